What follows belongs to an exercise in optimizing a design on an open flow for small area; a production flow would make more cautious choices.
In this exercise RTL edits were held to simulation tests only and were not proved equivalent to the original.
Order is by start time. A run may have started before the one above it ended, and the first run may already hold edits.
Some runs may be left out. An edit can pass the tests and still lose a function that they never use.
Power figures rest on the tool's default switching activity, not on a simulated workload.

--- flow/config.mk ---
export PLATFORM = sky130hd
export DESIGN_NAME = GameUI
export DESIGN_NICKNAME = GameUI
export VERILOG_FILES = /design/flow/design.v
export SDC_FILE = /design/flow/constraint.sdc
export NUM_CORES = 4
export LEC_CHECK = 0
export CAP_MARGIN = 20
export CORE_MARGIN = 2
export CORE_UTILIZATION = 40
export PLACE_DENSITY = 0.6
export SLEW_MARGIN = 20
--- flow/constraint.sdc ---
create_clock -name core_clock -period 12.0 [get_ports {myClock}]
set_input_delay 2.4000 -clock core_clock [delete_from_list [all_inputs] [get_ports {myClock}]]
set_output_delay 2.4000 -clock core_clock [all_outputs]
set_load 0.01 [all_outputs]
--- flow/design.v ---
`timescale 1ns / 1ps
module GameUI(input myClock, input rst, input left_button_result, input right_button_result, input center_button_result, input [12:0]pixel_index, output reg [15:0]oled_data, output reg [3:0]anode_seg_output, output reg [6:0]led_seg_output);
reg [7:0]x_coordinate;
reg [6:0]y_coordinate;
reg [3:0]points_counter;
reg [7:0] var1;  
reg [7:0] var2;  
reg [6:0] var3;  
reg [13:0] counter;
reg [15:0] counter2;
reg [13:0] counter3;
reg [14:0] counter4;
reg flag;
reg release_flag;
always @(posedge myClock)
if (rst)
begin
    points_counter = 0;
    var1 = 0;
    var2 = 0;
    var3 = 0;
    counter = 0;
    counter2 = 0;
    counter3 = 0;
    counter4 = 0;
    flag = 0;
    release_flag = 0;
end
else
begin
    y_coordinate = pixel_index/96;
    x_coordinate = pixel_index%96;
    if( y_coordinate >=0 && y_coordinate < 41) 
        oled_data = 16'h5FFD;  
    else
        oled_data = 16'h1620;     
    if(y_coordinate == 1)
    begin
        if(x_coordinate == 3 || x_coordinate == 6 )
            oled_data = 16'hFE81;  
    end 
    if(y_coordinate == 2)
    begin
        if(x_coordinate == 8)
            oled_data =  16'hFE81;
        if(x_coordinate >= 22 && x_coordinate <= 24)
            oled_data = 16'hFFFF;
    end 
    if(y_coordinate == 3)
    begin 
        if(x_coordinate == 1)
            oled_data = 16'hFE81;  
        if(x_coordinate >=4 && x_coordinate <=6)
            oled_data = 16'hFE81;  
        if(x_coordinate >= 21 && x_coordinate <= 27) 
            oled_data = 16'hFFFF;  
    end
    if(y_coordinate == 4)
    begin 
        if(x_coordinate >= 3 && x_coordinate <= 7)
            oled_data = 16'hFE81;  
        if(x_coordinate == 10)
            oled_data = 16'hFE81;  
        if(x_coordinate >= 18 && x_coordinate <= 30)
            oled_data = 16'hFFFF;  
        if(x_coordinate >= 75 && x_coordinate <= 77)
            oled_data = 16'hFFFF;  
    end 
    if(y_coordinate == 5)
    begin
        if(x_coordinate >=2 && x_coordinate <= 8)
            oled_data = 16'hFE81;  
        if(x_coordinate >= 17 && x_coordinate <= 31)
            oled_data = 16'hFFFF;  
        if(x_coordinate >= 45 && x_coordinate <= 49)
                oled_data = 16'hFFFF;  
        if(x_coordinate >= 73 && x_coordinate <= 81)
                    oled_data = 16'hFFFF;  
    end 
    if(y_coordinate == 6)
    begin
        if(x_coordinate == 0)
            oled_data = 16'hFE81;  
        if(x_coordinate >=2 && x_coordinate <= 8)
            oled_data = 16'hFE81;  
        if(x_coordinate == 10)
            oled_data = 16'hFE81;  
        if(x_coordinate >=14 && x_coordinate <= 32)
            oled_data = 16'hFFFF;   
        if(x_coordinate >= 44 && x_coordinate <= 52)
            oled_data = 16'hFFFF;  
        if(x_coordinate >= 72 && x_coordinate <= 82)
                oled_data = 16'hFFFF;  
    end
    if(y_coordinate == 7)
    begin
        if(x_coordinate >=2 && x_coordinate <= 8)
            oled_data = 16'hFE81;  
        if(x_coordinate >= 14 && x_coordinate <= 33)
                oled_data = 16'hFFFF;  
        if(x_coordinate >= 42 && x_coordinate <= 53)
            oled_data = 16'hFFFF;  
        if(x_coordinate >= 69 && x_coordinate <= 83)
            oled_data = 16'hFFFF;  
    end
    if(y_coordinate == 8)
    begin
        if(x_coordinate >= 3 && x_coordinate <= 7)
            oled_data = 16'hFE81;  
        if(x_coordinate == 10)
            oled_data = 16'hFE81;  
        if(x_coordinate >= 14 && x_coordinate <= 33)
            oled_data = 16'hFFFF;  
        if(x_coordinate >= 39 && x_coordinate <= 56)
                oled_data = 16'hFFFF;  
        if(x_coordinate >= 68 && x_coordinate <= 84)
                oled_data = 16'hFFFF;  
    end 
    if(y_coordinate == 9)
    begin
        if(x_coordinate == 1)
            oled_data = 16'hFE81;  
        if(x_coordinate >=4 && x_coordinate <= 6)
            oled_data = 16'hFE81;  
        if(x_coordinate >= 16 && x_coordinate <= 31)
                oled_data = 16'hFFFF;  
        if(x_coordinate >= 37 && x_coordinate <= 57)
                    oled_data = 16'hFFFF;  
        if(x_coordinate >= 70 && x_coordinate <= 86)
            oled_data = 16'hFFFF;  
    end
    if(y_coordinate == 10)
    begin
        if(x_coordinate == 9)
            oled_data = 16'hFE81;  
        if(x_coordinate >= 18 && x_coordinate <= 30)
                oled_data = 16'hFFFF;  
        if(x_coordinate >= 37 && x_coordinate <= 58)
                    oled_data = 16'hFFFF;  
        if(x_coordinate >= 70 && x_coordinate <= 86)
                        oled_data = 16'hFFFF;  
    end
    if(y_coordinate == 11)
    begin
        if(x_coordinate == 3 || x_coordinate == 7)
            oled_data = 16'hFE81;
        if(x_coordinate >= 18 && x_coordinate <= 28)
                oled_data = 16'hFFFF;  
        if(x_coordinate >= 39 && x_coordinate <= 59)
            oled_data = 16'hFFFF;  
        if(x_coordinate >= 71 && x_coordinate <= 85)
                oled_data = 16'hFFFF;  
    end
    if(y_coordinate == 12)
    begin
        if(x_coordinate == 5)
            oled_data = 16'hFE81;
        if(x_coordinate >= 21 && x_coordinate <= 27)
                oled_data = 16'hFFFF;  
        if(x_coordinate >= 40 && x_coordinate <= 55)
                    oled_data = 16'hFFFF;  
        if(x_coordinate >= 74 && x_coordinate <= 84)
                        oled_data = 16'hFFFF;  
    end 
    if(y_coordinate == 13)
    begin 
        if(x_coordinate >= 23  && x_coordinate <= 26)
        oled_data = 16'hFFFF;  
        if(x_coordinate >= 43 && x_coordinate <= 52)
            oled_data = 16'hFFFF;  
        if(x_coordinate >= 74 && x_coordinate <= 79)
            oled_data = 16'hFFFF;  
    end
    if(y_coordinate == 14)
    begin
        if(x_coordinate >= 44 && x_coordinate <= 45)
            oled_data = 16'hFFFF;  
        if(x_coordinate >= 48 && x_coordinate <= 50)
            oled_data = 16'hFFFF;  
        if(x_coordinate>= 56 && x_coordinate <= 60)
            oled_data = 16'd0;  
    end 
    if(y_coordinate == 15)
    begin
        if(x_coordinate >= 55 && x_coordinate <= 56)
            oled_data = 16'd0;  
        if(x_coordinate >= 57 && x_coordinate <= 60)
            oled_data = 16'hFFFF;  
        if(x_coordinate >= 61 && x_coordinate <= 62)
            oled_data = 16'd0;  
        if(x_coordinate >= 70 && x_coordinate <= 71)
                oled_data = 16'd0;  
    end
    if(y_coordinate == 16)
    begin
        if(x_coordinate >= 54 && x_coordinate <= 55)
            oled_data = 16'd0;  
        if(x_coordinate >=56 && x_coordinate <= 61)
            oled_data = 16'hFFFF;  
        if(x_coordinate == 62)
            oled_data = 16'd0;  
        if(x_coordinate >= 69 && x_coordinate <= 70)
            oled_data = 16'd0;          
        if(x_coordinate == 72)
            oled_data = 16'd0;  
    end
    if(y_coordinate == 17)
    begin
        if((x_coordinate >= 39 && x_coordinate <= 42) || x_coordinate == 53 || x_coordinate == 54 || x_coordinate == 63 || x_coordinate == 64 || (x_coordinate >= 68 && x_coordinate <= 69) || (x_coordinate>=72 && x_coordinate <= 73)) 
            oled_data = 16'd0;  
         if((x_coordinate >= 55 && x_coordinate <= 62) || x_coordinate == 70 || x_coordinate === 71)
            oled_data = 16'hFFFF;    
    end
    if(y_coordinate == 18)
    begin
        if((x_coordinate >= 37 && x_coordinate <= 39) || (x_coordinate >= 42 && x_coordinate <= 43) || (x_coordinate >= 51 && x_coordinate <= 53) || x_coordinate == 65 || x_coordinate == 67 || x_coordinate == 68 || x_coordinate == 73 || x_coordinate == 74)
            oled_data = 16'd0;  
        if(x_coordinate == 40 || x_coordinate == 41 || (x_coordinate >= 54 && x_coordinate <= 64) || (x_coordinate >= 69 && x_coordinate <= 72))     
            oled_data = 16'hFFFF;  
    end
    if(y_coordinate == 19)
    begin
        if(x_coordinate == 36 || x_coordinate == 37 || x_coordinate == 43 || x_coordinate == 44 || x_coordinate == 50 || x_coordinate == 51 || (x_coordinate >= 65 && x_coordinate <= 67) || x_coordinate == 74 || x_coordinate == 75 ||(x_coordinate >= 88 && x_coordinate <= 90))
            oled_data = 16'd0;  
        if((x_coordinate >= 38 && x_coordinate <= 42) || (x_coordinate >= 52 && x_coordinate <= 64) || (x_coordinate >= 68 && x_coordinate <= 73))
            oled_data = 16'hFFFF;  
    end
    if(y_coordinate == 20)
    begin
        if((x_coordinate >= 15 && x_coordinate <= 18) || x_coordinate == 35 || x_coordinate == 36 || x_coordinate == 44 || x_coordinate == 49 || x_coordinate == 50 || x_coordinate == 66 || x_coordinate == 67 || x_coordinate == 75 || x_coordinate == 76 || x_coordinate == 87 || x_coordinate == 88 || x_coordinate == 91 || x_coordinate == 92)
            oled_data = 16'd0;  
        if((x_coordinate >= 37 && x_coordinate <= 43) || (x_coordinate >= 51 && x_coordinate <= 65) || (x_coordinate >= 68 && x_coordinate <= 74) || x_coordinate == 89 || x_coordinate == 90)     
            oled_data = 16'hFFFF; 
    end
    if(y_coordinate == 21)
    begin
        if((x_coordinate >= 13 && x_coordinate <= 15) || x_coordinate == 19 || (x_coordinate >= 29 && x_coordinate <= 32) || x_coordinate == 35 || x_coordinate == 45 || x_coordinate == 48 || x_coordinate == 49 || x_coordinate == 66 || x_coordinate == 76 ||(x_coordinate >= 85 && x_coordinate <= 87 ) || x_coordinate == 93)
            oled_data = 16'd0;  
        if((x_coordinate >= 16 && x_coordinate <= 18) || (x_coordinate >= 36 && x_coordinate <= 44) || (x_coordinate >= 50 && x_coordinate <= 65) || (x_coordinate >= 67 && x_coordinate <= 75) || (x_coordinate >= 88 && x_coordinate <= 92))
            oled_data = 16'hFFFF;  
    end
    if(y_coordinate == 22)
    begin 
        if(x_coordinate == 12 || x_coordinate == 13 || x_coordinate == 20 || x_coordinate == 28 || x_coordinate == 32 || x_coordinate == 33 || x_coordinate == 34 || x_coordinate == 45 || x_coordinate == 46 || x_coordinate == 47 || x_coordinate == 66 || x_coordinate == 77 || x_coordinate == 78 || x_coordinate == 83 || x_coordinate == 84 || x_coordinate == 94)
            oled_data =  16'd0;  
        if((x_coordinate >= 14 && x_coordinate <= 19)|| (x_coordinate>= 29 && x_coordinate <= 31)||(x_coordinate >= 35 && x_coordinate <= 44) || (x_coordinate >= 48 && x_coordinate <= 65) || (x_coordinate >= 67 && x_coordinate <= 76) || (x_coordinate >= 85 && x_coordinate <=93))
            oled_data = 16'hFFFF;  
    end
   if(y_coordinate == 23)
   begin 
       if(x_coordinate == 11 || x_coordinate == 12 || x_coordinate == 21 || (x_coordinate >= 26 && x_coordinate <= 28) || x_coordinate == 33 || x_coordinate == 34 || x_coordinate == 46 || x_coordinate == 47 || x_coordinate == 65 || x_coordinate == 78 || x_coordinate == 83 || x_coordinate == 94)
        oled_data = 16'd0;  
       if((x_coordinate >= 13 && x_coordinate <= 20) || (x_coordinate >= 29 && x_coordinate <= 32) || (x_coordinate >= 35 && x_coordinate <= 45)||(x_coordinate >= 48 && x_coordinate <=64) || (x_coordinate >= 66 && x_coordinate <= 77) || (x_coordinate>= 84 && x_coordinate <= 93))
         oled_data = 16'hFFFF;  
   end 
   if(y_coordinate == 24)
   begin
        if(x_coordinate == 10 || x_coordinate == 11 || x_coordinate == 22 || x_coordinate == 26 || x_coordinate == 33 || x_coordinate == 47 || x_coordinate == 64 || x_coordinate == 65 || x_coordinate == 78 || x_coordinate == 79 || x_coordinate == 82 || x_coordinate == 95)
            oled_data = 16'd0;  
        if((x_coordinate >= 12 && x_coordinate <= 21) || (x_coordinate >= 27 && x_coordinate <= 32) || (x_coordinate >= 34 && x_coordinate <= 46) || (x_coordinate >= 52 && x_coordinate <= 62) || x_coordinate == 66 || x_coordinate == 67 || (x_coordinate >=69 && x_coordinate <= 77) || (x_coordinate >= 83 && x_coordinate <=94))
            oled_data = 16'hFFFF;  
        if((x_coordinate >=48 && x_coordinate <= 51) || x_coordinate == 63)
            oled_data = 16'h0B9D;  
        if(x_coordinate == 68)
            oled_data = 16'hCE79;  
   end  
   if(y_coordinate == 25)
   begin 
        if(x_coordinate == 10 || x_coordinate == 22 || x_coordinate == 25 || x_coordinate == 32 || x_coordinate == 48 || x_coordinate == 64 || x_coordinate == 79 || x_coordinate == 81 || x_coordinate == 95)
            oled_data = 16'd0;  
        if((x_coordinate >= 11 && x_coordinate <= 21) || (x_coordinate >= 26 && x_coordinate <= 31) || (x_coordinate >= 33 && x_coordinate <= 47 ) || (x_coordinate >= 58 && x_coordinate <= 60) || (x_coordinate >= 70 && x_coordinate <= 75) || (x_coordinate >= 84 && x_coordinate <= 95))
            oled_data = 16'hFFFF;  
        if((x_coordinate >= 49 && x_coordinate <= 57) || (x_coordinate >= 61 && x_coordinate <= 63) || (x_coordinate >= 76 && x_coordinate <= 78) || x_coordinate == 82 || x_coordinate == 83) 
            oled_data = 16'h0B9D;  
        if(x_coordinate >= 65 && x_coordinate <= 69)
            oled_data = 16'hCE79;            
   end  
   if(y_coordinate == 26)
   begin
        if(x_coordinate == 9 || x_coordinate == 10 || x_coordinate == 22 || x_coordinate == 23 || x_coordinate == 25 || x_coordinate == 31 || x_coordinate == 32 || (x_coordinate >= 49 && x_coordinate <= 52) || x_coordinate == 63 || x_coordinate == 80)
            oled_data = 16'd0;  
        if((x_coordinate >= 11 && x_coordinate <= 21) || (x_coordinate >= 26 && x_coordinate <= 30 ) || (x_coordinate >= 34 && x_coordinate <= 45 ) || (x_coordinate >= 71 && x_coordinate <= 73) || (x_coordinate >= 84 && x_coordinate <=92))
            oled_data = 16'hFFFF;  
        if(x_coordinate == 33 || (x_coordinate >= 46 && x_coordinate <= 48)|| (x_coordinate >= 53 && x_coordinate <= 62) || (x_coordinate >= 74 && x_coordinate <= 79) || (x_coordinate >= 81 && x_coordinate <= 83) || (x_coordinate >= 93 && x_coordinate <= 95))
           oled_data = 16'h0B9D;  
       if(x_coordinate >= 64 && x_coordinate <= 70)
            oled_data = 16'hCE79;  
   end
   if(y_coordinate == 27)
   begin 
    if(x_coordinate == 9  || x_coordinate == 23 || x_coordinate == 24 || x_coordinate == 31 || x_coordinate == 52 || x_coordinate == 63 || x_coordinate == 81 )
        oled_data = 16'd0;  
    if((x_coordinate >= 12 && x_coordinate <= 22) || (x_coordinate >= 35 && x_coordinate <= 43) || (x_coordinate >= 85 && x_coordinate <= 89))
        oled_data = 16'hFFFF;
    if(x_coordinate == 10 || x_coordinate == 11 || (x_coordinate >= 32 && x_coordinate <= 34) || (x_coordinate >= 44 && x_coordinate <= 51) || (x_coordinate >= 53 && x_coordinate <= 62) || (x_coordinate >= 72 && x_coordinate <= 80 ) || (x_coordinate >= 82 && x_coordinate <= 84) || (x_coordinate >= 90 && x_coordinate <= 95))    
        oled_data = 16'h0B9D;  
       if(x_coordinate >= 64 && x_coordinate <= 71)
             oled_data = 16'hCE79;  
   end
   if(y_coordinate == 28)
   begin
    if(x_coordinate == 8 || x_coordinate == 9 || x_coordinate == 23 || x_coordinate == 24 || x_coordinate == 31 || x_coordinate == 53 || x_coordinate == 62 || x_coordinate == 81)
        oled_data = 16'd0;  
    if((x_coordinate >= 12 && x_coordinate <= 22) || (x_coordinate >= 36 && x_coordinate <= 41))
        oled_data = 16'hFFFF;  
    if(x_coordinate == 10 || x_coordinate == 11 || (x_coordinate >=25 && x_coordinate <= 28) || (x_coordinate >= 32 && x_coordinate <= 35) ||(x_coordinate >= 42 && x_coordinate <= 52) || (x_coordinate >=54 && x_coordinate <= 61) || x_coordinate == 63 || (x_coordinate >= 73 && x_coordinate <= 80) || (x_coordinate >= 82 && x_coordinate <= 95))    
        oled_data = 16'h0B9D;  
       if(x_coordinate >= 64 && x_coordinate <= 72)
              oled_data = 16'hCE79;  
   end 
   if(y_coordinate == 29)
   begin
    if(x_coordinate >= 3 && x_coordinate <= 7 || x_coordinate == 24 || x_coordinate == 30 || x_coordinate == 53 || x_coordinate == 61 || x_coordinate == 62 || x_coordinate == 81)
        oled_data = 16'd0;   
    if((x_coordinate >= 17 && x_coordinate <= 19) || (x_coordinate >= 37 && x_coordinate <= 41))
        oled_data = 16'hFFFF;  
    if((x_coordinate >= 11 && x_coordinate <= 16 ) || (x_coordinate >= 20 && x_coordinate <= 23) || (x_coordinate  >= 31 && x_coordinate <= 36) || (x_coordinate >= 42 && x_coordinate <=52) || (x_coordinate >= 54 && x_coordinate <= 60) || x_coordinate == 63 || x_coordinate ==  64 || (x_coordinate >= 73 && x_coordinate <= 80) || (x_coordinate >= 82 && x_coordinate <= 95))
        oled_data = 16'h0B9D;   
    if(x_coordinate >= 8 && x_coordinate <= 10)
        oled_data = 16'h0401; 
    if(x_coordinate >= 65 && x_coordinate <= 72)
        oled_data = 16'hCE79;   
   end 
   if(y_coordinate == 30)
   begin 
        if(x_coordinate == 2 || x_coordinate == 24 || x_coordinate == 29 || x_coordinate == 30 || x_coordinate == 54 || x_coordinate == 60 || x_coordinate == 61 || (x_coordinate >= 81 && x_coordinate <= 83))
            oled_data = 16'd0;  
        if((x_coordinate >=3 && x_coordinate <=5) || x_coordinate == 38 || x_coordinate == 39)
            oled_data = 16'hFFFF;  
        if((x_coordinate >= 13 && x_coordinate <= 23) || (x_coordinate >= 31 && x_coordinate <= 37) || (x_coordinate >= 40 && x_coordinate <= 53) || (x_coordinate >= 55 && x_coordinate <= 59) || (x_coordinate >= 62 && x_coordinate <= 66) || (x_coordinate >= 73 && x_coordinate <= 80) || (x_coordinate >= 84 && x_coordinate <= 95))
            oled_data = 16'h0B9D;  
        if(x_coordinate >= 6 && x_coordinate <= 12)
            oled_data = 16'h0401;  
        if(x_coordinate >= 67 && x_coordinate <= 72)
            oled_data = 16'hCE79;  
   end
   if(y_coordinate == 31)
   begin
        if(x_coordinate == 1 || x_coordinate == 25 || x_coordinate == 29 || x_coordinate == 54 || x_coordinate == 59 || x_coordinate == 60 || x_coordinate == 83 || x_coordinate == 84 || x_coordinate == 75)
            oled_data = 16'd0;  
        if(x_coordinate >= 2 && x_coordinate <= 4)
            oled_data = 16'hFFFF;  
        if((x_coordinate >= 14 && x_coordinate <= 24 ) || (x_coordinate >= 26 && x_coordinate <=28) || (x_coordinate >= 30 && x_coordinate <= 53 ) || (x_coordinate >= 55 && x_coordinate <= 58 ) || (x_coordinate >= 61 && x_coordinate <= 67) || x_coordinate == 73 || x_coordinate == 74 || (x_coordinate >= 76 && x_coordinate <= 82) || (x_coordinate >= 85 && x_coordinate <= 95))
            oled_data = 16'h0B9D;  
        if(x_coordinate == 5 || x_coordinate == 6 || (x_coordinate >= 8 && x_coordinate <= 13))
            oled_data = 16'h0401;  
        if(x_coordinate >= 68 && x_coordinate <= 72)
            oled_data = 16'hCE79;  
        if(x_coordinate == 7)    
            oled_data = 16'hF8C0;  
   end
   if(y_coordinate == 32)
   begin 
        if(x_coordinate == 0 || x_coordinate == 25 || x_coordinate == 28 || x_coordinate == 29 || x_coordinate == 54 || x_coordinate == 59 || (x_coordinate >= 69 && x_coordinate  <= 72) || x_coordinate == 74 || x_coordinate == 76 || x_coordinate == 85)
            oled_data = 16'd0; 
        if(x_coordinate == 1 || x_coordinate == 2 ||(x_coordinate >= 15 && x_coordinate <= 24) || x_coordinate == 26 || x_coordinate == 27 || (x_coordinate >= 30 && x_coordinate <= 53) || (x_coordinate >= 55 && x_coordinate <= 58 ) || (x_coordinate >= 60 && x_coordinate <= 68) || x_coordinate == 73 || (x_coordinate >= 77 && x_coordinate <= 84) || (x_coordinate >= 86 && x_coordinate <= 95))
            oled_data = 16'h0B9D; 
        if((x_coordinate >= 3 && x_coordinate <= 9) || (x_coordinate >= 11 && x_coordinate <= 14))
            oled_data = 16'h0401;  
        if(x_coordinate == 10 || x_coordinate == 75)
            oled_data = 16'hF8C0;  
   end
   if(y_coordinate == 33)
   begin
        if(x_coordinate == 25 || x_coordinate == 27 || x_coordinate == 55 || x_coordinate == 58 || x_coordinate == 59 || x_coordinate == 69 || x_coordinate == 72 || x_coordinate == 73 || x_coordinate == 77 || x_coordinate == 85)
            oled_data = 16'd0;
        if(x_coordinate == 0 || x_coordinate == 1 || (x_coordinate >= 16 && x_coordinate <= 24 ) || x_coordinate == 26 || (x_coordinate >= 28 && x_coordinate <= 54) || x_coordinate == 56 || x_coordinate == 57 || (x_coordinate >= 60 && x_coordinate <= 68) || (x_coordinate >= 78 && x_coordinate <= 84 ) || (x_coordinate >= 86 && x_coordinate <=95))
            oled_data = 16'h0B9D;  
        if(x_coordinate >= 2 && x_coordinate <= 15)
            oled_data = 16'h0401;  
        if(x_coordinate == 70 || x_coordinate == 71)
            oled_data = 16'h8C71;  
        if(x_coordinate >= 74 && x_coordinate <= 76)
                oled_data = 16'hF8C0;  
   end
   if(y_coordinate == 34)
   begin 
        if(x_coordinate == 26 || x_coordinate == 55 || x_coordinate == 58 || x_coordinate == 69 || x_coordinate == 72 || x_coordinate == 78 || x_coordinate == 86)
            oled_data = 16'd0;  
        if(x_coordinate == 0 || x_coordinate == 1 || (x_coordinate >= 17 && x_coordinate <= 25) || (x_coordinate >= 27 && x_coordinate <= 54) || x_coordinate == 56 || x_coordinate == 57 || (x_coordinate >= 59 && x_coordinate <= 68) || (x_coordinate >= 79 && x_coordinate <= 85) || (x_coordinate >= 87 && x_coordinate <= 95))
            oled_data = 16'h0B9D;  
        if(x_coordinate == 2 || x_coordinate == 3 || (x_coordinate >= 5 && x_coordinate <= 16))
            oled_data = 16'h0401;  
        if(x_coordinate == 4 || (x_coordinate >= 73 && x_coordinate <= 77))
            oled_data = 16'hF8C0;  
        if(x_coordinate == 70 || x_coordinate == 71)
            oled_data = 16'h8C71;  
   end
   if(y_coordinate == 35)
   begin
        if(x_coordinate == 26 || x_coordinate == 56 || x_coordinate == 57 || x_coordinate == 69 || x_coordinate == 71 || x_coordinate == 79 || x_coordinate == 87) 
            oled_data = 16'd0;  
        if(x_coordinate == 0 || (x_coordinate >= 18 && x_coordinate <= 25) || (x_coordinate >= 27 && x_coordinate <= 55) || (x_coordinate >= 58 && x_coordinate <= 68) || (x_coordinate >= 80 && x_coordinate <= 86) || (x_coordinate >= 88 && x_coordinate <= 95))
            oled_data = 16'h0B9D;  
        if((x_coordinate >= 1 && x_coordinate <= 6) || (x_coordinate >= 8 && x_coordinate <= 12 ) || (x_coordinate >= 14 && x_coordinate <= 17 ))
            oled_data = 16'h0401;  
        if(x_coordinate == 7 || x_coordinate == 13 || (x_coordinate >= 72 && x_coordinate <= 78))
            oled_data = 16'hF8C0;  
        if(x_coordinate == 70)
                oled_data = 16'h8C71;  
   end
   if(y_coordinate == 36)
   begin 
        if(x_coordinate == 25 || x_coordinate == 56 || x_coordinate == 69 || x_coordinate == 70 || x_coordinate == 80 || x_coordinate == 88)
            oled_data = 16'd0;  
        if(x_coordinate == 0 || (x_coordinate >= 18 && x_coordinate <= 24) || (x_coordinate >= 26 && x_coordinate <= 55) || (x_coordinate >= 57 && x_coordinate <= 68) || (x_coordinate >= 81 && x_coordinate <= 87) || (x_coordinate >= 89 && x_coordinate <= 95))
            oled_data  = 16'h0B9D;  
        if((x_coordinate >= 1 && x_coordinate <= 9) || (x_coordinate >= 11 && x_coordinate <= 15) || x_coordinate == 17)    
            oled_data = 16'h0401;  
        if(x_coordinate == 10 || x_coordinate == 16 || (x_coordinate >= 71 && x_coordinate <= 79))
            oled_data = 16'hF8C0;  
   end
   if(y_coordinate == 37)
   begin
        if(x_coordinate == 24 || x_coordinate == 57 || x_coordinate == 69 || x_coordinate == 81 || x_coordinate == 89 || x_coordinate == 90) 
            oled_data = 16'd0;  
        if(x_coordinate == 0 || (x_coordinate >= 18 && x_coordinate <= 23) || (x_coordinate >= 25 && x_coordinate <= 56) || (x_coordinate >= 58 && x_coordinate <= 68) || (x_coordinate >= 82 && x_coordinate <= 88) || (x_coordinate >= 91 && x_coordinate <= 95))
            oled_data = 16'h0B9D;  
        if(x_coordinate >= 1 && x_coordinate <= 17)
            oled_data = 16'h0401;  
        if(x_coordinate >= 70 && x_coordinate <= 80)
            oled_data = 16'hF8C0;    
   end
   if(y_coordinate == 38)
   begin
        if(x_coordinate == 24 || x_coordinate == 57 || (x_coordinate >= 68 && x_coordinate <= 82) || (x_coordinate >= 91 && x_coordinate <= 92))
            oled_data = 16'd0;  
        if(x_coordinate == 0 || (x_coordinate >= 18 && x_coordinate <= 23) || (x_coordinate >= 25 && x_coordinate <= 56) || (x_coordinate >= 58 && x_coordinate <= 67) || (x_coordinate >= 83 && x_coordinate <= 90)|| (x_coordinate >= 93 && x_coordinate <= 95))
            oled_data = 16'h0B9D;  
        if(x_coordinate == 1 || (x_coordinate >= 3 && x_coordinate <= 13) || (x_coordinate >= 15 && x_coordinate <= 17))
            oled_data = 16'h0401;  
        if(x_coordinate == 2 || x_coordinate == 14)
            oled_data = 16'hF8C0;  
   end 
   if(y_coordinate == 39)  
   begin
        if(x_coordinate == 23 || x_coordinate == 24 || x_coordinate == 58 || x_coordinate == 68 || x_coordinate == 82 || x_coordinate == 93)
            oled_data = 16'd0;  
        if(x_coordinate == 0 || (x_coordinate >= 18 && x_coordinate <= 22) || (x_coordinate >= 25 && x_coordinate <= 57 ) || (x_coordinate >= 58 && x_coordinate <= 67) || (x_coordinate >= 83 && x_coordinate <= 92) || x_coordinate == 94 || x_coordinate == 95)
            oled_data = 16'h0B9D;  
        if((x_coordinate >= 1 && x_coordinate <= 6) || (x_coordinate >= 8 && x_coordinate <= 17))
            oled_data = 16'h0401;  
        if(x_coordinate == 7)
            oled_data = 16'hF8C0;  
        if(x_coordinate >= 69 && x_coordinate <= 81)
            oled_data = 16'hFF80;  
   end
   if(y_coordinate == 40)
   begin
        if(x_coordinate == 68 || x_coordinate == 82)
            oled_data = 16'd0;  
        if(x_coordinate >= 1 && x_coordinate <= 17)
            oled_data = 16'h0401;  
        if(x_coordinate >= 69 && x_coordinate <= 81)
            oled_data = 16'hFF80;  
   end
   if(y_coordinate == 41)
   begin
        if(x_coordinate == 68 || x_coordinate == 82)
            oled_data = 16'd0;  
        if((x_coordinate >= 1 && x_coordinate <= 3) || (x_coordinate>=5 && x_coordinate <= 10) || (x_coordinate >= 12 && x_coordinate <= 15))
            oled_data = 16'h0401;  
        if(x_coordinate >= 69 && x_coordinate <= 81)
            oled_data = 16'hFF80;  
        if(x_coordinate == 4 || x_coordinate == 11)
            oled_data = 16'hF8C0;  
   end 
   if(y_coordinate == 42)
   begin
        if(x_coordinate == 68 || x_coordinate == 82)
            oled_data = 16'd0;  
        if(x_coordinate >= 2 && x_coordinate <= 15)
            oled_data = 16'h0401;  
        if(x_coordinate >= 69 && x_coordinate <= 81)
                oled_data = 16'hFF80;  
        if(x_coordinate >= 27 && x_coordinate <= 58)
                oled_data = 16'h4DDD;  
   end
   if(y_coordinate == 43)
   begin
         if(x_coordinate == 68 || x_coordinate == 82)
             oled_data = 16'd0;  
         if(x_coordinate >= 5 && x_coordinate <= 12)
             oled_data = 16'h0401;  
        if(x_coordinate >= 69 && x_coordinate <= 81)
            oled_data = 16'hFF80;  
        if(x_coordinate >= 25 && x_coordinate <= 60)
            oled_data = 16'h4DDD;  
   end
   if(y_coordinate == 44)
   begin
        if(x_coordinate == 68 || x_coordinate == 82)
            oled_data = 16'd0;  
        if(x_coordinate >= 8 && x_coordinate <= 10)
            oled_data = 16'hB4E0;  
        if(x_coordinate >= 13 && x_coordinate <= 15)
            oled_data = 16'h0401;  
        if(x_coordinate >= 69 && x_coordinate <= 81)
            oled_data = 16'hFF80;  
        if(x_coordinate >= 24 && x_coordinate <= 61)
            oled_data = 16'h4DDD;  
   end
   if(y_coordinate == 45)
   begin
        if(x_coordinate == 68 || x_coordinate == 82)
            oled_data = 16'd0;  
        if((x_coordinate >= 8 && x_coordinate <= 10) || x_coordinate == 12)
            oled_data = 16'hB4E0;  
        if((x_coordinate >= 3 && x_coordinate <= 5)||(x_coordinate >= 13 && x_coordinate <= 15))
            oled_data = 16'h0401;  
        if(x_coordinate >= 69 && x_coordinate <= 81)
            oled_data = 16'hFF80;  
        if(x_coordinate >= 73 && x_coordinate <= 77)
            oled_data = 16'hF8C0;
        if(x_coordinate >= 23 && x_coordinate <= 63)
            oled_data = 16'h4DDD;  
   end
   if(y_coordinate == 46)
   begin
        if(x_coordinate == 68 || x_coordinate == 82)
            oled_data = 16'd0;  
        if((x_coordinate >= 8 && x_coordinate <= 10) || x_coordinate == 12)
            oled_data = 16'hB4E0;  
        if(x_coordinate >= 2 && x_coordinate <= 5)
            oled_data = 16'h0401;  
        if(x_coordinate >= 69 && x_coordinate <= 81)
            oled_data = 16'hFF80;  
        if(x_coordinate >= 73 && x_coordinate <= 77)
            oled_data = 16'hF8C0;  
        if(x_coordinate >= 22 && x_coordinate <= 63)
            oled_data = 16'h4DDD;  
   end
   if(y_coordinate == 47)
   begin
        if(x_coordinate == 68 || x_coordinate == 82)
            oled_data = 16'd0;  
        if((x_coordinate == 5)||(x_coordinate >= 8 && x_coordinate <= 12))
            oled_data = 16'hB4E0;  
        if(x_coordinate >= 3 && x_coordinate <= 5)
            oled_data = 16'h0401;  
        if(x_coordinate >= 69 && x_coordinate <= 81)
            oled_data = 16'hFF80;  
        if(x_coordinate == 73 || x_coordinate == 77)
            oled_data = 16'hF8C0;  
        if(x_coordinate >= 20 && x_coordinate <= 62)
            oled_data = 16'h4DDD;  
   end   
   if(y_coordinate == 48)
   begin
        if(x_coordinate == 68 || x_coordinate == 82)
            oled_data = 16'd0;  
        if(x_coordinate >= 5 && x_coordinate <= 10)
            oled_data = 16'hB4E0;  
        if(x_coordinate >= 69 && x_coordinate <= 81)
            oled_data = 16'hFF80;  
        if(x_coordinate == 73 || x_coordinate == 74 || x_coordinate == 77)
            oled_data = 16'hF8C0;  
        if(x_coordinate >= 19 && x_coordinate <= 61)
            oled_data = 16'h4DDD;  
   end 
   if(y_coordinate == 49)
   begin
        if(x_coordinate == 68 || x_coordinate == 82)
            oled_data = 16'd0;  
        if((x_coordinate >= 8 && x_coordinate <= 10))
            oled_data = 16'hB4E0;  
        if(x_coordinate >= 69 && x_coordinate <= 81)
            oled_data = 16'hFF80;  
        if(x_coordinate == 73 || x_coordinate == 77)
            oled_data = 16'hF8C0;  
        if(x_coordinate >= 19 && x_coordinate <= 59)
            oled_data = 16'h4DDD;  
   end
   if(y_coordinate == 50)
   begin
        if(x_coordinate >= 68 && x_coordinate <= 82)
            oled_data = 16'd0;  
        if((x_coordinate >= 8 && x_coordinate <= 10))
            oled_data = 16'hB4E0;  
        if(x_coordinate >= 18 && x_coordinate <= 56)
            oled_data = 16'h4DDD;  
   end   
   if(y_coordinate == 51)
   begin
        if((x_coordinate >= 8 && x_coordinate <= 10))
            oled_data = 16'hB4E0;  
        if(x_coordinate >= 19 && x_coordinate <= 54)
            oled_data = 16'h4DDD;  
   end 
   if(y_coordinate == 52)
   begin
        if((x_coordinate >= 8 && x_coordinate <= 10))
            oled_data = 16'hB4E0;  
        if(x_coordinate >= 19 && x_coordinate <= 51)
            oled_data = 16'h4DDD;  
   end 
   if(y_coordinate == 53)
   begin    
        if(x_coordinate >= 20 && x_coordinate <= 46)
            oled_data = 16'h4DDD;  
   end 
   if(y_coordinate == 54)
   begin    
        if(x_coordinate >= 27 && x_coordinate <= 43)
            oled_data = 16'h4DDD;  
   end   
     if(center_button_result == 1)
     begin 
        release_flag = 1;
     end 
     if(right_button_result == 1 && release_flag == 0)
     begin
        if(var2 + 6 != 95)
        begin
        var2 = (counter2 == 16'b1111_1111_1111_1111)? var2 + 1 : var2;
        counter2 = (counter2 == 16'b1111_1111_1111_1111)?0:counter2 +1;
        end     
     end
     if(left_button_result == 1 && release_flag == 0)
     begin
        if(var2 != 0)
        var2 = (counter2 == 16'b1111_1111_1111_1111)? var2 - 1 : var2;
        counter2 = (counter2 == 16'b1111_1111_1111_1111)?0:counter2 +1;
     end 
 if(release_flag == 0)begin    
     if(y_coordinate == 0)
     begin
        if(x_coordinate >= 1 + var2 && x_coordinate <=5 + var2)
        begin
            oled_data = 16'd0; 
        end 
     end   
     if(y_coordinate == 1)
     begin 
        if(x_coordinate >= 0 + var2 && x_coordinate <= 6 + var2)
        begin 
            oled_data = 16'd0;
        end
     end 
     if(y_coordinate == 2)
     begin
        if(x_coordinate >= 0 + var2 && x_coordinate <= 6 + var2)
        begin
            oled_data = 16'd0; 
        end
     end
     if(y_coordinate == 3)
     begin 
        if(x_coordinate >= 0 + var2 && x_coordinate <= 6 + var2)
        begin 
            oled_data = 16'd0;
        end 
     end
     if(y_coordinate == 4)
     begin
        if(x_coordinate >= 0 + var2 && x_coordinate <= 6 + var2)
        begin 
            oled_data = 16'd0;
        end  
     end
     if(y_coordinate == 5)
     begin
        if(x_coordinate >= 1 + var2 && x_coordinate <= 5 + var2)
        begin
            oled_data = 16'd0;
        end 
     end
 end    
     if(release_flag == 1)
     begin
        if(y_coordinate == var3)
        begin
            if(x_coordinate >= 1 + var2 && x_coordinate <=5 + var2)
            begin
                oled_data = 16'd0; 
            end 
        end   
        if(y_coordinate == 1 + var3)
        begin 
            if(x_coordinate >= 0 + var2 && x_coordinate <= 6 + var2)
            begin 
                oled_data = 16'd0;
            end
        end 
        if(y_coordinate == 2 + var3)
        begin
            if(x_coordinate >= 0 + var2 && x_coordinate <= 6 + var2)
            begin
                oled_data = 16'd0; 
            end
        end
        if(y_coordinate == 3 + var3)
        begin 
            if(x_coordinate >= 0 + var2 && x_coordinate <= 6 + var2)
            begin 
                oled_data = 16'd0;
            end 
        end
        if(y_coordinate == 4 + var3)
        begin
            if(x_coordinate >= 0 + var2 && x_coordinate <= 6 + var2)
            begin 
                oled_data = 16'd0;
            end  
        end
        if(y_coordinate == 5 + var3)
        begin
            if(x_coordinate >= 1 + var2 && x_coordinate <= 5 + var2)
            begin
                oled_data = 16'd0;
            end 
        end 
        if(var3 != 58)
        begin 
        var3 = (counter3 == 14'b11_1111_1111_1111)? var3 + 1 : var3;
        counter3 = (counter3 == 14'b11_1111_1111_1111)?0:counter3 +1;
        end 
        else 
        begin
            var3 = 0;
            release_flag =0;
        end 
     end
     if (flag == 0)
     begin
         if(y_coordinate == 56)
         begin
             if(x_coordinate >= var1 + 2 && x_coordinate <= var1 + 20)
                 oled_data = 16'h9491;
         end 
         if(y_coordinate == 57)
         begin
             if(x_coordinate >= var1  && x_coordinate <= var1 + 1) 
                 oled_data = 16'h9491;
             if(x_coordinate >= var1 + 3 && x_coordinate <= var1 + 19 )
                 oled_data = 16'd0;
             if(x_coordinate >= var1 + 20 && x_coordinate <= var1 + 21)
                 oled_data = 16'h9491;    
         end
         if(y_coordinate == 58)
         begin
             if(x_coordinate >= var1 && x_coordinate <= var1 + 1) 
                 oled_data = 16'h9491;
             if(x_coordinate >= var1 + 3 && x_coordinate <= var1 + 19)
                 oled_data = 16'd0;
             if(x_coordinate >= var1 + 20  && x_coordinate <= var1 + 21 )
                 oled_data = 16'h9491;    
         end
         if(y_coordinate >= 59 && y_coordinate <64)
         begin
             if(x_coordinate >= var1  && x_coordinate <= var1 + 22) 
                 oled_data = 16'h9491;
         end
         var1 = (counter == 14'b11_1111_1111_1111)? var1 + 1 : var1;
         counter = (counter == 14'b11_1111_1111_1111)?0:counter +1;
         if(var1 + 22 == 95)
         begin   
             flag = 1;
         end     
      end 
 if (flag == 1)
     begin
         if(y_coordinate == 56)
         begin
             if(x_coordinate >= var1 + 2 && x_coordinate <= var1 + 20)
                 oled_data = 16'h9491;
         end 
         if(y_coordinate == 57)
         begin
             if(x_coordinate >= var1  && x_coordinate <= var1 + 1) 
                 oled_data = 16'h9491;
             if(x_coordinate >= var1 + 3 && x_coordinate <= var1 + 19 )
                 oled_data = 16'd0;
             if(x_coordinate >= var1 + 21 && x_coordinate <= var1 + 21)
                 oled_data = 16'h9491;    
         end
         if(y_coordinate == 58)
         begin
             if(x_coordinate >= var1 && x_coordinate <= var1 + 1) 
                 oled_data = 16'h9491;
             if(x_coordinate >= var1 + 3 && x_coordinate <= var1 + 20)
                 oled_data = 16'd0;
             if(x_coordinate >= var1 + 21  && x_coordinate <= var1 + 22)
                 oled_data = 16'h9491;    
         end
         if(y_coordinate >= 59 && y_coordinate <64)
         begin
             if(x_coordinate >= var1  && x_coordinate <= var1 + 22) 
                 oled_data = 16'h9491;
         end
         var1 = (counter == 14'b11_1111_1111_1111)? var1 - 1 : var1;
         counter = (counter == 14'b11_1111_1111_1111)?0:counter +1;
         if(var1 == 0)
         begin   
             flag = 0;
         end     
      end        
      if(var3 == 57)
      begin
        if(points_counter != 4'd10)
        begin
         if(var2 > var1 && var2+6 < var1 + 21 )
         begin     
               points_counter = (counter4 == 14'b11_1111_1111_1111)? points_counter + 1 : points_counter;
               counter4 = (counter4 == 14'b11_1111_1111_1111)?0:counter4 +1;            
         end
        end    
        else 
            points_counter = 4'd0;
      end 
      case(points_counter)
        4'd0: begin anode_seg_output = 4'b1100; led_seg_output = 7'b1000000; end
        4'd1: begin anode_seg_output = 4'b1100; led_seg_output = 7'b1111001; end
        4'd2: begin anode_seg_output = 4'b1100; led_seg_output = 7'b0100100; end
        4'd3: begin anode_seg_output = 4'b1100; led_seg_output = 7'b0110000; end
        4'd4: begin anode_seg_output = 4'b1100; led_seg_output = 7'b0011001; end
        4'd5: begin anode_seg_output = 4'b1100; led_seg_output = 7'b0010010; end
        4'd6: begin anode_seg_output = 4'b1100; led_seg_output = 7'b0000010; end
        4'd7: begin anode_seg_output = 4'b1100; led_seg_output = 7'b1111000; end 
        4'd8: begin anode_seg_output = 4'b1100; led_seg_output = 7'b0000000; end 
        4'd9: begin anode_seg_output = 4'b1100; led_seg_output = 7'b0010000; end
      endcase
end 
endmodule
--- flow/run.sh ---
#!/bin/bash
# synth_recipe.tcl (not shown) runs the flow's synth.tcl, then flattens the netlist and writes it again
# the make line also repeats each setting of config.mk as NAME=value (left out here)
make -C /OpenROAD-flow-scripts/flow DESIGN_CONFIG=/design/flow/config.mk WORK_HOME=/design/flow/orfs CLKGATE_MAP_FILE= SYNTH_SCRIPT=/design/flow/synth_recipe.tcl finish
==> metrics.log, run 1 <==
[metrics] run status: complete, no violations
[metrics] half-perimeter wire length of the detailed placement result: a little over 100000 um
[metrics] number of clock sinks: approximately 110
[metrics] post-route clock skew: approximately 0.021 ns
[metrics] GRT Util Overall: 0.445
[metrics] weighted congestion reported at the end of routability-driven placement: ~1.1
[metrics] CTS tree: yes
[metrics] worst endpoint required time: roughly 12 ns
[metrics] # setup viols final: 0
[metrics] number of setup buffers added after CTS: 0
[metrics] total wirelength of the detailed-routed design: about 130000 um
[metrics] Final Net Count: about 3400
[metrics] synthesized area per cell: between 6 and 7 um^2
[metrics] unrepaired setup endpoints after global routing: false
[metrics] fraction of post-synthesis cell area in the top cell type by area: 0.112
[metrics] cts hold-fix bufs: 0
[metrics] Bufs on Longest Clock Path: 2
[metrics] number of remaining DRC errors: 0
[metrics] number of synthesis warnings: 1
[metrics] maximum fanout along the worst path: 24
[metrics] vias after detailed routing: approximately 28000
[metrics] post-placement setup slack: 1.46 ns
[metrics] dominant delay contributor by cell family on the critical path: simple AND/OR/NAND/NOR gates
[metrics] slew at the pin closest to its max-slew limit: around 1.2 ns
[metrics] minimum clock period after layout: about 10 ns
[metrics] DRT met1 WL: around 51000 um
[metrics] max-capacitance violation count: 0
[metrics] initial core utilization: 0.407
[metrics] routed via count divided by cell count: just over 7
[metrics] wire length of the first global-routing pass: 186000 um
[metrics] commonest cells in the synthesized netlist: sky130_fd_sc_hd__nor2_1, sky130_fd_sc_hd__nand2_1, sky130_fd_sc_hd__a21oi_1, sky130_fd_sc_hd__ha_1, sky130_fd_sc_hd__o21ai_0
[metrics] Max stage delay cell, worst path: sky130_fd_sc_hd__nor4b_1
[metrics] period utilization: 0.853
[metrics] met3 WL: 17200 um
[metrics] Post-Synthesis Cells: 3170
[metrics] # IOs: 45
[metrics] antenna-violating nets left: 0
[metrics] met2 WL: 53000 um
[metrics] post-synth cell types: ~130
[metrics] Peak Freq: 97.7 MHz
[metrics] Seq/Total Area, Yosys: 0.112
[metrics] max-slew headroom at the worst pin: 0.164
[metrics] Register-to-Register Setup Slack: 3.25 ns
[metrics] CTS-repair resized insts: 0
[metrics] WL/cell: around 34 um
[metrics] Die Outline Area: roughly 57000 um^2
[metrics] top cells by area in the synthesized netlist: sky130_fd_sc_hd__ha_1, sky130_fd_sc_hd__dfxtp_1, sky130_fd_sc_hd__nor2_1, sky130_fd_sc_hd__xnor2_1, sky130_fd_sc_hd__nand2_1
[metrics] Final Worst Setup Slack: about 1.8 ns
[metrics] most frequent cell after synthesis: sky130_fd_sc_hd__nor2_1
[metrics] worst vdd ir: ~0.00006 V
[metrics] Post-Syn Area: approximately 22000 um^2
[metrics] Lkg Pwr: between 0.008 and 0.009 uW
[metrics] Async SR Flop Fraction: 0
[metrics] maximum number of pins on one net before global-route repair: just over 50
[metrics] most common flop cell mapped by yosys: sky130_fd_sc_hd__dfxtp_1
[metrics] worst path arrival time: between 10 and 15 ns
[metrics] clock network latency to the later pin of the worst-skew pair: ~0.38 ns
[metrics] initial antenna violation count: 4
[metrics] highest metal layer with signal wires: met5
[metrics] initial DRC count: about 4400
[metrics] number of enable-type register cells in the synthesized netlist: 23
[metrics] WP buf/inv: 4
[metrics] layout overhead on the synthesized area: 7.49%
[metrics] number of H-tree levels: 3
[metrics] start-to-end type of the worst setup path: in2reg
[metrics] overflow left after global routing: 0
[metrics] count of cells along the worst register-to-register path: 28
[metrics] final slew viol count: 0
[metrics] startpoint of the most critical setup path: pixel_index[11]
[metrics] Die X-Extent: approximately 240 um
[metrics] Levels on crit path: 25
[metrics] cell at the root of the clock tree: sky130_fd_sc_hd__clkbuf_16
[metrics] startpoint class of the critical path: input port
[metrics] final hold viol count: 0
[metrics] number of port buffers: 40
[metrics] number of standard-cell rows in the floorplan: 85
[metrics] delay of the slowest cell on the worst path: 0.68 ns
[metrics] Crit. End Element: flip-flop
[metrics] core area: about 54000 um^2
[metrics] Critical R2R Launch: flag
[metrics] Die H: 238 um
[metrics] share of cells above drive strength 1: 0.0844
[metrics] TritonCTS Buffers: 9
[metrics] Total Negative Setup Slacks: 0 ns
[metrics] HP Start: counter4[14]
[metrics] most area-hungry cell type in the Yosys netlist: sky130_fd_sc_hd__ha_1
[metrics] P per Cell Area: around 80 nW/um^2
[metrics] Hold Path Class: reg2reg
[metrics] dominant cell type by count on the critical path: sky130_fd_sc_hd__o21a_1
[metrics] vias in the first global route: between 20000 and 30000
[metrics] post-synthesis sequential element count: approximately 110
[metrics] Pre-Repair DR Iteration Count: 7
[metrics] WHS Path Cells: 2
[metrics] clock-pin slew reported for the worst setup and hold paths after clock tree synthesis: about 0.090 ns
area by class of cell:
| class | instances | area (um^2) |
|---|---|---|
| Multi-Input combinational cell | 2786 | 18500 |
| Inverter | 97 | 370 |
| Sequential cell | 111 | 2450 |
| Fill cell | 5582 | 30400 |
| Clock buffer | 9 | 225 |
| Antenna cell | 1 | 2.50 |
| Clock inverter | 7 | 77.6 |
| Timing Repair Buffer | 143 | 1150 |
| Tap cell | 696 | 871 |
kinds of logic after synthesis:
logic type,synth area share
AO/OA/AOI/OAI,0.317
multiplexers,0.0128
AND/OR/NAND/NOR,0.308
adder cells (fa/ha/maj),0.112
other,0.000342
XOR/XNOR,0.0850
buffers and inverters,0.0527
flip-flops,0.112
final timing paths:
| kind | endpoint |
|---|---|
| min reg2reg | counter4[14] |
| max reg2reg | led_seg_output[3] |
| max | oled_data[10] |
| min | counter4[14] |
registers in the layout, summed over array words and instances (netlist names):
name            flops
counter            14
counter2           16
counter3           14
counter4           15
flag                1
led_seg_output      7
oled_data          16
points_counter      4
release_flag        1
var1                8
var2                8
var3                7
stage by stage:
step | util | cell area (um^2) | power [uW] | std cells | hold slack (ns)
floorplan | - | 22000 | 1020 | 3172 | 0.413
global placement | 0.431 | 23300 | 1520 | 3833 | 0.424
detailed placement | 0.431 | 23300 | 1520 | 3833 | 0.445
CTS | 0.437 | 23600 | 1830 | 3849 | 0.457
global route | 0.437 | 23600 | 1930 | 3849 | 0.482
finish | 0.437 | 23600 | 1900 | 3850 | 0.451
tightest hold or removal path, cell delays in order (launching register included):
cell and delay [ns]:
sky130_fd_sc_hd__dfxtp_1 0.32, sky130_fd_sc_hd__nand2_1 0.06, sky130_fd_sc_hd__a31oi_1 0.03
per-layer routing:
metal,up-vias,GRT usage
li1,11800,-
met1,13400,0.571
met2,2278,0.657
met3,568,0.137
met4,4,0.251
met5,-,0
power by group:
part | internal (uW) | switching [uW]
clock network | 148 | 167
registers | 402 | 11.1
logic | 333 | 838
total | 883 | 1020
placed cells by master, fill, tap and decap left out, drive strengths merged, types with 15 or more instances in the layout:
cell type	n
inv	93
a22oi	16
and3	41
o2111ai	15
o22ai	42
nand3	146
a211o	15
a2111oi	15
a21oi	242
ha	197
o21a	62
o31ai	24
xnor2	144
clkdlybuf4s50	35
nand2	324
a221oi	15
nor3b	15
o21ai	206
nor2b	41
nor4	38
mux2i	15
nor2	370
o221ai	17
nand4	62
edfxtp	23
a31oi	46
o211ai	32
xor2	64
buf	108
nand2b	41
or3	32
a21o	53
or2	15
and2	22
a211oi	42
dfxtp	88
nor3	119
==> run 2, diff against run 1 <==
==> flow/design.v (replaced) <==
module GameUI(input myClock, input rst, input left_button_result, input right_button_result, input center_button_result, input [12:0]pixel_index, output [15:0]oled_data, output [3:0]anode_seg_output, output [6:0]led_seg_output);
localparam TW = 14;   
localparam BW = 16;   
reg [6:0]    var1;            
reg          flag;            
reg [TW-1:0] counter;         
reg [6:0]    var2;            
reg [BW-1:0] counter2;        
reg          release_flag;    
reg [5:0]    var3;            
reg [TW-1:0] counter3;        
reg [3:0]    points_counter;  
reg [TW-1:0] counter4;        
reg [3:0]    cidx;            
wire [5:0] y_coordinate;
wire [1:0] xr;
GameUI_div3 u_div(.q(pixel_index[12:5]), .y(y_coordinate), .r(xr));
wire [6:0] x_coordinate = {xr, pixel_index[4:0]};    
wire w1 = &counter;                                   
wire v1_72 = var1[6] & var1[3];                       
wire v1_1 = ~|var1[6:1];                              
wire trans = ~flag & w1 & v1_72;                      
wire flag_n = flag ? ~(w1 & v1_1) : trans;
wire [6:0] var1_n = var1 + {{6{flag & w1}}, w1};
wire [TW-1:0] counter_n = (counter + 1'b1) | trans;
wire rel1 = release_flag | center_button_result;
wire v2_89 = var2[6] & var2[4] & var2[3] & var2[0];   
wire v2_0 = ~|var2;
wire ra = right_button_result & ~rel1 & ~v2_89;
wire la = left_button_result & ~rel1;
wire c2_hi = &counter2[BW-1:1];
wire up = ra & c2_hi & counter2[0];                   
wire down = la & c2_hi & (counter2[0] ^ ra) & ~v2_0;  
wire [BW-1:0] counter2_n = counter2 + {ra & la, ra ^ la};
wire [6:0] var2_n = var2 + {{6{down}}, up | down};
wire v3_58 = var3[5] & var3[4] & var3[3] & var3[1];   
wire rel_n = rel1 & ~v3_58;
wire [TW+5:0] fall_n = ({var3, counter3} + 1'b1) & {(TW+6){rel_n}};
wire w3 = &counter3;
wire at57 = (var3[5:1] == 5'b11100) & (var3[0] ^ w3);    
wire [7:0] dcatch = {1'b0, var2} - {1'b0, var1_n};     
wire caught = ~dcatch[7] & ~|dcatch[6:4] & |dcatch[3:0] & ~&dcatch[3:0];   
wire pc10 = points_counter[3] & points_counter[1];     
wire cnt_en = at57 & ~pc10 & caught;
wire [TW+3:0] pts_inc = {points_counter, counter4} + cnt_en;
wire [3:0] points_n = pts_inc[TW+3:TW] & ~{4{at57 & pc10}};
wire [3:0] bg;
GameUI_bg u_bg(.y(y_coordinate), .x(x_coordinate), .c(bg));
wire [7:0] bdx = {1'b0, x_coordinate} - {1'b0, var2_n};
wire [6:0] bdy = {1'b0, y_coordinate} - {1'b0, var3};
wire bx_wide = ~|bdx[7:3] & ~&bdx[2:0];                  
wire bx_narrow = bx_wide & |bdx[2:0] & (bdx[2:0] != 3'd6);  
wire by_mid = ~|bdy[6:3] & |bdy[2:0] & (bdy[2:0] != 3'd5) & ~&bdy[2:1];  
wire by_end = ~|bdy[6:3] & ((bdy[2:0] == 3'd0) | (bdy[2:0] == 3'd5));    
wire ball = (by_mid & bx_wide) | (by_end & bx_narrow);
wire [7:0] cdx = {1'b0, x_coordinate} - {1'b0, var1};
wire [4:0] d = cdx[4:0];
wire cin = ~|cdx[7:5];
wire rows = &y_coordinate[5:3];                         
wire r56 = rows & (y_coordinate[2:0] == 3'd0);
wire r57 = rows & (y_coordinate[2:0] == 3'd1);
wire r58 = rows & (y_coordinate[2:0] == 3'd2);
wire rlo = rows & (y_coordinate[2:0] >= 3'd3);          
reg cgrey, cblack;
always @* begin
    cgrey = 1'b0; cblack = 1'b0;
    if (r56)
        cgrey = (d >= 5'd2) && (d <= (trans ? 5'd21 : 5'd20));
    if (r57 || r58) begin
        cblack = (d >= 5'd3) && (d <= (trans ? (r58 ? 5'd21 : 5'd20) : (flag && r58) ? 5'd20 : 5'd19));
        if (trans)
            cgrey = (d <= 5'd2) || (r57 ? (d == 5'd21 || d == 5'd22) : (d == 5'd22 || d == 5'd23));
        else if (flag)
            cgrey = (d <= 5'd1) || d == 5'd21 || (r58 && d == 5'd22);
        else
            cgrey = (d <= 5'd1) || d == 5'd20 || d == 5'd21;
    end
    if (rlo)
        cgrey = d <= (trans ? 5'd23 : 5'd22);
    cgrey = cgrey & cin;
    cblack = cblack & cin;
end
localparam [3:0] C_GREY = 4'd4;
localparam [3:0] C_BLACK = 4'd15;
wire [3:0] cidx_n = cgrey ? C_GREY : (cblack | ball) ? C_BLACK : bg;
always @(posedge myClock) begin
    cidx <= cidx_n;
    if (rst) begin
        var1 <= 7'd0; flag <= 1'b0; counter <= 1'b0;
        var2 <= 7'd0; counter2 <= 1'b0;
        release_flag <= 1'b0; var3 <= 6'd0; counter3 <= 1'b0;
        points_counter <= 4'd0; counter4 <= 1'b0;
    end else begin
        var1 <= var1_n; flag <= flag_n; counter <= counter_n;
        var2 <= var2_n; counter2 <= counter2_n;
        release_flag <= rel_n; {var3, counter3} <= fall_n;
        points_counter <= points_n; counter4 <= pts_inc[TW-1:0];
    end
end
assign anode_seg_output = 4'b1100;
assign led_seg_output[0] = (points_counter[2] & ~points_counter[1] & ~points_counter[0]) | (~points_counter[3] & ~points_counter[2] & ~points_counter[1] & points_counter[0]);
assign led_seg_output[1] = (points_counter[2] & ~points_counter[1] & points_counter[0]) | (points_counter[2] & points_counter[1] & ~points_counter[0]);
assign led_seg_output[2] = (~points_counter[3] & ~points_counter[2] & points_counter[1] & ~points_counter[0]);
assign led_seg_output[3] = (points_counter[2] & ~points_counter[1] & ~points_counter[0]) | (points_counter[2] & points_counter[1] & points_counter[0]) | (~points_counter[3] & ~points_counter[2] & ~points_counter[1] & points_counter[0]);
assign led_seg_output[4] = (points_counter[0]) | (points_counter[3] & points_counter[1]) | (points_counter[2] & ~points_counter[1]);
assign led_seg_output[5] = (points_counter[1] & points_counter[0]) | (~points_counter[3] & ~points_counter[2] & points_counter[1]) | (~points_counter[3] & ~points_counter[2] & points_counter[0]);
assign led_seg_output[6] = (~points_counter[3] & ~points_counter[2] & ~points_counter[1]) | (points_counter[2] & points_counter[1] & points_counter[0]);
assign oled_data[0] = (~cidx[3] & cidx[2]) | (~cidx[3] & ~cidx[0]) | (cidx[3] & ~cidx[2] & cidx[1]) | (cidx[3] & ~cidx[1] & cidx[0]);
assign oled_data[1] = (cidx[3] & ~cidx[2] & ~cidx[1] & cidx[0]);
assign oled_data[2] = (cidx[3] & ~cidx[2] & cidx[0]) | (cidx[2] & ~cidx[1] & cidx[0]);
assign oled_data[3] = (~cidx[3] & cidx[2] & cidx[0]) | (cidx[3] & ~cidx[2] & cidx[0]) | (cidx[3] & ~cidx[1] & cidx[0]);
assign oled_data[4] = (~cidx[3] & cidx[2]) | (cidx[3] & ~cidx[2] & cidx[0]) | (cidx[3] & ~cidx[1] & cidx[0]);
assign oled_data[5] = (~cidx[3] & cidx[1]) | (~cidx[2] & cidx[0]);
assign oled_data[6] = (~cidx[3] & cidx[1]) | (~cidx[3] & cidx[2] & cidx[0]) | (cidx[3] & ~cidx[2] & cidx[0]) | (cidx[3] & cidx[2] & ~cidx[0]);
assign oled_data[7] = (cidx[3] & ~cidx[2]) | (~cidx[2] & cidx[1]) | (cidx[2] & ~cidx[1]);
assign oled_data[8] = (cidx[3] & ~cidx[2] & ~cidx[1]) | (cidx[3] & ~cidx[2] & cidx[0]) | (cidx[2] & ~cidx[1] & cidx[0]);
assign oled_data[9] = (cidx[3] & ~cidx[2]) | (cidx[3] & ~cidx[1] & cidx[0]) | (~cidx[2] & ~cidx[1] & cidx[0]) | (~cidx[3] & cidx[2] & cidx[1] & cidx[0]);
assign oled_data[10] = (~cidx[3]) | (~cidx[2]);
assign oled_data[11] = (cidx[3] & ~cidx[2]) | (cidx[3] & ~cidx[1]) | (cidx[1] & ~cidx[0]) | (~cidx[3] & cidx[2] & cidx[0]);
assign oled_data[12] = (cidx[3] & ~cidx[2]) | (~cidx[2] & cidx[0]) | (cidx[2] & ~cidx[1] & ~cidx[0]);
assign oled_data[13] = (cidx[3] & ~cidx[0]) | (~cidx[3] & ~cidx[2] & cidx[1]) | (cidx[3] & ~cidx[2] & ~cidx[1]);
assign oled_data[14] = (cidx[3] & ~cidx[2]) | (cidx[3] & ~cidx[0]) | (~cidx[3] & cidx[2] & cidx[0]);
assign oled_data[15] = (~cidx[3] & cidx[1]) | (cidx[3] & ~cidx[0]) | (cidx[2] & ~cidx[0]) | (cidx[3] & ~cidx[2] & ~cidx[1]);
endmodule
module GameUI_bg(input [5:0] y, input [6:0] x, output [3:0] c);
  wire x00 = y[5];
  wire x01 = y[4];
  wire x02 = y[3];
  wire x03 = y[2];
  wire x04 = y[1];
  wire x05 = y[0];
  wire x06 = x[6];
  wire x07 = x[5];
  wire x08 = x[4];
  wire x09 = x[3];
  wire x10 = x[2];
  wire x11 = x[1];
  wire x12 = x[0];
  wire z0, z1, z2, z3;
wire new_n18, new_n19, new_n20, new_n21, new_n22, new_n23, new_n24,
    new_n25, new_n26, new_n27, new_n28, new_n29, new_n30, new_n31, new_n32,
    new_n33, new_n34, new_n35, new_n36, new_n37, new_n38, new_n39, new_n40,
    new_n41, new_n42, new_n43, new_n44, new_n45, new_n46, new_n47, new_n48,
    new_n49, new_n50, new_n51, new_n52, new_n53, new_n54, new_n55, new_n56,
    new_n57, new_n58, new_n59, new_n60, new_n61, new_n62, new_n63, new_n64,
    new_n65, new_n66, new_n67, new_n68, new_n69, new_n70, new_n71, new_n72,
    new_n73, new_n74, new_n75, new_n76, new_n77, new_n78, new_n79, new_n80,
    new_n81, new_n82, new_n83, new_n84, new_n85, new_n86, new_n87, new_n88,
    new_n89, new_n90, new_n91, new_n92, new_n93, new_n94, new_n95, new_n96,
    new_n97, new_n98, new_n99, new_n100, new_n101, new_n102, new_n103,
    new_n104, new_n105, new_n106, new_n107, new_n108, new_n109, new_n110,
    new_n111, new_n112, new_n113, new_n114, new_n115, new_n116, new_n117,
    new_n118, new_n119, new_n120, new_n121, new_n122, new_n123, new_n124,
    new_n125, new_n126, new_n127, new_n128, new_n129, new_n130, new_n131,
    new_n132, new_n133, new_n134, new_n135, new_n136, new_n137, new_n138,
    new_n139, new_n140, new_n141, new_n142, new_n143, new_n144, new_n145,
    new_n146, new_n147, new_n148, new_n149, new_n150, new_n151, new_n152,
    new_n153, new_n154, new_n155, new_n156, new_n157, new_n158, new_n159,
    new_n160, new_n161, new_n162, new_n163, new_n164, new_n165, new_n166,
    new_n167, new_n168, new_n169, new_n170, new_n171, new_n172, new_n173,
    new_n174, new_n175, new_n176, new_n177, new_n178, new_n179, new_n180,
    new_n181, new_n182, new_n183, new_n184, new_n185, new_n186, new_n187,
    new_n188, new_n189, new_n190, new_n191, new_n192, new_n193, new_n194,
    new_n195, new_n196, new_n197, new_n198, new_n199, new_n200, new_n201,
    new_n202, new_n203, new_n204, new_n205, new_n206, new_n207, new_n208,
    new_n209, new_n210, new_n211, new_n212, new_n213, new_n214, new_n215,
    new_n216, new_n217, new_n218, new_n219, new_n220, new_n221, new_n222,
    new_n223, new_n224, new_n225, new_n226, new_n227, new_n228, new_n229,
    new_n230, new_n231, new_n232, new_n233, new_n234, new_n235, new_n236,
    new_n237, new_n238, new_n240, new_n241, new_n242, new_n243, new_n244,
    new_n245, new_n246, new_n247, new_n248, new_n249, new_n250, new_n251,
    new_n252, new_n253, new_n254, new_n255, new_n256, new_n257, new_n258,
    new_n259, new_n260, new_n261, new_n262, new_n263, new_n264, new_n265,
    new_n266, new_n267, new_n268, new_n269, new_n270, new_n271, new_n272,
    new_n273, new_n274, new_n275, new_n276, new_n277, new_n278, new_n279,
    new_n280, new_n281, new_n282, new_n283, new_n284, new_n285, new_n286,
    new_n287, new_n288, new_n289, new_n290, new_n291, new_n292, new_n293,
    new_n294, new_n295, new_n296, new_n297, new_n298, new_n299, new_n300,
    new_n301, new_n302, new_n303, new_n304, new_n305, new_n306, new_n307,
    new_n308, new_n309, new_n310, new_n311, new_n312, new_n313, new_n314,
    new_n315, new_n316, new_n317, new_n318, new_n319, new_n320, new_n321,
    new_n322, new_n323, new_n324, new_n325, new_n326, new_n327, new_n328,
    new_n329, new_n330, new_n331, new_n332, new_n333, new_n334, new_n335,
    new_n336, new_n337, new_n338, new_n339, new_n340, new_n341, new_n342,
    new_n343, new_n344, new_n345, new_n346, new_n347, new_n348, new_n349,
    new_n350, new_n351, new_n352, new_n353, new_n354, new_n355, new_n356,
    new_n357, new_n358, new_n359, new_n360, new_n361, new_n362, new_n363,
    new_n364, new_n365, new_n366, new_n367, new_n368, new_n369, new_n370,
    new_n371, new_n372, new_n373, new_n374, new_n375, new_n376, new_n377,
    new_n378, new_n379, new_n380, new_n381, new_n382, new_n383, new_n384,
    new_n385, new_n386, new_n387, new_n388, new_n389, new_n390, new_n391,
    new_n392, new_n393, new_n394, new_n395, new_n396, new_n397, new_n398,
    new_n399, new_n400, new_n401, new_n402, new_n403, new_n404, new_n405,
    new_n406, new_n407, new_n408, new_n409, new_n410, new_n411, new_n412,
    new_n413, new_n414, new_n415, new_n416, new_n417, new_n418, new_n419,
    new_n420, new_n421, new_n422, new_n423, new_n424, new_n425, new_n426,
    new_n427, new_n428, new_n429, new_n430, new_n431, new_n432, new_n433,
    new_n434, new_n435, new_n436, new_n437, new_n438, new_n439, new_n440,
    new_n441, new_n442, new_n443, new_n444, new_n445, new_n446, new_n447,
    new_n448, new_n449, new_n450, new_n451, new_n452, new_n453, new_n454,
    new_n455, new_n456, new_n457, new_n458, new_n459, new_n460, new_n461,
    new_n462, new_n463, new_n464, new_n465, new_n466, new_n467, new_n468,
    new_n469, new_n470, new_n471, new_n472, new_n473, new_n474, new_n475,
    new_n476, new_n477, new_n478, new_n479, new_n480, new_n481, new_n482,
    new_n483, new_n484, new_n485, new_n486, new_n487, new_n488, new_n489,
    new_n490, new_n491, new_n492, new_n493, new_n494, new_n495, new_n496,
    new_n497, new_n498, new_n499, new_n500, new_n501, new_n502, new_n503,
    new_n504, new_n505, new_n506, new_n507, new_n508, new_n509, new_n510,
    new_n511, new_n512, new_n513, new_n514, new_n515, new_n516, new_n517,
    new_n518, new_n519, new_n520, new_n521, new_n522, new_n523, new_n524,
    new_n525, new_n526, new_n527, new_n528, new_n529, new_n530, new_n531,
    new_n532, new_n533, new_n534, new_n535, new_n536, new_n537, new_n538,
    new_n539, new_n540, new_n541, new_n542, new_n543, new_n544, new_n545,
    new_n546, new_n547, new_n548, new_n549, new_n550, new_n551, new_n552,
    new_n553, new_n554, new_n555, new_n557, new_n558, new_n559, new_n560,
    new_n561, new_n562, new_n563, new_n564, new_n565, new_n566, new_n567,
    new_n568, new_n569, new_n570, new_n571, new_n572, new_n573, new_n574,
    new_n575, new_n576, new_n577, new_n578, new_n579, new_n580, new_n581,
    new_n582, new_n583, new_n584, new_n585, new_n586, new_n587, new_n588,
    new_n589, new_n590, new_n591, new_n592, new_n593, new_n594, new_n595,
    new_n596, new_n597, new_n598, new_n599, new_n600, new_n601, new_n602,
    new_n603, new_n604, new_n605, new_n606, new_n607, new_n608, new_n609,
    new_n610, new_n611, new_n612, new_n613, new_n614, new_n615, new_n616,
    new_n617, new_n618, new_n619, new_n620, new_n621, new_n622, new_n623,
    new_n624, new_n625, new_n626, new_n627, new_n628, new_n629, new_n630,
    new_n631, new_n632, new_n633, new_n634, new_n635, new_n636, new_n637,
    new_n638, new_n639, new_n640, new_n641, new_n642, new_n643, new_n644,
    new_n645, new_n646, new_n647, new_n648, new_n649, new_n650, new_n651,
    new_n652, new_n653, new_n654, new_n655, new_n656, new_n657, new_n658,
    new_n659, new_n660, new_n661, new_n662, new_n663, new_n664, new_n665,
    new_n666, new_n667, new_n668, new_n669, new_n670, new_n671, new_n672,
    new_n673, new_n674, new_n675, new_n676, new_n677, new_n678, new_n679,
    new_n680, new_n681, new_n682, new_n683, new_n684, new_n685, new_n686,
    new_n687, new_n688, new_n689, new_n690, new_n691, new_n692, new_n693,
    new_n694, new_n695, new_n696, new_n697, new_n698, new_n699, new_n700,
    new_n701, new_n702, new_n703, new_n704, new_n705, new_n706, new_n707,
    new_n708, new_n709, new_n710, new_n711, new_n712, new_n713, new_n714,
    new_n715, new_n716, new_n717, new_n718, new_n719, new_n720, new_n721,
    new_n722, new_n723, new_n724, new_n725, new_n726, new_n727, new_n728,
    new_n729, new_n730, new_n731, new_n732, new_n733, new_n734, new_n735,
    new_n736, new_n737, new_n738, new_n739, new_n740, new_n741, new_n742,
    new_n743, new_n744, new_n745, new_n746, new_n747, new_n748, new_n749,
    new_n750, new_n751, new_n752, new_n753, new_n754, new_n755, new_n756,
    new_n757, new_n758, new_n759, new_n760, new_n761, new_n762, new_n763,
    new_n764, new_n765, new_n766, new_n767, new_n768, new_n769, new_n770,
    new_n771, new_n772, new_n773, new_n774, new_n775, new_n776, new_n777,
    new_n778, new_n779, new_n780, new_n781, new_n782, new_n783, new_n784,
    new_n785, new_n786, new_n787, new_n788, new_n789, new_n790, new_n791,
    new_n792, new_n793, new_n794, new_n795, new_n796, new_n797, new_n798,
    new_n799, new_n800, new_n801, new_n802, new_n803, new_n804, new_n805,
    new_n806, new_n807, new_n808, new_n809, new_n810, new_n811, new_n812,
    new_n813, new_n814, new_n815, new_n816, new_n817, new_n818, new_n819,
    new_n820, new_n821, new_n822, new_n823, new_n824, new_n825, new_n826,
    new_n827, new_n828, new_n829, new_n830, new_n831, new_n832, new_n833,
    new_n834, new_n835, new_n836, new_n837, new_n838, new_n839, new_n840,
    new_n841, new_n842, new_n843, new_n844, new_n845, new_n846, new_n847,
    new_n848, new_n849, new_n850, new_n851, new_n852, new_n853, new_n854,
    new_n855, new_n856, new_n857, new_n858, new_n859, new_n860, new_n861,
    new_n862, new_n863, new_n864, new_n865, new_n866, new_n867, new_n868,
    new_n869, new_n870, new_n871, new_n872, new_n873, new_n874, new_n875,
    new_n876, new_n877, new_n878, new_n879, new_n880, new_n881, new_n882,
    new_n883, new_n884, new_n885, new_n886, new_n887, new_n888, new_n889,
    new_n890, new_n891, new_n892, new_n893, new_n894, new_n895, new_n897,
    new_n898, new_n899, new_n900, new_n901, new_n902, new_n903, new_n904,
    new_n905, new_n906, new_n907, new_n908, new_n909, new_n910, new_n911,
    new_n912, new_n913, new_n914, new_n915, new_n916, new_n917, new_n918,
    new_n919, new_n920, new_n921, new_n922, new_n923, new_n924, new_n925,
    new_n926, new_n927, new_n928, new_n929, new_n930, new_n931, new_n932,
    new_n933, new_n934, new_n935, new_n936, new_n937, new_n938, new_n939,
    new_n940, new_n941, new_n942, new_n943, new_n944, new_n945, new_n946,
    new_n947, new_n948, new_n949, new_n950, new_n951, new_n952, new_n953,
    new_n954, new_n955, new_n956, new_n957, new_n958, new_n959, new_n960,
    new_n961, new_n962, new_n963, new_n964, new_n965;
  assign new_n18 = x09 & ~x10;
  assign new_n19 = ~x11 & ~x12;
  assign new_n20 = x10 & ~new_n19;
  assign new_n21 = ~x09 & ~new_n20;
  assign new_n22 = ~x05 & x12;
  assign new_n23 = x10 & x11;
  assign new_n24 = new_n22 & ~new_n23;
  assign new_n25 = ~new_n21 & ~new_n24;
  assign new_n26 = x03 & x04;
  assign new_n27 = new_n25 & new_n26;
  assign new_n28 = ~new_n18 & ~new_n27;
  assign new_n29 = x04 & x05;
  assign new_n30 = x04 & ~x11;
  assign new_n31 = ~new_n29 & ~new_n30;
  assign new_n32 = x11 & x12;
  assign new_n33 = ~x10 & new_n32;
  assign new_n34 = x10 & ~x11;
  assign new_n35 = ~new_n33 & ~new_n34;
  assign new_n36 = ~new_n31 & new_n35;
  assign new_n37 = ~x09 & ~x12;
  assign new_n38 = ~x04 & new_n37;
  assign new_n39 = x08 & ~new_n38;
  assign new_n40 = ~new_n36 & ~new_n39;
  assign new_n41 = ~x09 & ~x11;
  assign new_n42 = ~new_n29 & new_n41;
  assign new_n43 = ~new_n40 & ~new_n42;
  assign new_n44 = ~x10 & ~new_n32;
  assign new_n45 = ~x04 & x05;
  assign new_n46 = ~x06 & x07;
  assign new_n47 = ~new_n19 & new_n46;
  assign new_n48 = new_n45 & ~new_n47;
  assign new_n49 = ~new_n44 & new_n48;
  assign new_n50 = ~new_n43 & new_n49;
  assign new_n51 = ~x09 & x10;
  assign new_n52 = ~new_n18 & ~new_n51;
  assign new_n53 = x09 & x11;
  assign new_n54 = ~new_n29 & ~new_n53;
  assign new_n55 = ~new_n52 & new_n54;
  assign new_n56 = ~new_n30 & new_n46;
  assign new_n57 = new_n55 & new_n56;
  assign new_n58 = x05 & x10;
  assign new_n59 = new_n32 & new_n58;
  assign new_n60 = x06 & ~x07;
  assign new_n61 = ~new_n46 & ~new_n60;
  assign new_n62 = ~x04 & ~x05;
  assign new_n63 = new_n18 & new_n62;
  assign new_n64 = new_n61 & ~new_n63;
  assign new_n65 = ~new_n59 & new_n64;
  assign new_n66 = ~new_n57 & ~new_n65;
  assign new_n67 = x09 & x10;
  assign new_n68 = ~new_n19 & new_n67;
  assign new_n69 = ~x09 & ~x10;
  assign new_n70 = x11 & ~x12;
  assign new_n71 = new_n69 & new_n70;
  assign new_n72 = ~new_n68 & ~new_n71;
  assign new_n73 = x08 & x09;
  assign new_n74 = new_n62 & new_n73;
  assign new_n75 = new_n72 & new_n74;
  assign new_n76 = x04 & ~x05;
  assign new_n77 = ~new_n72 & new_n76;
  assign new_n78 = x05 & ~x12;
  assign new_n79 = new_n41 & new_n78;
  assign new_n80 = x04 & ~x09;
  assign new_n81 = ~new_n29 & ~new_n80;
  assign new_n82 = ~new_n79 & new_n81;
  assign new_n83 = x11 & new_n67;
  assign new_n84 = ~x08 & ~new_n83;
  assign new_n85 = ~new_n82 & ~new_n84;
  assign new_n86 = ~new_n77 & ~new_n85;
  assign new_n87 = ~new_n75 & new_n86;
  assign new_n88 = ~new_n66 & new_n87;
  assign new_n89 = ~new_n50 & new_n88;
  assign new_n90 = ~new_n28 & new_n89;
  assign new_n91 = ~new_n44 & new_n76;
  assign new_n92 = x04 & new_n69;
  assign new_n93 = x03 & new_n92;
  assign new_n94 = ~new_n91 & new_n93;
  assign new_n95 = ~x10 & new_n19;
  assign new_n96 = x09 & ~new_n95;
  assign new_n97 = new_n60 & ~new_n96;
  assign new_n98 = ~new_n94 & new_n97;
  assign new_n99 = ~new_n90 & ~new_n98;
  assign new_n100 = x04 & ~new_n22;
  assign new_n101 = new_n23 & ~new_n100;
  assign new_n102 = x10 & ~x12;
  assign new_n103 = new_n62 & ~new_n102;
  assign new_n104 = ~x09 & ~new_n103;
  assign new_n105 = ~new_n101 & new_n104;
  assign new_n106 = ~x03 & ~new_n105;
  assign new_n107 = ~x10 & ~x11;
  assign new_n108 = new_n45 & new_n107;
  assign new_n109 = new_n37 & new_n108;
  assign new_n110 = ~x08 & ~new_n46;
  assign new_n111 = x02 & new_n110;
  assign new_n112 = ~new_n109 & new_n111;
  assign new_n113 = ~new_n106 & new_n112;
  assign new_n114 = ~new_n99 & new_n113;
  assign new_n115 = ~x00 & ~new_n114;
  assign new_n116 = x08 & new_n60;
  assign new_n117 = ~new_n32 & new_n69;
  assign new_n118 = new_n116 & new_n117;
  assign new_n119 = ~x08 & new_n60;
  assign new_n120 = x11 & ~new_n62;
  assign new_n121 = ~x02 & ~x03;
  assign new_n122 = ~x01 & new_n121;
  assign new_n123 = new_n120 & new_n122;
  assign new_n124 = x10 & ~new_n123;
  assign new_n125 = ~x09 & ~new_n124;
  assign new_n126 = new_n119 & ~new_n125;
  assign new_n127 = ~new_n118 & ~new_n126;
  assign new_n128 = ~x03 & ~new_n29;
  assign new_n129 = ~x02 & new_n128;
  assign new_n130 = ~new_n127 & new_n129;
  assign new_n131 = x01 & ~new_n130;
  assign new_n132 = ~new_n115 & new_n131;
  assign new_n133 = ~x02 & ~x04;
  assign new_n134 = ~x11 & x12;
  assign new_n135 = ~new_n70 & ~new_n134;
  assign new_n136 = x05 & x11;
  assign new_n137 = ~new_n135 & ~new_n136;
  assign new_n138 = new_n51 & new_n137;
  assign new_n139 = x05 & ~x10;
  assign new_n140 = ~new_n18 & ~new_n139;
  assign new_n141 = new_n19 & ~new_n140;
  assign new_n142 = ~new_n138 & ~new_n141;
  assign new_n143 = new_n133 & ~new_n142;
  assign new_n144 = new_n18 & new_n70;
  assign new_n145 = x11 & new_n139;
  assign new_n146 = x12 & new_n69;
  assign new_n147 = ~new_n145 & ~new_n146;
  assign new_n148 = ~new_n144 & new_n147;
  assign new_n149 = x04 & ~new_n148;
  assign new_n150 = ~new_n143 & ~new_n149;
  assign new_n151 = ~x04 & x09;
  assign new_n152 = new_n19 & new_n151;
  assign new_n153 = ~new_n71 & ~new_n152;
  assign new_n154 = x03 & ~x08;
  assign new_n155 = ~new_n153 & new_n154;
  assign new_n156 = new_n150 & new_n155;
  assign new_n157 = ~new_n21 & ~new_n68;
  assign new_n158 = x04 & x11;
  assign new_n159 = ~new_n157 & ~new_n158;
  assign new_n160 = new_n135 & ~new_n159;
  assign new_n161 = ~new_n62 & ~new_n69;
  assign new_n162 = x03 & x08;
  assign new_n163 = ~new_n161 & new_n162;
  assign new_n164 = new_n160 & new_n163;
  assign new_n165 = ~new_n20 & ~new_n107;
  assign new_n166 = x08 & ~new_n165;
  assign new_n167 = x05 & ~new_n166;
  assign new_n168 = x10 & new_n32;
  assign new_n169 = ~x08 & ~new_n44;
  assign new_n170 = ~new_n168 & new_n169;
  assign new_n171 = new_n67 & new_n134;
  assign new_n172 = ~new_n69 & ~new_n171;
  assign new_n173 = ~new_n170 & new_n172;
  assign new_n174 = ~new_n167 & new_n173;
  assign new_n175 = x05 & ~new_n19;
  assign new_n176 = new_n69 & new_n175;
  assign new_n177 = x08 & new_n69;
  assign new_n178 = new_n70 & new_n177;
  assign new_n179 = ~x04 & ~new_n178;
  assign new_n180 = ~new_n176 & new_n179;
  assign new_n181 = x02 & ~new_n180;
  assign new_n182 = ~new_n174 & new_n181;
  assign new_n183 = x03 & ~x12;
  assign new_n184 = new_n83 & new_n183;
  assign new_n185 = ~new_n32 & new_n139;
  assign new_n186 = new_n73 & new_n121;
  assign new_n187 = new_n185 & new_n186;
  assign new_n188 = ~new_n184 & ~new_n187;
  assign new_n189 = x04 & ~new_n188;
  assign new_n190 = ~new_n182 & ~new_n189;
  assign new_n191 = ~new_n164 & new_n190;
  assign new_n192 = ~new_n156 & new_n191;
  assign new_n193 = x03 & new_n192;
  assign new_n194 = x05 & x09;
  assign new_n195 = new_n33 & new_n194;
  assign new_n196 = new_n61 & new_n195;
  assign new_n197 = new_n34 & new_n37;
  assign new_n198 = ~x02 & x03;
  assign new_n199 = ~new_n197 & ~new_n198;
  assign new_n200 = ~new_n196 & new_n199;
  assign new_n201 = x05 & ~new_n111;
  assign new_n202 = x02 & x04;
  assign new_n203 = ~new_n62 & ~new_n202;
  assign new_n204 = ~new_n201 & new_n203;
  assign new_n205 = ~new_n200 & new_n204;
  assign new_n206 = ~new_n193 & new_n205;
  assign new_n207 = ~new_n100 & new_n117;
  assign new_n208 = x12 & new_n83;
  assign new_n209 = ~new_n207 & ~new_n208;
  assign new_n210 = ~new_n120 & new_n121;
  assign new_n211 = ~new_n209 & new_n210;
  assign new_n212 = ~x04 & ~x12;
  assign new_n213 = ~x05 & new_n212;
  assign new_n214 = ~x02 & ~x10;
  assign new_n215 = new_n213 & new_n214;
  assign new_n216 = ~new_n41 & ~new_n53;
  assign new_n217 = new_n215 & ~new_n216;
  assign new_n218 = new_n29 & new_n171;
  assign new_n219 = new_n121 & new_n218;
  assign new_n220 = ~new_n217 & ~new_n219;
  assign new_n221 = ~new_n211 & new_n220;
  assign new_n222 = ~new_n206 & new_n221;
  assign new_n223 = ~new_n19 & ~new_n60;
  assign new_n224 = ~x08 & new_n69;
  assign new_n225 = ~new_n223 & new_n224;
  assign new_n226 = ~x11 & new_n69;
  assign new_n227 = ~new_n46 & new_n226;
  assign new_n228 = ~new_n110 & ~new_n227;
  assign new_n229 = ~new_n225 & ~new_n228;
  assign new_n230 = new_n32 & new_n51;
  assign new_n231 = new_n29 & new_n230;
  assign new_n232 = new_n229 & ~new_n231;
  assign new_n233 = ~x03 & new_n62;
  assign new_n234 = x02 & ~new_n233;
  assign new_n235 = ~new_n232 & ~new_n234;
  assign new_n236 = x00 & new_n127;
  assign new_n237 = ~new_n235 & new_n236;
  assign new_n238 = new_n222 & new_n237;
  assign z0 = ~new_n132 & ~new_n238;
  assign new_n240 = x00 & ~x01;
  assign new_n241 = ~new_n44 & new_n73;
  assign new_n242 = new_n240 & ~new_n241;
  assign new_n243 = new_n58 & ~new_n135;
  assign new_n244 = ~new_n20 & ~new_n175;
  assign new_n245 = ~new_n58 & new_n244;
  assign new_n246 = ~new_n243 & ~new_n245;
  assign new_n247 = x02 & x03;
  assign new_n248 = ~x01 & new_n73;
  assign new_n249 = new_n247 & new_n248;
  assign new_n250 = ~new_n246 & new_n249;
  assign new_n251 = ~new_n242 & ~new_n250;
  assign new_n252 = x01 & new_n121;
  assign new_n253 = new_n32 & new_n177;
  assign new_n254 = new_n252 & new_n253;
  assign new_n255 = new_n251 & ~new_n254;
  assign new_n256 = x04 & new_n61;
  assign new_n257 = new_n255 & new_n256;
  assign new_n258 = ~new_n19 & new_n29;
  assign new_n259 = ~x03 & ~new_n258;
  assign new_n260 = new_n61 & ~new_n259;
  assign new_n261 = ~new_n23 & ~new_n107;
  assign new_n262 = ~new_n62 & new_n154;
  assign new_n263 = new_n261 & new_n262;
  assign new_n264 = ~new_n260 & ~new_n263;
  assign new_n265 = x09 & ~new_n264;
  assign new_n266 = x02 & ~new_n265;
  assign new_n267 = ~new_n29 & new_n60;
  assign new_n268 = new_n229 & ~new_n267;
  assign new_n269 = ~new_n266 & ~new_n268;
  assign new_n270 = x03 & new_n46;
  assign new_n271 = ~new_n45 & ~new_n76;
  assign new_n272 = x08 & new_n83;
  assign new_n273 = new_n271 & new_n272;
  assign new_n274 = new_n270 & ~new_n273;
  assign new_n275 = new_n71 & new_n116;
  assign new_n276 = new_n119 & new_n197;
  assign new_n277 = ~new_n275 & ~new_n276;
  assign new_n278 = ~new_n274 & new_n277;
  assign new_n279 = ~new_n269 & new_n278;
  assign new_n280 = ~new_n257 & new_n279;
  assign new_n281 = new_n222 & new_n280;
  assign new_n282 = new_n240 & ~new_n281;
  assign new_n283 = ~x00 & x01;
  assign new_n284 = ~x03 & ~x08;
  assign new_n285 = ~new_n150 & new_n284;
  assign new_n286 = new_n192 & ~new_n285;
  assign new_n287 = new_n60 & ~new_n286;
  assign new_n288 = ~x08 & new_n46;
  assign new_n289 = ~x10 & ~x12;
  assign new_n290 = new_n140 & new_n289;
  assign new_n291 = ~new_n83 & ~new_n290;
  assign new_n292 = x04 & ~new_n291;
  assign new_n293 = ~x12 & ~new_n158;
  assign new_n294 = ~x04 & ~x11;
  assign new_n295 = new_n69 & ~new_n294;
  assign new_n296 = ~new_n293 & new_n295;
  assign new_n297 = ~new_n160 & new_n296;
  assign new_n298 = ~new_n292 & ~new_n297;
  assign new_n299 = new_n288 & ~new_n298;
  assign new_n300 = ~x08 & x09;
  assign new_n301 = ~new_n53 & ~new_n300;
  assign new_n302 = new_n61 & ~new_n301;
  assign new_n303 = ~new_n53 & new_n116;
  assign new_n304 = ~new_n302 & ~new_n303;
  assign new_n305 = new_n20 & new_n45;
  assign new_n306 = ~new_n304 & new_n305;
  assign new_n307 = new_n33 & new_n119;
  assign new_n308 = x08 & new_n46;
  assign new_n309 = new_n71 & new_n308;
  assign new_n310 = ~new_n307 & ~new_n309;
  assign new_n311 = new_n62 & ~new_n310;
  assign new_n312 = x08 & new_n37;
  assign new_n313 = x12 & new_n300;
  assign new_n314 = ~new_n312 & ~new_n313;
  assign new_n315 = new_n34 & new_n76;
  assign new_n316 = ~new_n308 & new_n315;
  assign new_n317 = ~new_n314 & new_n316;
  assign new_n318 = ~new_n311 & ~new_n317;
  assign new_n319 = ~new_n306 & new_n318;
  assign new_n320 = ~new_n299 & new_n319;
  assign new_n321 = x03 & ~new_n320;
  assign new_n322 = ~new_n46 & ~new_n294;
  assign new_n323 = ~new_n43 & ~new_n322;
  assign new_n324 = ~new_n46 & new_n67;
  assign new_n325 = x04 & ~new_n60;
  assign new_n326 = new_n25 & new_n325;
  assign new_n327 = ~x10 & x11;
  assign new_n328 = new_n119 & ~new_n327;
  assign new_n329 = new_n46 & ~new_n69;
  assign new_n330 = ~new_n328 & ~new_n329;
  assign new_n331 = new_n23 & new_n62;
  assign new_n332 = ~new_n208 & ~new_n331;
  assign new_n333 = ~new_n330 & new_n332;
  assign new_n334 = ~new_n326 & ~new_n333;
  assign new_n335 = ~new_n324 & ~new_n334;
  assign new_n336 = ~new_n323 & new_n335;
  assign new_n337 = new_n121 & ~new_n336;
  assign new_n338 = ~new_n145 & ~new_n315;
  assign new_n339 = new_n80 & ~new_n338;
  assign new_n340 = ~new_n23 & ~new_n58;
  assign new_n341 = ~x04 & ~new_n22;
  assign new_n342 = ~new_n340 & new_n341;
  assign new_n343 = ~new_n21 & new_n342;
  assign new_n344 = ~new_n339 & ~new_n343;
  assign new_n345 = new_n308 & ~new_n344;
  assign new_n346 = new_n337 & new_n345;
  assign new_n347 = ~new_n89 & new_n247;
  assign new_n348 = ~x11 & ~new_n341;
  assign new_n349 = ~new_n78 & ~new_n348;
  assign new_n350 = ~new_n92 & ~new_n226;
  assign new_n351 = ~new_n349 & ~new_n350;
  assign new_n352 = ~x05 & ~new_n69;
  assign new_n353 = ~x03 & ~x04;
  assign new_n354 = new_n352 & new_n353;
  assign new_n355 = x08 & ~new_n354;
  assign new_n356 = new_n29 & new_n67;
  assign new_n357 = ~new_n355 & ~new_n356;
  assign new_n358 = ~new_n351 & new_n357;
  assign new_n359 = x02 & new_n46;
  assign new_n360 = new_n151 & new_n165;
  assign new_n361 = new_n359 & ~new_n360;
  assign new_n362 = ~new_n358 & new_n361;
  assign new_n363 = ~new_n347 & ~new_n362;
  assign new_n364 = ~new_n346 & new_n363;
  assign new_n365 = ~new_n321 & new_n364;
  assign new_n366 = ~new_n287 & new_n365;
  assign new_n367 = new_n283 & ~new_n366;
  assign new_n368 = x03 & ~x04;
  assign new_n369 = x05 & x08;
  assign new_n370 = new_n61 & new_n369;
  assign new_n371 = ~new_n288 & ~new_n370;
  assign new_n372 = ~x09 & ~new_n19;
  assign new_n373 = x01 & ~x02;
  assign new_n374 = new_n34 & new_n373;
  assign new_n375 = ~new_n372 & new_n374;
  assign new_n376 = ~new_n371 & new_n375;
  assign new_n377 = ~new_n246 & new_n376;
  assign new_n378 = new_n46 & new_n226;
  assign new_n379 = x08 & x12;
  assign new_n380 = ~new_n78 & ~new_n379;
  assign new_n381 = new_n283 & ~new_n380;
  assign new_n382 = new_n378 & new_n381;
  assign new_n383 = ~new_n377 & ~new_n382;
  assign new_n384 = new_n368 & ~new_n383;
  assign new_n385 = ~new_n119 & ~new_n247;
  assign new_n386 = new_n69 & new_n134;
  assign new_n387 = ~new_n385 & new_n386;
  assign new_n388 = x02 & new_n18;
  assign new_n389 = ~new_n19 & new_n284;
  assign new_n390 = new_n388 & new_n389;
  assign new_n391 = ~new_n387 & ~new_n390;
  assign new_n392 = ~new_n46 & new_n283;
  assign new_n393 = ~new_n391 & new_n392;
  assign new_n394 = x00 & ~x02;
  assign new_n395 = ~new_n60 & new_n394;
  assign new_n396 = new_n162 & new_n359;
  assign new_n397 = ~new_n395 & ~new_n396;
  assign new_n398 = ~x01 & new_n230;
  assign new_n399 = ~new_n397 & new_n398;
  assign new_n400 = ~x01 & new_n46;
  assign new_n401 = x00 & ~new_n20;
  assign new_n402 = new_n400 & new_n401;
  assign new_n403 = ~new_n34 & new_n247;
  assign new_n404 = ~new_n52 & new_n403;
  assign new_n405 = ~x00 & x10;
  assign new_n406 = new_n119 & new_n405;
  assign new_n407 = new_n404 & new_n406;
  assign new_n408 = ~new_n402 & ~new_n407;
  assign new_n409 = ~new_n399 & new_n408;
  assign new_n410 = ~new_n393 & new_n409;
  assign new_n411 = new_n29 & ~new_n410;
  assign new_n412 = x11 & ~new_n341;
  assign new_n413 = ~new_n110 & ~new_n412;
  assign new_n414 = ~new_n41 & ~new_n67;
  assign new_n415 = ~new_n61 & ~new_n414;
  assign new_n416 = ~new_n413 & new_n415;
  assign new_n417 = x12 & ~new_n128;
  assign new_n418 = ~x12 & new_n128;
  assign new_n419 = ~new_n417 & ~new_n418;
  assign new_n420 = x08 & new_n61;
  assign new_n421 = ~x11 & new_n18;
  assign new_n422 = new_n420 & new_n421;
  assign new_n423 = new_n419 & new_n422;
  assign new_n424 = ~new_n416 & ~new_n423;
  assign new_n425 = x02 & new_n283;
  assign new_n426 = ~x05 & new_n294;
  assign new_n427 = ~new_n21 & new_n426;
  assign new_n428 = new_n425 & ~new_n427;
  assign new_n429 = ~new_n424 & new_n428;
  assign new_n430 = ~new_n353 & new_n425;
  assign new_n431 = x03 & x05;
  assign new_n432 = new_n240 & new_n431;
  assign new_n433 = ~new_n430 & ~new_n432;
  assign new_n434 = new_n168 & new_n420;
  assign new_n435 = ~new_n433 & new_n434;
  assign new_n436 = ~x00 & x09;
  assign new_n437 = ~x02 & ~new_n436;
  assign new_n438 = new_n352 & new_n437;
  assign new_n439 = ~x03 & x04;
  assign new_n440 = x00 & new_n439;
  assign new_n441 = new_n119 & new_n440;
  assign new_n442 = new_n438 & new_n441;
  assign new_n443 = x02 & x09;
  assign new_n444 = new_n134 & new_n443;
  assign new_n445 = new_n240 & new_n444;
  assign new_n446 = x03 & ~new_n62;
  assign new_n447 = new_n119 & new_n446;
  assign new_n448 = new_n445 & new_n447;
  assign new_n449 = ~new_n442 & ~new_n448;
  assign new_n450 = ~new_n435 & new_n449;
  assign new_n451 = ~new_n429 & new_n450;
  assign new_n452 = ~new_n411 & new_n451;
  assign new_n453 = ~new_n384 & new_n452;
  assign new_n454 = ~new_n60 & new_n162;
  assign new_n455 = new_n240 & new_n454;
  assign new_n456 = ~new_n340 & new_n455;
  assign new_n457 = ~new_n46 & ~new_n456;
  assign new_n458 = x04 & ~new_n457;
  assign new_n459 = ~new_n255 & new_n458;
  assign new_n460 = new_n67 & ~new_n212;
  assign new_n461 = ~new_n134 & ~new_n158;
  assign new_n462 = new_n460 & new_n461;
  assign new_n463 = ~new_n272 & new_n462;
  assign new_n464 = x04 & x09;
  assign new_n465 = new_n33 & new_n464;
  assign new_n466 = x05 & new_n465;
  assign new_n467 = ~new_n32 & new_n62;
  assign new_n468 = new_n32 & new_n45;
  assign new_n469 = ~new_n467 & ~new_n468;
  assign new_n470 = new_n177 & ~new_n469;
  assign new_n471 = ~new_n466 & ~new_n470;
  assign new_n472 = ~new_n463 & new_n471;
  assign new_n473 = new_n198 & ~new_n472;
  assign new_n474 = ~new_n26 & ~new_n233;
  assign new_n475 = ~new_n216 & ~new_n474;
  assign new_n476 = new_n157 & new_n369;
  assign new_n477 = new_n475 & new_n476;
  assign new_n478 = ~x04 & new_n134;
  assign new_n479 = new_n32 & ~new_n62;
  assign new_n480 = ~new_n478 & ~new_n479;
  assign new_n481 = new_n390 & new_n480;
  assign new_n482 = x08 & new_n51;
  assign new_n483 = new_n128 & new_n482;
  assign new_n484 = ~new_n63 & ~new_n483;
  assign new_n485 = x02 & new_n70;
  assign new_n486 = ~new_n484 & new_n485;
  assign new_n487 = ~new_n481 & ~new_n486;
  assign new_n488 = ~new_n477 & new_n487;
  assign new_n489 = ~new_n473 & new_n488;
  assign new_n490 = new_n61 & new_n283;
  assign new_n491 = ~new_n489 & new_n490;
  assign new_n492 = ~new_n459 & ~new_n491;
  assign new_n493 = new_n453 & new_n492;
  assign new_n494 = ~new_n67 & new_n213;
  assign new_n495 = ~new_n478 & ~new_n494;
  assign new_n496 = ~new_n95 & new_n119;
  assign new_n497 = ~new_n372 & new_n496;
  assign new_n498 = ~new_n495 & new_n497;
  assign new_n499 = ~x01 & new_n60;
  assign new_n500 = ~new_n29 & ~new_n294;
  assign new_n501 = new_n118 & new_n500;
  assign new_n502 = ~new_n499 & ~new_n501;
  assign new_n503 = ~new_n498 & new_n502;
  assign new_n504 = ~x03 & ~new_n503;
  assign new_n505 = ~x09 & new_n62;
  assign new_n506 = ~new_n353 & ~new_n505;
  assign new_n507 = ~x10 & ~new_n506;
  assign new_n508 = ~x03 & ~new_n53;
  assign new_n509 = ~new_n194 & new_n508;
  assign new_n510 = new_n29 & new_n32;
  assign new_n511 = ~new_n289 & new_n464;
  assign new_n512 = ~new_n510 & ~new_n511;
  assign new_n513 = new_n509 & new_n512;
  assign new_n514 = new_n446 & new_n460;
  assign new_n515 = ~x08 & ~new_n514;
  assign new_n516 = ~new_n513 & ~new_n515;
  assign new_n517 = ~new_n507 & new_n516;
  assign new_n518 = new_n46 & ~new_n517;
  assign new_n519 = ~x09 & new_n446;
  assign new_n520 = new_n32 & ~new_n519;
  assign new_n521 = ~x03 & new_n76;
  assign new_n522 = x11 & new_n521;
  assign new_n523 = ~new_n26 & ~new_n69;
  assign new_n524 = ~new_n67 & ~new_n523;
  assign new_n525 = ~new_n522 & new_n524;
  assign new_n526 = ~new_n520 & new_n525;
  assign new_n527 = new_n420 & ~new_n526;
  assign new_n528 = ~new_n518 & ~new_n527;
  assign new_n529 = ~new_n504 & new_n528;
  assign new_n530 = x05 & new_n26;
  assign new_n531 = new_n394 & ~new_n530;
  assign new_n532 = ~new_n529 & new_n531;
  assign new_n533 = x09 & new_n44;
  assign new_n534 = ~new_n230 & ~new_n533;
  assign new_n535 = new_n45 & ~new_n534;
  assign new_n536 = new_n34 & new_n78;
  assign new_n537 = ~x09 & new_n20;
  assign new_n538 = ~new_n536 & ~new_n537;
  assign new_n539 = new_n30 & ~new_n538;
  assign new_n540 = ~x05 & ~new_n52;
  assign new_n541 = new_n158 & new_n540;
  assign new_n542 = ~new_n465 & ~new_n541;
  assign new_n543 = ~new_n539 & new_n542;
  assign new_n544 = ~new_n535 & new_n543;
  assign new_n545 = new_n288 & ~new_n544;
  assign new_n546 = ~new_n62 & ~new_n497;
  assign new_n547 = x11 & new_n308;
  assign new_n548 = new_n62 & ~new_n547;
  assign new_n549 = new_n55 & ~new_n548;
  assign new_n550 = ~new_n546 & new_n549;
  assign new_n551 = ~new_n545 & ~new_n550;
  assign new_n552 = new_n252 & ~new_n551;
  assign new_n553 = ~new_n532 & ~new_n552;
  assign new_n554 = new_n493 & new_n553;
  assign new_n555 = ~new_n367 & new_n554;
  assign z1 = new_n282 | ~new_n555;
  assign new_n557 = ~x04 & ~new_n18;
  assign new_n558 = new_n366 & ~new_n557;
  assign new_n559 = x05 & ~new_n51;
  assign new_n560 = ~x02 & new_n116;
  assign new_n561 = ~new_n559 & new_n560;
  assign new_n562 = ~new_n558 & new_n561;
  assign new_n563 = new_n83 & ~new_n308;
  assign new_n564 = ~x08 & ~new_n29;
  assign new_n565 = ~new_n72 & new_n564;
  assign new_n566 = ~new_n563 & ~new_n565;
  assign new_n567 = ~new_n61 & ~new_n566;
  assign new_n568 = new_n61 & new_n157;
  assign new_n569 = ~new_n567 & ~new_n568;
  assign new_n570 = new_n320 & new_n569;
  assign new_n571 = new_n373 & ~new_n570;
  assign new_n572 = x01 & new_n19;
  assign new_n573 = new_n233 & ~new_n572;
  assign new_n574 = x02 & ~x07;
  assign new_n575 = ~new_n23 & new_n574;
  assign new_n576 = ~new_n108 & new_n575;
  assign new_n577 = ~new_n573 & new_n576;
  assign new_n578 = ~new_n61 & ~new_n577;
  assign new_n579 = ~new_n26 & ~new_n578;
  assign new_n580 = x07 & ~new_n32;
  assign new_n581 = ~new_n19 & ~new_n271;
  assign new_n582 = new_n580 & ~new_n581;
  assign new_n583 = ~x10 & ~new_n582;
  assign new_n584 = x02 & ~new_n62;
  assign new_n585 = new_n107 & ~new_n584;
  assign new_n586 = new_n582 & ~new_n585;
  assign new_n587 = ~new_n368 & ~new_n586;
  assign new_n588 = ~new_n583 & new_n587;
  assign new_n589 = ~x01 & ~new_n588;
  assign new_n590 = ~new_n579 & ~new_n589;
  assign new_n591 = ~x09 & ~new_n590;
  assign new_n592 = new_n69 & new_n521;
  assign new_n593 = new_n586 & new_n592;
  assign new_n594 = ~x03 & ~x10;
  assign new_n595 = x02 & ~new_n107;
  assign new_n596 = ~new_n594 & new_n595;
  assign new_n597 = ~new_n290 & new_n596;
  assign new_n598 = x09 & ~new_n62;
  assign new_n599 = ~new_n214 & new_n598;
  assign new_n600 = ~new_n418 & new_n599;
  assign new_n601 = new_n61 & ~new_n600;
  assign new_n602 = ~new_n597 & new_n601;
  assign new_n603 = x01 & new_n386;
  assign new_n604 = x03 & ~new_n29;
  assign new_n605 = ~new_n584 & ~new_n604;
  assign new_n606 = new_n603 & new_n605;
  assign new_n607 = ~x04 & ~x07;
  assign new_n608 = new_n67 & new_n607;
  assign new_n609 = new_n373 & new_n608;
  assign new_n610 = ~new_n606 & ~new_n609;
  assign new_n611 = ~new_n602 & new_n610;
  assign new_n612 = ~new_n593 & new_n611;
  assign new_n613 = ~new_n591 & new_n612;
  assign new_n614 = ~x08 & ~new_n613;
  assign new_n615 = x05 & ~new_n32;
  assign new_n616 = x03 & new_n461;
  assign new_n617 = ~new_n615 & ~new_n616;
  assign new_n618 = x02 & ~new_n617;
  assign new_n619 = ~x03 & ~new_n293;
  assign new_n620 = new_n177 & ~new_n619;
  assign new_n621 = ~new_n618 & new_n620;
  assign new_n622 = ~new_n226 & ~new_n463;
  assign new_n623 = x04 & ~new_n175;
  assign new_n624 = ~x03 & ~new_n623;
  assign new_n625 = ~new_n622 & new_n624;
  assign new_n626 = x01 & ~new_n625;
  assign new_n627 = ~new_n621 & new_n626;
  assign new_n628 = new_n60 & ~new_n627;
  assign new_n629 = new_n78 & new_n353;
  assign new_n630 = ~new_n133 & ~new_n629;
  assign new_n631 = new_n378 & ~new_n630;
  assign new_n632 = ~x03 & ~x09;
  assign new_n633 = new_n202 & new_n632;
  assign new_n634 = ~new_n95 & new_n633;
  assign new_n635 = new_n308 & new_n634;
  assign new_n636 = new_n244 & new_n635;
  assign new_n637 = ~new_n631 & ~new_n636;
  assign new_n638 = ~new_n628 & new_n637;
  assign new_n639 = ~x05 & new_n44;
  assign new_n640 = new_n96 & ~new_n639;
  assign new_n641 = new_n102 & new_n439;
  assign new_n642 = ~new_n368 & ~new_n641;
  assign new_n643 = ~new_n136 & ~new_n421;
  assign new_n644 = ~new_n642 & ~new_n643;
  assign new_n645 = ~new_n640 & new_n644;
  assign new_n646 = new_n21 & ~new_n58;
  assign new_n647 = ~new_n32 & new_n632;
  assign new_n648 = x08 & ~new_n647;
  assign new_n649 = ~new_n646 & new_n648;
  assign new_n650 = ~x01 & ~new_n215;
  assign new_n651 = ~new_n649 & new_n650;
  assign new_n652 = ~new_n645 & new_n651;
  assign new_n653 = ~new_n638 & ~new_n652;
  assign new_n654 = ~new_n51 & ~new_n466;
  assign new_n655 = ~x08 & ~new_n654;
  assign new_n656 = new_n80 & new_n536;
  assign new_n657 = new_n45 & new_n134;
  assign new_n658 = ~new_n91 & ~new_n657;
  assign new_n659 = new_n146 & ~new_n658;
  assign new_n660 = ~new_n656 & ~new_n659;
  assign new_n661 = ~new_n655 & new_n660;
  assign new_n662 = new_n60 & ~new_n661;
  assign new_n663 = new_n54 & new_n464;
  assign new_n664 = ~new_n80 & ~new_n151;
  assign new_n665 = new_n70 & ~new_n664;
  assign new_n666 = ~new_n657 & ~new_n665;
  assign new_n667 = ~new_n663 & new_n666;
  assign new_n668 = x10 & new_n308;
  assign new_n669 = ~new_n667 & new_n668;
  assign new_n670 = ~new_n46 & new_n107;
  assign new_n671 = new_n81 & ~new_n670;
  assign new_n672 = ~x01 & ~new_n73;
  assign new_n673 = ~new_n639 & new_n672;
  assign new_n674 = ~new_n671 & new_n673;
  assign new_n675 = ~new_n23 & new_n46;
  assign new_n676 = ~x01 & x04;
  assign new_n677 = ~new_n675 & new_n676;
  assign new_n678 = ~new_n674 & ~new_n677;
  assign new_n679 = ~new_n669 & new_n678;
  assign new_n680 = ~new_n662 & new_n679;
  assign new_n681 = new_n247 & ~new_n680;
  assign new_n682 = new_n45 & ~new_n183;
  assign new_n683 = new_n226 & ~new_n682;
  assign new_n684 = x08 & ~new_n683;
  assign new_n685 = ~x01 & new_n61;
  assign new_n686 = ~new_n475 & new_n685;
  assign new_n687 = ~new_n684 & new_n686;
  assign new_n688 = ~new_n337 & ~new_n687;
  assign new_n689 = ~new_n681 & new_n688;
  assign new_n690 = ~new_n653 & new_n689;
  assign new_n691 = ~new_n614 & new_n690;
  assign new_n692 = ~new_n571 & new_n691;
  assign new_n693 = ~new_n562 & new_n692;
  assign new_n694 = ~x00 & ~new_n693;
  assign new_n695 = ~new_n228 & ~new_n276;
  assign new_n696 = new_n20 & new_n499;
  assign new_n697 = ~new_n240 & ~new_n696;
  assign new_n698 = new_n51 & new_n70;
  assign new_n699 = new_n308 & new_n698;
  assign new_n700 = ~x02 & ~new_n699;
  assign new_n701 = ~new_n697 & ~new_n700;
  assign new_n702 = ~new_n695 & new_n701;
  assign new_n703 = new_n283 & ~new_n580;
  assign new_n704 = new_n563 & new_n703;
  assign new_n705 = ~new_n330 & new_n704;
  assign new_n706 = new_n225 & new_n685;
  assign new_n707 = ~new_n705 & ~new_n706;
  assign new_n708 = ~new_n702 & new_n707;
  assign new_n709 = ~new_n491 & new_n708;
  assign new_n710 = new_n233 & ~new_n709;
  assign new_n711 = ~new_n240 & ~new_n685;
  assign new_n712 = ~new_n108 & ~new_n213;
  assign new_n713 = ~new_n23 & new_n119;
  assign new_n714 = ~new_n712 & new_n713;
  assign new_n715 = x05 & ~new_n294;
  assign new_n716 = ~new_n32 & ~new_n715;
  assign new_n717 = ~x10 & ~new_n158;
  assign new_n718 = new_n308 & new_n717;
  assign new_n719 = ~new_n716 & new_n718;
  assign new_n720 = ~new_n714 & ~new_n719;
  assign new_n721 = x09 & ~new_n720;
  assign new_n722 = ~new_n711 & ~new_n721;
  assign new_n723 = new_n76 & new_n497;
  assign new_n724 = x01 & ~new_n501;
  assign new_n725 = ~new_n723 & new_n724;
  assign new_n726 = ~x03 & ~new_n725;
  assign new_n727 = ~new_n722 & new_n726;
  assign new_n728 = new_n400 & new_n421;
  assign new_n729 = ~x11 & new_n60;
  assign new_n730 = x01 & ~new_n19;
  assign new_n731 = ~x08 & x10;
  assign new_n732 = new_n62 & new_n731;
  assign new_n733 = ~new_n730 & new_n732;
  assign new_n734 = ~new_n729 & new_n733;
  assign new_n735 = ~new_n728 & ~new_n734;
  assign new_n736 = ~x00 & ~new_n735;
  assign new_n737 = ~new_n240 & new_n353;
  assign new_n738 = new_n276 & new_n737;
  assign new_n739 = ~x00 & new_n400;
  assign new_n740 = ~new_n441 & ~new_n739;
  assign new_n741 = new_n51 & ~new_n100;
  assign new_n742 = ~new_n740 & new_n741;
  assign new_n743 = ~new_n738 & ~new_n742;
  assign new_n744 = ~new_n736 & new_n743;
  assign new_n745 = ~new_n727 & new_n744;
  assign new_n746 = ~x02 & ~new_n745;
  assign new_n747 = new_n61 & new_n682;
  assign new_n748 = new_n419 & new_n747;
  assign new_n749 = new_n19 & new_n62;
  assign new_n750 = new_n134 & ~new_n271;
  assign new_n751 = ~new_n749 & ~new_n750;
  assign new_n752 = new_n270 & ~new_n751;
  assign new_n753 = ~new_n60 & new_n521;
  assign new_n754 = new_n267 & new_n431;
  assign new_n755 = ~new_n753 & ~new_n754;
  assign new_n756 = new_n70 & ~new_n755;
  assign new_n757 = ~new_n752 & ~new_n756;
  assign new_n758 = ~new_n748 & new_n757;
  assign new_n759 = new_n214 & new_n248;
  assign new_n760 = ~new_n758 & new_n759;
  assign new_n761 = new_n283 & new_n396;
  assign new_n762 = new_n121 & new_n499;
  assign new_n763 = ~new_n761 & ~new_n762;
  assign new_n764 = new_n478 & ~new_n763;
  assign new_n765 = new_n100 & new_n119;
  assign new_n766 = new_n425 & new_n765;
  assign new_n767 = new_n32 & new_n122;
  assign new_n768 = ~new_n271 & new_n308;
  assign new_n769 = new_n767 & new_n768;
  assign new_n770 = ~new_n766 & ~new_n769;
  assign new_n771 = ~new_n764 & new_n770;
  assign new_n772 = new_n51 & ~new_n771;
  assign new_n773 = new_n60 & ~new_n233;
  assign new_n774 = ~new_n60 & ~new_n202;
  assign new_n775 = new_n32 & ~new_n774;
  assign new_n776 = ~new_n773 & new_n775;
  assign new_n777 = ~new_n260 & ~new_n400;
  assign new_n778 = ~new_n776 & new_n777;
  assign new_n779 = x02 & new_n137;
  assign new_n780 = ~new_n61 & ~new_n202;
  assign new_n781 = new_n32 & new_n62;
  assign new_n782 = x03 & ~new_n781;
  assign new_n783 = ~new_n780 & new_n782;
  assign new_n784 = ~new_n779 & new_n783;
  assign new_n785 = new_n73 & new_n405;
  assign new_n786 = ~new_n784 & new_n785;
  assign new_n787 = ~new_n778 & new_n786;
  assign new_n788 = ~x12 & ~new_n261;
  assign new_n789 = new_n442 & new_n788;
  assign new_n790 = ~new_n787 & ~new_n789;
  assign new_n791 = ~new_n772 & new_n790;
  assign new_n792 = ~new_n760 & new_n791;
  assign new_n793 = ~new_n197 & new_n540;
  assign new_n794 = new_n534 & ~new_n793;
  assign new_n795 = ~new_n119 & ~new_n794;
  assign new_n796 = x09 & ~new_n20;
  assign new_n797 = x04 & new_n796;
  assign new_n798 = new_n761 & new_n797;
  assign new_n799 = new_n135 & ~new_n534;
  assign new_n800 = ~new_n685 & ~new_n799;
  assign new_n801 = ~x00 & new_n247;
  assign new_n802 = ~new_n800 & new_n801;
  assign new_n803 = ~new_n798 & ~new_n802;
  assign new_n804 = ~new_n795 & ~new_n803;
  assign new_n805 = ~new_n212 & new_n715;
  assign new_n806 = new_n18 & ~new_n805;
  assign new_n807 = ~x09 & new_n23;
  assign new_n808 = ~new_n806 & ~new_n807;
  assign new_n809 = new_n446 & ~new_n808;
  assign new_n810 = x05 & ~new_n165;
  assign new_n811 = new_n133 & ~new_n810;
  assign new_n812 = x11 & ~new_n202;
  assign new_n813 = ~new_n22 & ~new_n812;
  assign new_n814 = ~new_n30 & new_n73;
  assign new_n815 = ~new_n813 & new_n814;
  assign new_n816 = ~new_n811 & ~new_n815;
  assign new_n817 = ~new_n809 & new_n816;
  assign new_n818 = new_n251 & new_n817;
  assign new_n819 = new_n739 & ~new_n818;
  assign new_n820 = ~new_n804 & ~new_n819;
  assign new_n821 = new_n792 & new_n820;
  assign new_n822 = ~new_n746 & new_n821;
  assign new_n823 = ~new_n710 & new_n822;
  assign new_n824 = new_n35 & new_n446;
  assign new_n825 = ~new_n55 & ~new_n107;
  assign new_n826 = ~x03 & ~new_n41;
  assign new_n827 = ~new_n825 & new_n826;
  assign new_n828 = ~new_n133 & ~new_n799;
  assign new_n829 = ~new_n827 & new_n828;
  assign new_n830 = new_n283 & ~new_n829;
  assign new_n831 = new_n233 & new_n537;
  assign new_n832 = ~new_n533 & ~new_n831;
  assign new_n833 = ~x08 & new_n373;
  assign new_n834 = ~new_n832 & new_n833;
  assign new_n835 = ~new_n830 & ~new_n834;
  assign new_n836 = ~new_n824 & ~new_n835;
  assign new_n837 = ~x05 & new_n478;
  assign new_n838 = new_n70 & new_n439;
  assign new_n839 = ~new_n34 & ~new_n838;
  assign new_n840 = ~new_n837 & new_n839;
  assign new_n841 = ~new_n214 & ~new_n233;
  assign new_n842 = new_n240 & ~new_n841;
  assign new_n843 = ~new_n840 & new_n842;
  assign new_n844 = x10 & ~new_n293;
  assign new_n845 = ~new_n134 & new_n530;
  assign new_n846 = ~new_n62 & new_n283;
  assign new_n847 = ~new_n128 & new_n846;
  assign new_n848 = ~new_n845 & new_n847;
  assign new_n849 = ~new_n844 & new_n848;
  assign new_n850 = ~new_n843 & ~new_n849;
  assign new_n851 = new_n73 & ~new_n850;
  assign new_n852 = ~new_n78 & ~new_n100;
  assign new_n853 = new_n162 & new_n394;
  assign new_n854 = ~new_n852 & new_n853;
  assign new_n855 = new_n799 & new_n854;
  assign new_n856 = new_n796 & ~new_n852;
  assign new_n857 = new_n832 & ~new_n856;
  assign new_n858 = ~x08 & new_n247;
  assign new_n859 = ~new_n857 & new_n858;
  assign new_n860 = ~new_n855 & ~new_n859;
  assign new_n861 = ~x01 & ~new_n860;
  assign new_n862 = ~new_n851 & ~new_n861;
  assign new_n863 = ~new_n836 & new_n862;
  assign new_n864 = new_n61 & ~new_n863;
  assign new_n865 = x08 & ~new_n510;
  assign new_n866 = ~new_n121 & ~new_n143;
  assign new_n867 = ~new_n510 & ~new_n657;
  assign new_n868 = new_n731 & ~new_n867;
  assign new_n869 = ~new_n537 & ~new_n868;
  assign new_n870 = ~new_n866 & ~new_n869;
  assign new_n871 = ~new_n197 & ~new_n233;
  assign new_n872 = ~new_n438 & new_n871;
  assign new_n873 = ~x02 & ~new_n26;
  assign new_n874 = ~new_n354 & ~new_n873;
  assign new_n875 = ~new_n872 & new_n874;
  assign new_n876 = ~new_n870 & ~new_n875;
  assign new_n877 = ~new_n865 & ~new_n876;
  assign new_n878 = new_n80 & new_n716;
  assign new_n879 = ~new_n657 & ~new_n749;
  assign new_n880 = ~new_n878 & new_n879;
  assign new_n881 = ~x10 & ~new_n880;
  assign new_n882 = new_n91 & new_n796;
  assign new_n883 = ~new_n218 & ~new_n882;
  assign new_n884 = ~new_n881 & new_n883;
  assign new_n885 = new_n853 & ~new_n884;
  assign new_n886 = x00 & ~new_n873;
  assign new_n887 = new_n178 & new_n886;
  assign new_n888 = ~x02 & new_n521;
  assign new_n889 = new_n698 & new_n888;
  assign new_n890 = ~new_n887 & ~new_n889;
  assign new_n891 = ~new_n885 & new_n890;
  assign new_n892 = ~new_n877 & new_n891;
  assign new_n893 = new_n499 & ~new_n892;
  assign new_n894 = ~new_n864 & ~new_n893;
  assign new_n895 = new_n823 & new_n894;
  assign z2 = new_n694 | ~new_n895;
  assign new_n897 = new_n29 & ~new_n157;
  assign new_n898 = x03 & ~new_n68;
  assign new_n899 = ~new_n897 & ~new_n898;
  assign new_n900 = ~new_n185 & new_n519;
  assign new_n901 = ~new_n899 & ~new_n900;
  assign new_n902 = x00 & ~new_n901;
  assign new_n903 = ~new_n21 & new_n344;
  assign new_n904 = x03 & ~new_n903;
  assign new_n905 = new_n615 & new_n676;
  assign new_n906 = ~x00 & ~new_n468;
  assign new_n907 = ~new_n905 & new_n906;
  assign new_n908 = ~new_n904 & new_n907;
  assign new_n909 = ~new_n902 & ~new_n908;
  assign new_n910 = ~new_n30 & ~new_n369;
  assign new_n911 = new_n69 & ~new_n910;
  assign new_n912 = ~new_n22 & ~new_n158;
  assign new_n913 = new_n514 & ~new_n912;
  assign new_n914 = ~new_n911 & ~new_n913;
  assign new_n915 = ~new_n909 & new_n914;
  assign new_n916 = x02 & ~new_n915;
  assign new_n917 = ~x01 & ~new_n404;
  assign new_n918 = new_n425 & new_n446;
  assign new_n919 = ~new_n917 & ~new_n918;
  assign new_n920 = ~new_n211 & ~new_n919;
  assign new_n921 = ~new_n916 & new_n920;
  assign new_n922 = ~new_n60 & ~new_n921;
  assign new_n923 = x00 & ~new_n225;
  assign new_n924 = new_n76 & new_n160;
  assign new_n925 = ~new_n160 & new_n715;
  assign new_n926 = new_n134 & new_n214;
  assign new_n927 = ~new_n121 & ~new_n926;
  assign new_n928 = ~new_n925 & ~new_n927;
  assign new_n929 = ~new_n924 & new_n928;
  assign new_n930 = ~x01 & new_n640;
  assign new_n931 = ~new_n139 & ~new_n202;
  assign new_n932 = ~x03 & ~x12;
  assign new_n933 = ~new_n931 & new_n932;
  assign new_n934 = ~x00 & ~x08;
  assign new_n935 = ~new_n933 & new_n934;
  assign new_n936 = ~new_n53 & new_n62;
  assign new_n937 = new_n44 & new_n936;
  assign new_n938 = new_n226 & new_n431;
  assign new_n939 = ~new_n107 & new_n521;
  assign new_n940 = ~new_n938 & ~new_n939;
  assign new_n941 = ~new_n937 & new_n940;
  assign new_n942 = new_n935 & new_n941;
  assign new_n943 = ~new_n930 & new_n942;
  assign new_n944 = ~new_n929 & new_n943;
  assign new_n945 = ~new_n923 & ~new_n944;
  assign new_n946 = ~new_n37 & new_n368;
  assign new_n947 = ~x10 & ~new_n212;
  assign new_n948 = new_n271 & ~new_n615;
  assign new_n949 = ~new_n947 & new_n948;
  assign new_n950 = ~new_n83 & ~new_n95;
  assign new_n951 = ~new_n29 & ~new_n950;
  assign new_n952 = ~x03 & ~new_n478;
  assign new_n953 = ~new_n951 & new_n952;
  assign new_n954 = ~new_n949 & new_n953;
  assign new_n955 = ~new_n946 & ~new_n954;
  assign new_n956 = ~new_n41 & ~new_n955;
  assign new_n957 = new_n431 & ~new_n946;
  assign new_n958 = ~x02 & ~new_n957;
  assign new_n959 = ~new_n956 & new_n958;
  assign new_n960 = new_n240 & ~new_n959;
  assign new_n961 = new_n394 & new_n737;
  assign new_n962 = new_n60 & ~new_n961;
  assign new_n963 = ~new_n960 & new_n962;
  assign new_n964 = new_n695 & ~new_n963;
  assign new_n965 = ~new_n945 & new_n964;
  assign z3 = new_n922 | ~new_n965;
  assign c[3] = z0;
  assign c[2] = z1;
  assign c[1] = z2;
  assign c[0] = z3;
endmodule
module GameUI_div3(input [7:0] q, output [5:0] y, output [1:0] r);
wire [1:0] s6 = q[7:6];
wire d5 = s6[1] | (s6[0] & q[5]);
wire [1:0] s5 = {(s6[0] & ~q[5]) | (s6[1] & q[5]), (~s6[1] & ~s6[0] & q[5]) | (s6[1] & ~q[5])};
wire d4 = s5[1] | (s5[0] & q[4]);
wire [1:0] s4 = {(s5[0] & ~q[4]) | (s5[1] & q[4]), (~s5[1] & ~s5[0] & q[4]) | (s5[1] & ~q[4])};
wire d3 = s4[1] | (s4[0] & q[3]);
wire [1:0] s3 = {(s4[0] & ~q[3]) | (s4[1] & q[3]), (~s4[1] & ~s4[0] & q[3]) | (s4[1] & ~q[3])};
wire d2 = s3[1] | (s3[0] & q[2]);
wire [1:0] s2 = {(s3[0] & ~q[2]) | (s3[1] & q[2]), (~s3[1] & ~s3[0] & q[2]) | (s3[1] & ~q[2])};
wire d1 = s2[1] | (s2[0] & q[1]);
wire [1:0] s1 = {(s2[0] & ~q[1]) | (s2[1] & q[1]), (~s2[1] & ~s2[0] & q[1]) | (s2[1] & ~q[1])};
wire d0 = s1[1] | (s1[0] & q[0]);
wire [1:0] s0 = {(s1[0] & ~q[0]) | (s1[1] & q[0]), (~s1[1] & ~s1[0] & q[0]) | (s1[1] & ~q[0])};
assign y = {d5, d4, d3, d2, d1, d0};
assign r = s0;
endmodule
--- a/flow/config.mk
+++ b/flow/config.mk
@@ -7,2 +7,3 @@
 export LEC_CHECK = 0
+export ABC_AREA = 1
 export CAP_MARGIN = 20
==> metrics.log, run 2 <==
[metrics] fraction of post-synthesis cell area in the top cell type by area: 0.184 (+0.0717)
[metrics] Seq/Total Area, Yosys: 0.184 (+0.0723)
[metrics] most frequent cell after synthesis: sky130_fd_sc_hd__nand2_1
[metrics] clock-pin slew reported for the worst setup and hold paths after clock tree synthesis: 0.07 ns (-0.02 ns)
[metrics] dominant combinational cell family by area after synthesis: simple AND/OR/NAND/NOR gates
[metrics] startpoint class of the critical path: input port
[metrics] final hold viol count: 0 (unchanged)
[metrics] vias after detailed routing: 11600 (-59%)
[metrics] Bufs on Longest Clock Path: 2 (unchanged)
[metrics] max-capacitance violation count: 0 (unchanged)
[metrics] P per Cell Area: 108 nW/um^2 (+34%)
[metrics] number of setup buffers added after CTS: 0 (unchanged)
[metrics] number of remaining DRC errors: 0 (unchanged)
[metrics] GRT Util Overall: 0.331 (-0.113)
[metrics] delay of the slowest cell on the worst path: 0.70 ns (+0.02 ns)
[metrics] number of port buffers: 40 (unchanged)
[metrics] wire length of the first global-routing pass: 64100 um (-65%)
[metrics] number of standard-cell rows in the floorplan: 56 (-34%)
[metrics] dominant delay contributor by cell family on the critical path: simple AND/OR/NAND/NOR gates
[metrics] area of all placed cells without fillers: 10500 um^2 (-55%)
[metrics] layout overhead on the synthesized area: 9.89%
[metrics] post-route clock skew: 0.0110 ns (-0.00983 ns)
[metrics] Die H: 159 um (-33%)
[metrics] Post-Syn Area: 9580 um^2 (-56%)
[metrics] top register by number of flip-flops: counter2
[metrics] # setup viols final: 0 (unchanged)
[metrics] cell at the root of the clock tree: sky130_fd_sc_hd__clkbuf_16
[metrics] commonest cells in the synthesized netlist: sky130_fd_sc_hd__nand2_1, sky130_fd_sc_hd__inv_1, sky130_fd_sc_hd__nor2_1, sky130_fd_sc_hd__nand3_1, sky130_fd_sc_hd__a21oi_1
[metrics] Hold Path Class: reg2reg
[metrics] CTS tree: yes
[metrics] most common flop cell mapped by yosys: sky130_fd_sc_hd__dfxtp_1
[metrics] Die X-Extent: 159 um (-33%)
[metrics] highest metal layer with signal wires: met5
[metrics] worst path arrival time: 7.53 ns (-2.95 ns)
[metrics] CTS-repair resized insts: 0 (unchanged)
[metrics] minimum clock period after layout: 7.31 ns (-2.93 ns)
[metrics] number of enable-type register cells in the synthesized netlist: 0 (-100%)
[metrics] Async SR Flop Fraction: 0 (unchanged)
[metrics] clock network latency to the later pin of the worst-skew pair: 0.35 ns (-0.03 ns)
[metrics] start-to-end type of the worst setup path: in2reg
[metrics] TritonCTS Buffers: 9 (unchanged)
[metrics] placed cell count: 1890 (-51%)
[metrics] overflow left after global routing: 0 (unchanged)
[metrics] vias in the first global route: 10800 (-59%)
[metrics] initial DRC count: 1780 (-59%)
[metrics] cts hold-fix bufs: 0 (unchanged)
[metrics] top cells by area in the synthesized netlist: sky130_fd_sc_hd__dfxtp_1, sky130_fd_sc_hd__nand2_1, sky130_fd_sc_hd__ha_1, sky130_fd_sc_hd__inv_1, sky130_fd_sc_hd__nor2_1
[metrics] initial antenna violation count: 4 (unchanged)
[metrics] synthesized-area fraction occupied by and/or/nand/nor cells: 0.360 (+0.0527)
[metrics] post-synthesis share of cell area spent on full adders, half adders and majority gates: 0.107 (-0.00562)
[metrics] Total Negative Setup Slacks: 0 ns (unchanged)
[metrics] flip-flop count of the largest register after layout: 16
[metrics] half-perimeter wire length of the detailed placement result: 30700 um (-69%)
[metrics] core area: 23500 um^2 (-57%)
[metrics] highest-count cells in the layout ignoring fill and taps: sky130_fd_sc_hd__nand2_1, sky130_fd_sc_hd__inv_1, sky130_fd_sc_hd__nor2_1
[metrics] run status: complete, no violations
[metrics] final slew viol count: 0 (unchanged)
[metrics] maximum number of pins on one net before global-route repair: 39 (-24%)
[metrics] number of clock sinks: 88 (-21%)
[metrics] DRT met1 WL: 16400 um (-68%)
[metrics] Die Outline Area: 25200 um^2 (-56%)
[metrics] cell-by-cell trace of the critical path: clkdlybuf4s50_1, inv_1, nand2_1, nand3_1, nand2_2, nand2_2, nand2_2, nand4_1, nand2_2, inv_2, nand2_2, buf_4, inv_2, ha_1, nor2_2, inv_1, nor2_1, o21ai_0, a21oi_1, nor2_1, o21ai_0, nand2_1, nand2_1, a21oi_1
[metrics] max-slew headroom at the worst pin: 0.295 (+0.131)
[metrics] Pre-Repair DR Iteration Count: 12 (+5)
[metrics] Synth Area in XOR/XNOR: 0.0284 (-0.0566)
[metrics] initial core utilization: 0.408 (+0.00149)
[metrics] synthesized area per cell: 6.13 um^2 (-12%)
[metrics] Crit. End Element: flip-flop
[metrics] most common cell after layout, fill and taps aside: sky130_fd_sc_hd__nand2_1
[metrics] most area-hungry cell type in the Yosys netlist: sky130_fd_sc_hd__dfxtp_1
[metrics] worst vdd ir: 0.0000706 V (+17%)
[metrics] unrepaired setup endpoints after global routing: false
[metrics] filler cell count in the final layout: 2521 (-55%)
[metrics] share of cells above drive strength 1: 0.0624 (-0.0220)
[metrics] multiplexer share of the synthesized area: 0.00118 (-0.0116)
[metrics] Peak Freq: 137 MHz (+40%)
[metrics] WP buf/inv: 6 (+2)
[metrics] number of H-tree levels: 3 (unchanged)
[metrics] total wirelength of the detailed-routed design: 42800 um (-67%)
[metrics] antenna-violating nets left: 0 (unchanged)
[metrics] # IOs: 45 (unchanged)
[metrics] maximum fanout along the worst path: 27 (+13%)
[metrics] final non-filler cell total: 1908 (-50%)
[metrics] post-synth cell types: 66 (-50%)
[metrics] period utilization: 0.609 (-0.244)
[metrics] met3 WL: 6370 um (-63%)
[metrics] post-synthesis sequential element count: 88 (-21%)
[metrics] Post-Synthesis Cells: 1562 (-51%)
[metrics] Cell Area, Placed: 10200 um^2 (-56%)
[metrics] WL/cell: 22.4 um (-34%)
[metrics] share of the synthesized area in compound gates (AO/OA/AOI/OAI): 0.202 (-0.116)
[metrics] number of synthesis warnings: 1 (unchanged)
[metrics] routed via count divided by cell count: 6.09 (-16%)
[metrics] weighted congestion reported at the end of routability-driven placement: 1.19 (+7.1%)
[metrics] Max stage delay cell, worst path: sky130_fd_sc_hd__o21ai_0
[metrics] Final Net Count: 1679 (-50%)
[metrics] Lkg Pwr: 0.00456 uW (-46%)
[metrics] dominant cell type by count on the critical path: sky130_fd_sc_hd__nand2_2
[metrics] slew at the pin closest to its max-slew limit: 1.05 ns (-0.196 ns)
[metrics] worst endpoint required time: 12.22 ns (-0.02 ns)
[metrics] met2 WL: 16900 um (-68%)
run 2: stage by stage:
stage	utilization	hold slack, ns	power (uW)	setup WS, ns
2_1_floorplan	-	0.430	628	6.08
3_3_place_gp	0.436	0.450	846	4.56
3_5_place_dp	0.436	0.458	833	4.61
4_1_cts	0.448	0.474	1110	4.96
5_1_grt	0.448	0.492	1180	4.42
6_report	0.448	0.471	1130	4.69
run 2: worst paths after layout:
path | from | cells past startpoint | endpoint | slack, ns
hold / removal | counter2[9] | 2 | counter2[9] | 0.47
setup reg to reg | counter[0] | 40 | points_counter[2] | 5.69
setup / recovery | pixel_index[10] | 24 | cidx[0] | 4.69
hold reg to reg | counter2[9] | 2 | counter2[9] | 0.47
run 2: final cells by class:
class	instances	area, um^2	area share
inverter	231	872	0.0829
timing repair buffer	55	510	0.0485
sequential	88	1760	0.167
tap	319	399	0.0379
clock inverter	6	45.0	0.00428
antenna	2	5.00	0.000476
multi-input combinational	1198	6710	0.637
clock buffer	9	225	0.0214
run 2: power breakdown:
part / switching, uW / internal, uW
Combinational: 386 / 172
Sequential: 8.16 / 299
Clock: 129 / 140
Total: 523 / 611
run 2: tightest hold or removal path: stages (launching register included):
cell and delay [ns]:
sky130_fd_sc_hd__dfxtp_1 0.31, sky130_fd_sc_hd__inv_1 0.05, sky130_fd_sc_hd__a221oi_1 0.06
run 2: routing by layer:
layer	track usage	vias to the layer above
met5	0.0198	-
met4	0.182	2
met3	0.148	315
met2	0.469	885
met1	0.416	5136
li1	-	5285
run 2: cells by family (layout without fill, tap and decap cells):
| group | after synthesis | in the layout |
|---|---|---|
| compound gates | 331 | 331 |
| fa+ha+maj | 78 | 78 |
| xor+xnor | 31 | 31 |
| mux | 1 | 1 |
| flops | 88 | 88 |
| simple gates | 753 | 753 |
| buf+inv | 278 | 301 |
| other cells | 2 | 6 |

re-timing with driven ports:
No port has a modelled driver above. Below, the same layouts with a new extraction and two added sets of constraints.
Step 1, drivers: a clkbuf_16 drives myClock and a buf_2 each remaining input, both assumed.
Step 2 adds t to the input delays and takes it off the output delays; t is the mean of the earliest and latest rising clock arrival at the registers after step 1. Input paths then give back, and output paths get back, about the clock's delay inside the block.
a / b / c = no drivers / after step 1 / after step 2; a / b = the first two.
run	t, ns	slack for setup (ns)	worst data-port slew with drivers (ns)
run 1	0.434	1.762 / 1.785 / 1.351	0.06
run 2	0.391	4.689 / 4.709 / 4.319	0.04
After both steps every run listed still meets setup and hold. The setup slack of run 1, which loses most, moves by +0.023 ns with the drivers and by -0.411 ns with both steps.
